Source: an optimization exercise on an open RTL-to-GDS flow (aim: small area and a short achievable clock period). Production flows keep margins and buffers that such runs may drop.
RTL that was checked went through simulation tests only; none was proved equivalent to the original.
Order is by start time. A run may have started before the one above it ended, and the first run may already hold edits.
Some runs may be left out. An edit can pass the tests and still lose a function that they never use.
The RTL of runs 2 to 4 was laid out without a check of its function.
No activity file was given, so power comes from the tool's default toggle rates.

==> flow/design.v <==
`timescale 1ns / 1ps
module icache_fetch(
    input         clk,
    input         RESET,
    input  [13:0] fetch_addr,    
    input  [31:0] mem_rdata,     
    output [13:0] mem_addr,      
    output [31:0] instr,         
    output [15:0] instr_pc,      
    output        miss           
    );
    reg [9:0]  tag   [0:15];
    reg [1:0]  lru   [0:15];
    reg [15:0] valid;
    reg [31:0] d1 [0:15];
    reg [31:0] d2 [0:15];
    reg [31:0] d3 [0:15];
    reg [2:0]  ph;           
    reg [13:0] addr_q;       
    reg [3:0]  vict;         
    reg        use_mem;      
    reg [31:0] instr_q;
    wire [9:0] a_tag = fetch_addr[13:4];
    wire [1:0] a_set = fetch_addr[3:2];
    wire [1:0] a_off = fetch_addr[1:0];
    reg [3:0]  match;
    reg [1:0]  l [0:3];
    reg [31:0] cand [0:3];
    reg [31:0] hword;
    integer i, s;
    always @(*) begin
        for (i = 0; i < 4; i = i + 1) begin
            match[i] = 1'b0;
            l[i] = 2'b00;
            cand[i] = 32'b0;
            for (s = 0; s < 4; s = s + 1)
                if (a_set == s) begin
                    match[i] = valid[s*4+i] && (tag[s*4+i] == a_tag);
                    l[i] = lru[s*4+i];
                    cand[i] = a_off[1] ? (a_off[0] ? d3[s*4+i] : d2[s*4+i]) : d1[s*4+i];
                end
        end
        hword = match[3] ? cand[3] : match[2] ? cand[2] : match[1] ? cand[1] : cand[0];
    end
    wire hit = |match;
    reg [1:0] lhit [0:3];
    reg [1:0] L;
    always @(*) begin
        L = l[a_off];
        for (i = 0; i < 4; i = i + 1) begin
            lhit[i] = l[i];
            if (L != 2'b00) begin
                if (a_off == i) lhit[i] = 2'b00;
                else if (l[i] != 2'b00 && l[i] < L) lhit[i] = l[i] + 2'b01;
            end
        end
    end
    wire [1:0] q_set = addr_q[3:2];
    reg [3:0] fv;
    reg [1:0] fl [0:3];
    always @(*) begin
        for (i = 0; i < 4; i = i + 1) begin
            fv[i] = 1'b0;
            fl[i] = 2'b00;
            for (s = 0; s < 4; s = s + 1)
                if (q_set == s) begin
                    fv[i] = valid[s*4+i];
                    fl[i] = lru[s*4+i];
                end
        end
    end
    wire [3:0] vict_d = (&fv) ? {fl[3] == 2'b11, fl[2] == 2'b11, fl[1] == 2'b11, fl[0] == 2'b11}
                              : (~fv & (fv + 4'b0001));    
    always @(posedge clk) begin
        addr_q <= fetch_addr;
        vict   <= vict_d;
        use_mem <= (ph == 3'd0) && (a_off == 2'b00);
        if (ph == 3'd0)
            instr_q <= hword;
        else if (ph == {1'b1, addr_q[1:0]})
            instr_q <= mem_rdata;
    end
    genvar g;
    generate for (g = 0; g < 16; g = g + 1) begin : line
        wire sel = vict[g % 4] && (q_set == g / 4);
        always @(posedge clk) begin
            if (sel && ph == 3'd5) d1[g] <= mem_rdata;
            if (sel && ph == 3'd6) d2[g] <= mem_rdata;
            if (sel && ph == 3'd7) d3[g] <= mem_rdata;
            if (sel && ph == 3'd7) tag[g] <= addr_q[13:4];
        end
        always @(posedge clk) begin
            if (RESET) begin
                valid[g] <= 1'b0;
                lru[g]   <= 2'b00;
            end else if (ph == 3'd7) begin
                if (q_set == g / 4) begin
                    if (vict[g % 4]) begin
                        valid[g] <= 1'b1;
                        lru[g]   <= 2'b00;
                    end else if (valid[g])
                        lru[g] <= lru[g] + 2'b01;
                end
            end else if (ph == 3'd0) begin
                if (a_set == g / 4 && hit)
                    lru[g] <= lhit[g % 4];
            end
        end
    end endgenerate
    always @(posedge clk) begin
        if (RESET)
            ph <= 3'd0;
        else if (ph != 3'd0 || !hit)
            ph <= ph + 3'd1;
    end
    assign miss = |ph;
    assign mem_addr = {fetch_addr[13:2],
                       ph[2] & (ph[1] | ph[0]),
                       ph[2] & (ph[1] | ~ph[0])};
    assign instr = use_mem ? mem_rdata : instr_q;
    assign instr_pc = {addr_q, 2'b00};
endmodule
==> flow/run.sh <==
#!/bin/bash
# synth_recipe.tcl (not shown) runs the flow's synth.tcl, then flattens the netlist and writes it again
# the make line also repeats each setting of config.mk as NAME=value (left out here)
make -C /OpenROAD-flow-scripts/flow DESIGN_CONFIG=/design/flow/config.mk WORK_HOME=/design/flow/orfs CLKGATE_MAP_FILE= SYNTH_SCRIPT=/design/flow/synth_recipe.tcl finish
==> flow/config.mk <==
export PLATFORM = sky130hd
export DESIGN_NAME = icache_fetch
export DESIGN_NICKNAME = icache_fetch
export VERILOG_FILES = /design/flow/design.v
export SDC_FILE = /design/flow/constraint.sdc
export NUM_CORES = 4
export LEC_CHECK = 0
export CAP_MARGIN = 20
export CORE_MARGIN = 2
export CORE_UTILIZATION = 40
export SLEW_MARGIN = 20
==> flow/constraint.sdc <==
create_clock -name core_clock -period 8.0 [get_ports {clk}]
set_input_delay 1.6000 -clock core_clock [delete_from_list [all_inputs] [get_ports {clk}]]
set_output_delay 1.6000 -clock core_clock [all_outputs]
set_load 0.01 [all_outputs]
==> run summary, run 1 <==
die span in x approximately 430 µm; gr usage total 0.198; R2R Path End d3[1][18]; DR WL/cell about 26 µm; Crit path max-delay family buffers and inverters; drt total wl approximately 190,000 µm; critical path cell sequence clkdlybuf4s50_1, buf_4, mux2_2, clkdlybuf4s50_1; Num Clock Sinks around 1,800; mean number of vias per cell roughly 5.5; endpoints failing setup 0; Worst Path Required about 6.4 ns; Die Span Y 432 µm; HP Class flip-flop to flip-flop; FFs w/ async S/R, synth 0; Final Max Tran Viols 0; DP Area roughly 77,000 µm²; P_leak between 20 and 30 nW; antenna violations before repair 6; CP endpoint kind primary output; hold endpoint lru[1][1]; DR vias 40,000; GPL Wtd Cong around 0.82; area leader, netlist edfxtp_1; synth warn 10; Worst R2R Start ph[0]; crit share post-route 0.619; main flop type after synthesis edfxtp_1; Synth top area share 0.710; TNS Setup 0 ns; Cell variety after synth 65; clock tree buffer depth 3; Clock transition at path regs roughly 0.060 ns; # fillers approximately 16,000; RSZ-0062 raised after global routing no; flop-to-flop setup slack 4.00 ns; post-route ant nets 0; worst hold stages 2; synthesized area about 73,000 µm²; Setup Fix Bufs, Post-CTS 0; Cell Pwr Density 242 nW/µm²; CP peak stage delay approximately 0.6 ns; Reg2Reg Depth 6; Worst path slowest cell clkdlybuf4s50_1; CTS buffer count between 150 and 200; DRC viols 0; Clock Skews approximately 0.051 ns; GRT overflow 0; number of global-route vias before repair a little under 40,000; Core ar. 181,000 µm²; min-delay src lru[1][1]; Synth Area per Inst 15.6 µm²; # rows between 150 and 200; share of cells above drive strength 1 0.120; Ports about 110; Most common cell on crit path clkdlybuf4s50_1; Synth area leaders edfxtp_1 (71%), mux2i_1 (7.5%), mux4_2 (3.3%), o21ai_0 (2.7%), nand2_1 (2.1%); Max FO, Critical Path 50; status timing/DRC/antenna clean; Detail Placement HPWL 96,500 µm; CTS tree done; Max Cap Viol 0; First-pass DRT Iterations 5; final hold violation count 0; Max Clk Rate between 0.2 and 0.25 GHz; post-synthesis cell count ~4,700; H-tree depth 4; worst-margin pin slew between 1 and 1.5 ns; clock latency (worst-skew pair) 0.82 ns; Post-synth EDFFs 1,728; CP Depth 4; largest net degree at the start of global routing 200; Area Overhead vs Synth 12.6%; Buf/Inv on CP 3; Final nets approximately 4,800; post-route minimum period between 4 and 5 ns; first-pass GRT wire length 269,000 µm; cts hold-fix bufs 0; CTS root buf clkbuf_16; Seq cells post-synth ~1,800; Peak VDD IR 0.000204 V; die area around 190,000 µm²; share of the yosys chip area belonging to registers 0.729; IO Port Bufs approximately 110; Initial DRC Count around 4,000; Slew headroom 0.265; post-CTS sizing 0; final instance area approximately 82,000 µm²; kind of critical path primary input to primary output; critical path arrival 3.35 ns; critical path startpoint category primary input; Initial Util 0.404
-- state kept, by name, indices dropped and copies added, names as in the netlist --
signal   flops
use_mem      1
d3         512
ph           3
d1         512
vict         4
instr_q     32
tag        160
d2         512
addr_q      14
valid       16
lru         32
-- power breakdown --
group	internal, mW	switching (mW)
combinational	0.509	0.898
sequential	10.4	0.0773
clock	4.49	3.57
-- metal layers --
| metal | share of wire | GRT usage |
|---|---|---|
| met5 | 0.00014 | 0 |
| met4 | 0.036 | 0.0759 |
| met3 | 0.065 | 0.0366 |
| met2 | 0.48 | 0.317 |
| met1 | 0.42 | 0.270 |
-- area by class of cell --
class | count | area (µm²) | area share
Sequential cell | 1798 | 53300 | 0.647
Tap cell | 2370 | 2970 | 0.0360
Multi-Input combinational cell | 2562 | 18500 | 0.225
Antenna cell | 3 | 7.51 | 0.0000912
Clock buffer | 231 | 4820 | 0.0586
Inverter | 21 | 86.3 | 0.00105
Timing Repair Buffer | 213 | 1860 | 0.0226
Clock inverter | 102 | 783 | 0.00952
-- tightest hold or removal path, stage by stage (launching register included) --
cell      delay [ns]
dfxtp_1         0.33
o211ai_1        0.09
o21ai_1         0.07
-- worst max path at each step --
| stage | from | end | slack, ns |
|---|---|---|---|
| 3_5_place_dp | fetch_addr[5] | instr_q[31] | 2.54 |
| 2_1_floorplan | fetch_addr[2] | lru[14][0] | 4.26 |
| 3_3_place_gp | fetch_addr[5] | instr_q[20] | 2.53 |
| 6_report | mem_rdata[22] | instr[22] | 3.05 |
| 4_1_cts | mem_rdata[22] | instr[22] | 3.04 |
| 5_1_grt | mem_rdata[22] | instr[22] | 3.00 |
-- stage by stage --
| stage | setup slack (ns) | total power, mW | utilization | hold WS, ns | std cells |
|---|---|---|---|---|---|
| after floorplan | 4.26 | 11.4 | - | 0.497 | 4688 |
| after detailed placement | 2.54 | 12.1 | 0.423 | 0.531 | 6964 |
| after global placement | 2.53 | 12.1 | 0.423 | 0.527 | 6964 |
| after CTS | 3.04 | 20.1 | 0.454 | 0.545 | 7297 |
| after global routing | 3.00 | 20.5 | 0.454 | 0.559 | 7298 |
| final | 3.05 | 20.0 | 0.454 | 0.538 | 7300 |
-- cell usage after synthesis, drive strengths merged (2+ instances only) --
master / number
edfxtp: 1728
mux2i: 545
o21ai: 444
nand2: 413
a21oi: 219
nor2: 204
clkbuf: 178
buf: 129
mux4: 108
a211oi: 99
xnor2: 86
xor2: 77
dfxtp: 70
nor3: 56
and2: 49
mux2: 34
nand3: 24
nor4: 22
inv: 19
o211ai: 19
nor3b: 16
o21a: 16
nand4: 15
o21bai: 15
o22ai: 13
o311a: 13
nand2b: 11
ha: 9
a31oi: 8
o31ai: 7
nor2b: 5
o41ai: 4
or2: 4
a21o: 2
a2bb2oi: 2
a311oi: 2
a31o: 2
and4: 2
clkinv: 2
o22a: 2
or4: 2
-- cells by family after synthesis --
group           Yosys count  share of synthesized area
compound gates          874                     0.0679
fa+ha+maj                 9                    0.00154
buf+inv                 328                     0.0197
mux                     687                      0.113
flops                  1798                      0.729
xor+xnor                163                     0.0195
other cells               1                  0.0000513
simple gates            827                     0.0493
-- cell usage in the layout (no fill, tap or decap), types with 75 or more instances in the layout --
| cell type | instances |
|---|---|
| xor2_1 | 77 |
| mux4_2 | 108 |
| nand2_1 | 411 |
| a21oi_1 | 219 |
| clkdlybuf4s50_1 | 75 |
| buf_4 | 96 |
| nor2_1 | 202 |
| a211oi_1 | 98 |
| clkbuf_16 | 183 |
| xnor2_1 | 86 |
| edfxtp_1 | 1728 |
| o21ai_0 | 401 |
| mux2i_1 | 545 |
==> run 2, diff against run 1 <==
--- a/flow/design.v
+++ b/flow/design.v
@@ -13,7 +13,7 @@
     reg [1:0]  lru   [0:15];
     reg [15:0] valid;
-    reg [31:0] d1 [0:15];
-    reg [31:0] d2 [0:15];
-    reg [31:0] d3 [0:15];
+    reg [32:0] r0 [0:15];    
+    reg [32:0] r1 [0:15];
+    reg [32:0] r2 [0:15];
     reg [2:0]  ph;           
     reg [13:0] addr_q;       
@@ -29,15 +29,27 @@
     reg [31:0] hword;
     integer i, s;
+    reg [2:0]  sl [0:15];
+    reg [31:0] cw;
     always @(*) begin
+        for (i = 0; i < 16; i = i + 1)
+            case (a_off)
+                2'd2:    sl[i] = {r0[i][32], r2[i][32], r1[i][32]};
+                2'd3:    sl[i] = {r1[i][32], r0[i][32], r2[i][32]};
+                default: sl[i] = {r2[i][32], r1[i][32], r0[i][32]};
+            endcase
         for (i = 0; i < 4; i = i + 1) begin
             match[i] = 1'b0;
             l[i] = 2'b00;
-            cand[i] = 32'b0;
+            cw = 32'b0;
             for (s = 0; s < 4; s = s + 1)
                 if (a_set == s) begin
                     match[i] = valid[s*4+i] && (tag[s*4+i] == a_tag);
                     l[i] = lru[s*4+i];
-                    cand[i] = a_off[1] ? (a_off[0] ? d3[s*4+i] : d2[s*4+i]) : d1[s*4+i];
                 end
+            for (s = 0; s < 4; s = s + 1)
+                cw = cw | ({32{a_set == s && sl[s*4+i][0]}} & r0[s*4+i][31:0])
+                        | ({32{a_set == s && sl[s*4+i][1]}} & r1[s*4+i][31:0])
+                        | ({32{a_set == s && sl[s*4+i][2]}} & r2[s*4+i][31:0]);
+            cand[i] = cw;
         end
         hword = match[3] ? cand[3] : match[2] ? cand[2] : match[1] ? cand[1] : cand[0];
@@ -81,11 +93,12 @@
             instr_q <= mem_rdata;
     end
+    wire ins_ph = ph[2] & (ph[1] | ph[0]);
     genvar g;
     generate for (g = 0; g < 16; g = g + 1) begin : line
         wire sel = vict[g % 4] && (q_set == g / 4);
         always @(posedge clk) begin
-            if (sel && ph == 3'd5) d1[g] <= mem_rdata;
-            if (sel && ph == 3'd6) d2[g] <= mem_rdata;
-            if (sel && ph == 3'd7) d3[g] <= mem_rdata;
+            r0[g] <= (sel && ins_ph) ? {ph == 3'd5, mem_rdata} : r2[g];
+            r1[g] <= r0[g];
+            r2[g] <= r1[g];
             if (sel && ph == 3'd7) tag[g] <= addr_q[13:4];
         end
--- a/flow/config.mk
+++ b/flow/config.mk
@@ -9,3 +9,4 @@
 export CORE_MARGIN = 2
 export CORE_UTILIZATION = 40
+export SETUP_SLACK_MARGIN = 4.6
 export SLEW_MARGIN = 20
==> run summary, run 2 <==
status timing/DRC/antenna clean; final instance area 80,100 µm² (-2.7%); Cell variety after synth 77 (+18%); die span in x 396 µm (-8.2%); GRT overflow 0 (unchanged); share of cells above drive strength 1 0.352 (+0.232); GPL Wtd Cong 0.873 (+6.2%); mean number of vias per cell 6.02 (+9.7%); Worst Path Required 6.40 ns (about the same); Max Cap Viol 0 (unchanged); kind of critical path primary input to primary output; DP Worst Slack 2.05 ns (-0.490 ns); crit path launch mem_rdata[3]; leading cell type in the layout, fill and taps excluded dfxtp_1; Max FO, Critical Path 2 (-96%); most frequent cells in the layout dfxtp_1 (1,639), mux2_2 (516), a22oi_1 (395); Clock transition at path regs 0.06 ns (about the same); Worst R2R Start tag[11][0]; CTS tree done; die area 157,000 µm² (-16%); final hold violation count 0 (unchanged); HP Class flip-flop to flip-flop; Initial DRC Count 5,562 (+36%); Synth top area share 0.538 (-0.171); post-synthesis cell count 4,902 (+4.6%); drt total wl 233,000 µm (+24%); Logic pwr share 0.133 (+0.062); synth warn 11 (+1); Core ar. 152,000 µm² (-16%); Finished Layout Cells 7,607 (+4.2%); synthesized area 61,500 µm² (-16%); # rows 143 (-8.3%); First-pass DRT Iterations 6 (+1); DP Cell Count 6,866 (-1.4%); Synth Area per Inst 12.5 µm² (-20%); largest net degree at the start of global routing 54 (-73%); critical path startpoint category primary input; Post-synth EDFFs 192 (-89%); worst hold stages 0 (-2); DP Area 66,200 µm² (-14%); Max Clk Rate 0.254 GHz (+26%); Sw Share 0.264 (+0.0366); share of the yosys chip area belonging to registers 0.632 (-0.0966); FFs w/ async S/R, synth 0 (unchanged); Net Sw Power 5.66 mW (+25%); Cell Pwr Density 268 nW/µm² (+10%); post-route minimum period 3.93 ns (-1.02 ns); area leader, netlist dfxtp_1; Final Max Tran Viols 0 (unchanged); Top Registers r0: 528 flops, r1: 528 flops, r2: 528 flops; P_leak 30.2 nW (+11%); Slew headroom 0.272 (+0.00640); antenna violations before repair 8 (+2); Clk pwr share 0.402 (-0.002); PnR worst setup slack 4.07 ns (+1.02 ns); Num Clock Sinks 1,846 (+2.7%); flop-to-flop setup slack 5.01 ns (+1.01 ns); RSZ-0062 raised after global routing yes; Clock Skews 0.0690 ns (+0.0184 ns); final core occ 0.526 (+0.0713); H-tree depth 4 (unchanged); most frequent cell after synthesis dfxtp_1; hold_ws 0.294 ns (-0.244 ns); DRC viols 0 (unchanged); Reg2Reg Depth 12 (+6); Ports 111 (unchanged); Most common cell on crit path buf_6; Die Span Y 396 µm (-8.2%); first-pass GRT wire length 327,000 µm (+21%); P_int 15.8 mW (+2.3%); post-route ant nets 0 (unchanged); Final nets 5,482 (+13%); main flop type after synthesis dfxtp_1; gr usage total 0.286 (+0.0880); crit share post-route 0.492 (-0.127); cts hold-fix bufs 0 (unchanged); Worst path slowest cell mux2_4; worst-margin pin slew 1.09 ns (-0.0136 ns); min-delay src r1[6][6]; CP endpoint kind primary output; critical path arrival 2.33 ns (-1.02 ns); DR vias 45,800 (+14%); Synth area leaders dfxtp_1 (54%), mux2_2 (10%), edfxtp_1 (9.4%), a22oi_1 (5.1%), a221oi_1 (2.0%); CP peak stage delay 0.34 ns (-0.26 ns); endpoints failing setup 0 (unchanged); Flop pwr share 0.465 (-0.061); most frequent cells after synthesis dfxtp_1 (1,654), mux2_2 (550), a22oi_1 (417); clock tree buffer depth 3 (unchanged); number of global-route vias before repair 45,000 (+16%); Detail Placement HPWL 127,000 µm (+32%); clock latency (worst-skew pair) 0.84 ns (+0.02 ns); Area Overhead vs Synth 30.2%; critical path cell sequence buf_6, buf_12, mux2_4, buf_6; Seq cells post-synth 1,846 (+2.7%); total power 21.4 mW (+7.4%); CTS root buf clkbuf_16; IO Port Bufs 108 (unchanged); DR WL/cell 30.6 µm (+19%); TNS Setup 0 ns (unchanged); Initial Util 0.404 (about the same); Peak VDD IR 0.000201 V (-1.4%); CTS buffer count 182 (+1.1%)
## run 2: cell count changes in the layout (fill, tap and decap cells not counted), moves of 228 or more
| cell | before | now |
|---|---|---|
| a22oi_1 | 1 | 395 |
| buf_4 | 96 | 324 |
| dfxtp_1 | 69 | 1639 |
| edfxtp_1 | 1728 | 192 |
| mux2_2 | 34 | 516 |
| mux2i_1 | 545 | 20 |
| nand2_1 | 411 | 181 |
| o21ai_0 | 401 | 65 |
## run 2: repair_timing
item,in CTS,in global routing
pin swaps,159,122
cloned,30,3
setup endpoints to repair,490,112
resized for setup,1067,160
buffers inserted,304,64
## run 2: kinds of logic (layout without fill, tap and decap cells)
logic type      count (synthesis)  count (layout)  synth area share
flops                        1846            1846             0.632
mux                           623             623             0.115
buf+inv                       402            1064            0.0287
xor+xnor                      163             163            0.0232
other cells                     1               7         0.0000610
fa+ha+maj                      12              12           0.00244
simple gates                  688             695            0.0529
compound gates               1167            1167             0.145
## run 2: critical path: cells and delay by family
kind / cells / cell delay, ns
mux: 1 / 0.34
buf+inv: 3 / 0.38
## run 2: final cells by class
type                            instances  area, µm²
Fill cell                           12600      72200
Sequential cell                      1846      38900
Multi-Input combinational cell       2662      24200
Timing Repair Buffer                  668       8050
Clock buffer                          272       5370
Tap cell                             2030       2540
Clock inverter                         62        677
Inverter                               62        245
Antenna cell                            5       12.5
## run 2: worst paths after layout
kind / endpoint
hold reg to reg: r2[6][6]
setup / recovery: instr[3]
hold / removal: r2[6][6]
setup reg to reg: lru[3][1]
## run 2: layer usage
metal  global-route usage  wire length [µm]  vias up
met5                    0                 8        -
met4                0.139             12300        2
met3               0.0724             24400      559
met2                0.427            101000     2618
met1                0.387             95300    23200
li1                     -                 -    19400
## run 2: power groups by stage
stage	combinational, mW	sequential (mW)	clock, mW
final	2.86	9.97	8.61
after global routing	2.92	9.98	9.05
after CTS	2.67	9.94	8.67
after detailed placement	2.05	10.2	0
after global placement	2.04	10.2	0
after floorplan	1.12	10.0	0
==> run 3, diff against run 2 <==
--- a/flow/design.v
+++ b/flow/design.v
@@ -36,5 +36,6 @@
                 2'd2:    sl[i] = {r0[i][32], r2[i][32], r1[i][32]};
                 2'd3:    sl[i] = {r1[i][32], r0[i][32], r2[i][32]};
-                default: sl[i] = {r2[i][32], r1[i][32], r0[i][32]};
+                2'd1:    sl[i] = {r2[i][32], r1[i][32], r0[i][32]};
+                default: sl[i] = 3'b000;     
             endcase
         for (i = 0; i < 4; i = i + 1) begin
@@ -131,5 +132,5 @@
                        ph[2] & (ph[1] | ph[0]),
                        ph[2] & (ph[1] | ~ph[0])};
-    assign instr = use_mem ? mem_rdata : instr_q;
+    assign instr = ({32{use_mem}} & mem_rdata) | instr_q;
     assign instr_pc = {addr_q, 2'b00};
 endmodule
--- a/flow/config.mk
+++ b/flow/config.mk
@@ -8,5 +8,5 @@
 export CAP_MARGIN = 20
 export CORE_MARGIN = 2
-export CORE_UTILIZATION = 40
-export SETUP_SLACK_MARGIN = 4.6
+export CORE_UTILIZATION = 60
+export SETUP_SLACK_MARGIN = 4.3
 export SLEW_MARGIN = 20
==> run summary, run 3 <==
Peak VDD IR 0.000231 V (+15%); clock tree buffer depth 3 (unchanged); CTS root buf clkbuf_16; P_leak 29.0 nW (-4.0%); post-synthesis cell count 4,839 (-1.3%); critical path arrival 2.21 ns (-0.12 ns); Synth Area per Inst 12.7 µm² (+1.6%); DR vias 44,400 (-2.9%); CP endpoint kind primary output; Synth top area share 0.537 (-0.00146); Top Registers r0: 528 flops, r1: 528 flops, r2: 528 flops; crit share post-route 0.476 (-0.0158); Most common cell on crit path buf_6; H-tree depth 4 (unchanged); DRC viols 0 (unchanged); First-pass DRT Iterations 8 (+2); Max Cap Viol 0 (unchanged); final hold violation count 0 (unchanged); DP Worst Slack 1.95 ns (-0.100 ns); Cell Pwr Density 279 nW/µm² (+4.0%); TNS Setup 0 ns (unchanged); share of cells above drive strength 1 0.289 (-0.0627); Max Clk Rate 0.263 GHz (+3.3%); leading cell type in the layout, fill and taps excluded dfxtp_1; area leader, netlist dfxtp_1; most frequent cells after synthesis dfxtp_1 (1,654), mux2_2 (513), a22oi_1 (327); number of global-route vias before repair 42,800 (-4.9%); clock latency (worst-skew pair) 0.78 ns (-0.06 ns); first-pass GRT wire length 307,000 µm (-6.3%); Post-synth EDFFs 192 (unchanged); drt total wl 219,000 µm (-5.8%); DR WL/cell 32.9 µm (+7.7%); Initial Util 0.605 (+0.201); most frequent cell after synthesis dfxtp_1; Slew headroom 0.278 (+0.00635); Clock transition at path regs 0.06 ns (about the same); PnR worst setup slack 4.19 ns (+0.126 ns); gr usage total 0.400 (+0.113); worst-margin pin slew 1.08 ns (-0.00950 ns); Clock Skews 0.0252 ns (-0.0438 ns); FFs w/ async S/R, synth 0 (unchanged); Finished Layout Cells 6,656 (-13%); CP peak stage delay 0.24 ns (-0.10 ns); IO Port Bufs 108 (unchanged); Detail Placement HPWL 128,000 µm (+0.15%); status timing/DRC/antenna clean; Ports 111 (unchanged); main flop type after synthesis dfxtp_1; Max FO, Critical Path 2 (unchanged); Area Overhead vs Synth 20.7%; RSZ-0062 raised after global routing yes; endpoints failing setup 0 (unchanged); Num Clock Sinks 1,846 (unchanged); synth warn 11 (unchanged); Cell variety after synth 83 (+7.8%); post-route minimum period 3.81 ns (-0.126 ns); critical path cell sequence buf_6, buf_12, a21o_4, buf_6; CTS tree done; most frequent cells in the layout dfxtp_1 (1,644), mux2_2 (513), a22oi_1 (316); Final nets 5,207 (-5.0%); critical path startpoint category primary input; DP Cell Count 6,145 (-11%); Crit path max-delay family buffers and inverters; post-route ant nets 0 (unchanged); antenna violations before repair 14 (+6); GPL Wtd Cong 0.925 (+5.9%); synthesized area 61,700 µm² (+0.27%); Die Span Y 325 µm (-18%); Initial DRC Count 6,250 (+12%); Synth area leaders dfxtp_1 (54%), mux2_2 (9.4%), edfxtp_1 (9.4%), a22oi_1 (4.0%), a22o_1 (2.4%); mean number of vias per cell 6.67 (+11%); share of the yosys chip area belonging to registers 0.631 (-0.00172); HP Class flip-flop to flip-flop; CTS buffer count 177 (-2.7%); final core occ 0.730 (+0.205); Final Max Tran Viols 0 (unchanged); Seq cells post-synth 1,846 (unchanged); Worst Path Required 6.40 ns (about the same); die area 105,000 µm² (-33%); Buf/Inv on CP 3 (unchanged); kind of critical path primary input to primary output; Worst path slowest cell a21o_4; # rows 117 (-18%); Core ar. 102,000 µm² (-33%); GRT overflow 0 (unchanged); largest net degree at the start of global routing 50 (-7.4%); hold_ws 0.337 ns (+0.0431 ns); die span in x 325 µm (-18%)
[run 3: cell types whose count changed after synthesis, moves of 28 or more]
cell,before,now
a211oi_1,56,22
a21o_1,1,33
a22o_1,121,169
a22oi_1,417,327
buf_2,65,111
clkbuf_1,212,163
mux2_2,550,513
nand2_1,192,146
nor2_1,165,112
o21ai_0,105,77
[run 3: report_power, final]
group | switching [mW] | total, mW | internal, mW
Clock | 3.57 | 8.43 | 4.86
Combinational | 1.35 | 2.22 | 0.868
Sequential | 0.295 | 10.1 | 9.79
[run 3: layer usage]
layer | track usage | share of wire
met1 | 0.545 | 0.40
met5 | 0 | 0.000046
met3 | 0.106 | 0.11
met2 | 0.584 | 0.42
met4 | 0.214 | 0.065
[run 3: cell type report]
class	instances	area, µm²
Sequential cell	1846	38900
Fill cell	7012	27500
Multi-Input combinational cell	2597	22500
Timing Repair Buffer	471	5280
Clock buffer	258	5170
Tap cell	1368	1710
Clock inverter	60	656
Inverter	54	218
Antenna cell	2	5.00
[run 3: final timing paths]
path            startpoint          to  slack, ns  cells past startpoint
min reg2reg      r0[14][1]   r1[14][1]       0.34                      0
min              r0[14][1]   r1[14][1]       0.34                      0
max reg2reg     tag[13][3]  lru[13][1]       5.04                     11
max          mem_rdata[25]   instr[25]       4.19                      4
[run 3: per-stage QoR]
step / cell area (µm²) / total power, mW
after global placement: 64800 / 12.0
after CTS: 73000 / 20.6
after detailed placement: 64800 / 12.0
final: 74400 / 20.7
after global routing: 74400 / 21.2
after floorplan: 62100 / 11.0
[run 3: timing repair]
item / 4_1_cts / 5_1_grt
gates cloned: 13 / 8
pin swaps: 29 / 39
hold endpoints to repair: 0 / 0
hold buffers: 0 / 0
endpoints found under the setup margin: 121 / 90
setup buffers: 88 / 79
resized for setup: 730 / 108
[run 3: worst register-to-register path: cells and delay by family (launching register included)]
family	cells	cell delay, ns
and+or+nand+nor	2	0.68
buffers and inverters	3	0.49
xor gates and xnor gates	1	0.20
AOI/OAI and AO/OA	5	1.08
DFF	1	0.39
[run 3: logic make-up after synthesis]
group,share of synthesized area
AOI/OAI and AO/OA,0.153
xor gates and xnor gates,0.0232
adders and majority gates,0.00244
buffers and inverters,0.0303
DFF,0.631
muxes,0.110
other,0.0000608
and+or+nand+nor,0.0502
==> run 4, diff against run 3 <==
--- a/flow/config.mk
+++ b/flow/config.mk
@@ -9,4 +9,7 @@
 export CORE_MARGIN = 2
 export CORE_UTILIZATION = 60
+export CTS_BUF_LIST = sky130_fd_sc_hd__clkbuf_16
+export CTS_CLUSTER_DIAMETER = 100
+export CTS_CLUSTER_SIZE = 30
 export SETUP_SLACK_MARGIN = 4.3
 export SLEW_MARGIN = 20
==> run summary, run 4 <==
Clock Skews 0.0333 ns (+0.00806 ns); most frequent cells after synthesis dfxtp_1 (1,654), mux2_2 (513), a22oi_1 (327); Detail Placement HPWL 128,000 µm (unchanged); P_leak 27.1 nW (-6.8%); leading cell type in the layout, fill and taps excluded dfxtp_1; area leader, netlist dfxtp_1; drt total wl 214,000 µm (-2.6%); CP endpoint kind flip-flop; first-pass GRT wire length 300,000 µm (-2.0%); most frequent cell after synthesis dfxtp_1; main flop type after synthesis dfxtp_1; Cell Pwr Density 239 nW/µm² (-14%); Synth Area per Inst 12.7 µm² (unchanged); Ports 111 (unchanged); Final nets 5,071 (-2.6%); Peak VDD IR 0.000205 V (-11%); Die Span Y 325 µm (unchanged); DP Worst Slack 1.95 ns (unchanged); CTS tree done; First-pass DRT Iterations 8 (unchanged); synth warn 11 (unchanged); GPL Wtd Cong 0.925 (unchanged); post-synthesis cell count 4,839 (unchanged); DRC viols 0 (unchanged); Synth area leaders dfxtp_1 (54%), mux2_2 (9.4%), edfxtp_1 (9.4%), a22oi_1 (4.0%), a22o_1 (2.4%); CTS buffer count 71 (-60%); DP Cell Count 6,145 (unchanged); critical path startpoint category primary input; Final Max Tran Viols 0 (unchanged); final hold violation count 0 (unchanged); clock latency (worst-skew pair) 0.71 ns (-0.07 ns); synthesized area 61,700 µm² (unchanged); IO Port Bufs 108 (unchanged); Num Clock Sinks 1,846 (unchanged); crit share post-route 0.477 (+0.00132); number of global-route vias before repair 41,500 (-3.0%); most frequent cells in the layout dfxtp_1 (1,644), mux2_2 (513), a22oi_1 (318); Max Clk Rate 0.262 GHz (-0.28%); Clock transition at path regs 0.12 ns (+0.06 ns); Area Overhead vs Synth 14.2%; critical path arrival 4.35 ns (+2.14 ns); TNS Setup 0 ns (unchanged); PnR worst setup slack 4.18 ns (-0.0106 ns); DR vias 43,200 (-2.8%); # fillers 7,485 (+6.7%); die area 105,000 µm² (unchanged); share of the yosys chip area belonging to registers 0.631 (unchanged); GRT overflow 0 (unchanged); RSZ-0062 raised after global routing yes; Synth top area share 0.537 (unchanged); post-route minimum period 3.82 ns (+0.0106 ns); endpoints failing setup 0 (unchanged); cts hold-fix bufs 0 (unchanged); status timing/DRC/antenna clean; Top Registers r0: 528 flops, r1: 528 flops, r2: 528 flops; HP Class flip-flop to flip-flop; final core occ 0.691 (-0.0391); Finished Layout Cells 6,403 (-3.8%); kind of critical path primary input to flip-flop; Cell variety after synth 83 (unchanged); clock tree buffer depth 3 (unchanged); Initial DRC Count 6,131 (-1.9%); die span in x 325 µm (unchanged); # rows 117 (unchanged); Max Cap Viol 0 (unchanged); worst-margin pin slew 1.05 ns (-0.0283 ns); Worst Path Required 8.53 ns (+2.13 ns); FFs w/ async S/R, synth 0 (unchanged); largest net degree at the start of global routing 50 (unchanged); antenna violations before repair 9 (-5); post-route ant nets 0 (unchanged); Slew headroom 0.297 (+0.0189); gr usage total 0.391 (-0.00916); share of cells above drive strength 1 0.261 (-0.0280); DR WL/cell 33.4 µm (+1.2%); H-tree depth 3 (-1); Max FO, Critical Path 9 (+7); Seq cells post-synth 1,846 (unchanged); mean number of vias per cell 6.74 (+1.1%); Initial Util 0.605 (unchanged); CTS root buf clkbuf_16; Core ar. 102,000 µm² (unchanged); Post-synth EDFFs 192 (unchanged)
[run 4: cell counts after synthesis]
No cell type changed its count.
[run 4: worst paths after layout]
| kind | to | startpoint | cells past startpoint | slack [ns] |
|---|---|---|---|---|
| min reg2reg | r2[13][31] | r1[13][31] | 0 | 0.34 |
| max reg2reg | instr_q[31] | r1[13][32] | 8 | 4.98 |
| min | r2[13][31] | r1[13][31] | 0 | 0.34 |
| max | instr_q[31] | fetch_addr[1] | 10 | 4.18 |
[run 4: report_power, final]
group	switching (mW)	total, mW	leakage [nW]	internal (mW)
sequential	0.291	10.1	15.3	9.78
clock	2.81	4.53	1.04	1.72
combinational	1.34	2.21	10.7	0.868
[run 4: per-stage QoR]
stage | power, mW | hold WS (ns) | instance area (µm²)
after floorplan | 11.0 | 0.324 | 62100
after global placement | 12.0 | 0.325 | 64800
after detailed placement | 12.0 | 0.330 | 64800
after CTS | 16.7 | 0.349 | 69300
after global routing | 17.2 | 0.354 | 70400
final | 16.8 | 0.344 | 70400
[run 4: cells by family after synthesis]
group                      count (synthesis)  synth area share
AOI/OAI and AO/OA                       1194             0.153
other                                      1         0.0000608
buffers and inverters                    398            0.0303
adders and majority gates                 12           0.00244
muxes                                    600             0.110
xor gates and xnor gates                 163            0.0232
DFF                                     1846             0.631
and+or+nand+nor                          625            0.0502
[run 4: repair_timing]
action,in CTS,in global routing
setup buffers,96,46
gates cloned,14,3
setup endpoints to repair,121,90
pin swaps,32,49
resized for setup,735,105
[run 4: layer usage]
layer  track usage  vias to the layer above  wire length (µm)  share of wire
met5             0                        -                13       0.000061
met2         0.567                     2577             89800           0.42
met4         0.211                        2             14100          0.066
met1         0.541                    21700             86600           0.41
li1              -                    18400                 -              -
met3        0.0936                      512             23000           0.11
[run 4: layout make-up]
cell class / count / area [µm²] / area share
Clock inverter: 22 / 131 / 0.00187
Inverter: 54 / 221 / 0.00314
Sequential cell: 1846 / 38900 / 0.552
Tap cell: 1368 / 1710 / 0.0243
Timing Repair Buffer: 440 / 4990 / 0.0709
Multi-Input combinational cell: 2598 / 22600 / 0.321
Clock buffer: 74 / 1850 / 0.0263
Antenna cell: 1 / 2.50 / 0.0000355
[run 4: critical path, stage by stage]
cell and delay [ns]:
buf_16 0.15, buf_16 0.18, mux2i_4 0.20, buf_4 0.16
a21oi_2 0.56, a32oi_1 0.20, o211ai_1 0.68, or3_1 0.23
a311oi_2 0.10, o31ai_1 0.27
==> run 5, diff against run 4 <==
--- a/flow/design.v
+++ b/flow/design.v
@@ -21,9 +21,12 @@
     reg        use_mem;      
     reg [31:0] instr_q;
+    reg [31:0] mem_q;        
+    reg        done_q;       
     wire [9:0] a_tag = fetch_addr[13:4];
     wire [1:0] a_set = fetch_addr[3:2];
     wire [1:0] a_off = fetch_addr[1:0];
-    reg [3:0]  match;
-    reg [1:0]  l [0:3];
+    reg [15:0] m;            
+    reg [3:0]  hs;           
+    reg [3:0]  match;        
     reg [31:0] cand [0:3];
     reg [31:0] hword;
@@ -32,5 +35,6 @@
     reg [31:0] cw;
     always @(*) begin
-        for (i = 0; i < 16; i = i + 1)
+        for (i = 0; i < 16; i = i + 1) begin
+            m[i] = valid[i] && (tag[i] == a_tag);
             case (a_off)
                 2'd2:    sl[i] = {r0[i][32], r2[i][32], r1[i][32]};
@@ -39,31 +43,33 @@
                 default: sl[i] = 3'b000;     
             endcase
+        end
+        for (s = 0; s < 4; s = s + 1)
+            hs[s] = |m[s*4 +: 4];
         for (i = 0; i < 4; i = i + 1) begin
             match[i] = 1'b0;
-            l[i] = 2'b00;
             cw = 32'b0;
-            for (s = 0; s < 4; s = s + 1)
-                if (a_set == s) begin
-                    match[i] = valid[s*4+i] && (tag[s*4+i] == a_tag);
-                    l[i] = lru[s*4+i];
-                end
-            for (s = 0; s < 4; s = s + 1)
+            for (s = 0; s < 4; s = s + 1) begin
+                match[i] = match[i] | (a_set == s && m[s*4+i]);
                 cw = cw | ({32{a_set == s && sl[s*4+i][0]}} & r0[s*4+i][31:0])
                         | ({32{a_set == s && sl[s*4+i][1]}} & r1[s*4+i][31:0])
                         | ({32{a_set == s && sl[s*4+i][2]}} & r2[s*4+i][31:0]);
+            end
             cand[i] = cw;
         end
-        hword = match[3] ? cand[3] : match[2] ? cand[2] : match[1] ? cand[1] : cand[0];
+        hword = ({32{match[3]}} & cand[3]) | ({32{match[2]}} & cand[2])
+              | ({32{match[1]}} & cand[1]) | ({32{match[0]}} & cand[0]);
     end
-    wire hit = |match;
-    reg [1:0] lhit [0:3];
+    wire hit = |(hs & (4'b0001 << a_set));
+    reg [1:0] lhit [0:15];
     reg [1:0] L;
     always @(*) begin
-        L = l[a_off];
-        for (i = 0; i < 4; i = i + 1) begin
-            lhit[i] = l[i];
-            if (L != 2'b00) begin
-                if (a_off == i) lhit[i] = 2'b00;
-                else if (l[i] != 2'b00 && l[i] < L) lhit[i] = l[i] + 2'b01;
+        for (s = 0; s < 4; s = s + 1) begin
+            L = lru[s*4 + a_off];
+            for (i = 0; i < 4; i = i + 1) begin
+                lhit[s*4+i] = lru[s*4+i];
+                if (L != 2'b00) begin
+                    if (a_off == i) lhit[s*4+i] = 2'b00;
+                    else if (lru[s*4+i] != 2'b00 && lru[s*4+i] < L) lhit[s*4+i] = lru[s*4+i] + 2'b01;
+                end
             end
         end
@@ -85,19 +91,25 @@
     wire [3:0] vict_d = (&fv) ? {fl[3] == 2'b11, fl[2] == 2'b11, fl[1] == 2'b11, fl[0] == 2'b11}
                               : (~fv & (fv + 4'b0001));    
+    wire byp = done_q && (a_off == 2'd3) && (a_set == q_set) && |(match & vict);
     always @(posedge clk) begin
+        mem_q  <= mem_rdata;
+        done_q <= (ph == 3'd7);
         addr_q <= fetch_addr;
         vict   <= vict_d;
-        use_mem <= (ph == 3'd0) && (a_off == 2'b00);
+        use_mem <= ((ph == 3'd0) && (a_off == 2'd0)) || ((ph == 3'd7) && (addr_q[1:0] == 2'd3));
         if (ph == 3'd0)
-            instr_q <= hword;
-        else if (ph == {1'b1, addr_q[1:0]})
-            instr_q <= mem_rdata;
+            instr_q <= byp ? mem_q : hword;
+        else if ((ph == 3'd5 && addr_q[1:0] == 2'd0) || (ph == 3'd6 && addr_q[1:0] == 2'd1) ||
+                 (ph == 3'd7 && addr_q[1:0] == 2'd2))
+            instr_q <= mem_q;
+        else if (ph == 3'd7 && addr_q[1:0] == 2'd3)
+            instr_q <= 32'b0;
     end
-    wire ins_ph = ph[2] & (ph[1] | ph[0]);
+    wire ins_ph = (ph[2] & (ph[1] | ph[0])) | done_q;
     genvar g;
     generate for (g = 0; g < 16; g = g + 1) begin : line
         wire sel = vict[g % 4] && (q_set == g / 4);
         always @(posedge clk) begin
-            r0[g] <= (sel && ins_ph) ? {ph == 3'd5, mem_rdata} : r2[g];
+            r0[g] <= (sel && ins_ph) ? {ph == 3'd6, mem_q} : r2[g];
             r1[g] <= r0[g];
             r2[g] <= r1[g];
@@ -117,6 +129,6 @@
                 end
             end else if (ph == 3'd0) begin
-                if (a_set == g / 4 && hit)
-                    lru[g] <= lhit[g % 4];
+                if (a_set == g / 4 && hs[g / 4])
+                    lru[g] <= lhit[g];
             end
         end
--- a/flow/config.mk
+++ b/flow/config.mk
@@ -10,6 +10,6 @@
 export CORE_UTILIZATION = 60
 export CTS_BUF_LIST = sky130_fd_sc_hd__clkbuf_16
-export CTS_CLUSTER_DIAMETER = 100
-export CTS_CLUSTER_SIZE = 30
-export SETUP_SLACK_MARGIN = 4.3
+export CTS_CLUSTER_DIAMETER = 60
+export CTS_CLUSTER_SIZE = 20
+export SETUP_SLACK_MARGIN = 4.4
 export SLEW_MARGIN = 20
==> run summary, run 5 <==
status timing/DRC/antenna clean; critical path arrival 4.27 ns (-0.08 ns); Detail Placement HPWL 124,000 µm (-2.8%); most frequent cells in the layout dfxtp_1 (1,667), mux2_2 (522), nand2_1 (242); DR WL/cell 31.1 µm (-6.9%); die area 107,000 µm² (+1.6%); Final nets 5,165 (+1.9%); CP peak stage delay 0.50 ns (-0.18 ns); First-pass DRT Iterations 6 (-2); Synth top area share 0.539 (+0.00204); Synth area leaders dfxtp_1 (54%), mux2_2 (9.4%), edfxtp_1 (9.2%), a22o_1 (2.8%), a221oi_1 (2.6%); synthesized area 62,700 µm² (+1.6%); P_leak 27.3 nW (+0.92%); endpoints failing setup 0 (unchanged); Seq cells post-synth 1,879 (+1.8%); hold endpoint r2[0][22]; share of the yosys chip area belonging to registers 0.631 (about the same); Clock Skews 0.0317 ns (-0.00156 ns); post-route ant nets 0 (unchanged); min-delay src r1[0][22]; CTS buffer count 138 (+94%); R2R Path End r0[5][26]; kind of critical path primary input to flip-flop; CTS tree done; synth warn 10 (-1); Worst R2R Start ph[0]; Core ar. 103,000 µm² (+1.6%); number of global-route vias before repair 42,300 (+1.7%); GRT overflow 0 (unchanged); Initial Util 0.605 (about the same); Die Span Y 327 µm (+0.79%); area leader, netlist dfxtp_1; # rows 118 (+0.85%); Top Registers r0: 528 flops, r1: 528 flops, r2: 528 flops; critical path cell sequence buf_2, buf_12, buf_4, buf_12, xnor2_1, nand4_1, nor4_1, a211oi_1, a21o_2, clkbuf_16, a31oi_2, a2111oi_4, mux2i_1; post-synthesis cell count 4,937 (+2.0%); H-tree depth 4 (+1); critical path startpoint category primary input; Peak VDD IR 0.000277 V (+35%); Num Clock Sinks 1,879 (+1.8%); crit share post-route 0.461 (-0.0158); DRC viols 0 (unchanged); Initial DRC Count 4,992 (-19%); PnR worst setup slack 4.31 ns (+0.126 ns); RSZ-0062 raised after global routing yes; Slew headroom 0.174 (-0.123); DP Worst Slack 2.14 ns (+0.196 ns); Final Max Tran Viols 0 (unchanged); Max Clk Rate 0.271 GHz (+3.4%); Cell Pwr Density 244 nW/µm² (+2.1%); Worst path slowest cell a31oi_2; CP endpoint kind flip-flop; final hold violation count 0 (unchanged); Crit path max-delay family compound AO/OA/AOI/OAI gates; share of cells above drive strength 1 0.279 (+0.0181); leading cell type in the layout, fill and taps excluded dfxtp_1; main flop type after synthesis dfxtp_1; largest net degree at the start of global routing 60 (+20%); die span in x 327 µm (+0.79%); Worst Path Required 8.58 ns (+0.05 ns); IO Port Bufs 108 (unchanged); worst hold stages 0 (unchanged); Cell variety after synth 76 (-8.4%); most frequent cells after synthesis dfxtp_1 (1,687), mux2_2 (522), nand2_1 (257); HP Class flip-flop to flip-flop; Synth Area per Inst 12.7 µm² (-0.41%); mean number of vias per cell 6.57 (-2.6%); GPL Wtd Cong 0.900 (-2.7%); worst-margin pin slew 1.24 ns (+0.187 ns); most frequent cell after synthesis dfxtp_1; Ports 111 (unchanged); Area Overhead vs Synth 17.3%; DR vias 43,100 (-0.28%); TNS Setup 0 ns (unchanged); antenna violations before repair 9 (unchanged); Buf/Inv on CP 5 (+2); clock tree buffer depth 3 (unchanged); CTS root buf clkbuf_16; Clock transition at path regs 0.08 ns (-0.04 ns); Max Cap Viol 0 (unchanged); gr usage total 0.369 (-0.0215); Post-synth EDFFs 192 (unchanged); Max FO, Critical Path 16 (+7); Most common cell on crit path buf_12; first-pass GRT wire length 290,000 µm (-3.3%); Reg2Reg Depth 8 (unchanged); post-route minimum period 3.69 ns (-0.126 ns); FFs w/ async S/R, synth 0 (unchanged); drt total wl 204,000 µm (-4.6%); clock latency (worst-skew pair) 0.77 ns (+0.06 ns); flop-to-flop setup slack 4.96 ns (-0.02 ns)
run 5: cell types whose count changed after synthesis, sizes merged, moves of 35 or more:
cell	change
a221oi	+49
nand2	+110
xor2	-116
xnor2	+116
a22oi	-149
a31oi	+45
nand3	-35
run 5: how the worst max path moves through the flow:
stage | start | end | slack [ns] | cells past startpoint
3_5_place_dp | fetch_addr[8] | instr_q[8] | 2.14 | 11
5_1_grt | fetch_addr[4] | instr_q[26] | 4.28 | 13
3_3_place_gp | fetch_addr[8] | instr_q[8] | 2.15 | 11
6_report | fetch_addr[4] | instr_q[26] | 4.31 | 13
2_1_floorplan | fetch_addr[0] | instr_q[0] | 4.27 | 11
4_1_cts | fetch_addr[6] | mem_addr[6] | 4.17 | 3
run 5: cells by family (layout without fill, tap and decap cells):
group / count (synthesis) / count (layout) / share of synthesized area
other: 1 / 3 / 0.0000599
AND/OR/NAND/NOR: 648 / 649 / 0.0483
XOR/XNOR: 163 / 163 / 0.0228
flip-flops: 1879 / 1879 / 0.631
adder cells (fa/ha/maj): 37 / 37 / 0.00739
buffers and inverters: 399 / 637 / 0.0309
AO/OA/AOI/OAI: 1171 / 1171 / 0.145
multiplexers: 639 / 639 / 0.114
run 5: area by class of cell:
class,count,area [µm²]
Tap cell,1380,1730
Sequential cell,1879,39600
Antenna cell,1,2.50
Multi-Input combinational cell,2661,23700
Inverter,49,195
Timing Repair Buffer,351,3780
Fill cell,7266,30000
Clock inverter,92,851
Clock buffer,145,3630
run 5: stage by stage:
step	std cells	hold WS (ns)	area, µm²	utilization	power [mW]
5_1_grt	6557	0.344	73500	0.710	18.3
2_1_floorplan	4938	0.326	63100	-	10.4
4_1_cts	6526	0.344	72200	0.697	17.9
6_report	6558	0.339	73500	0.710	17.9
3_3_place_gp	6222	0.329	65500	0.633	10.9
3_5_place_dp	6223	0.335	65500	0.633	10.9
run 5: worst reg2reg max path, delay by kind of cell, from the launching register on:
family | cells | cell delay (ns)
fa+ha+maj | 1 | 0.23
buf+inv | 2 | 0.24
flops | 1 | 0.36
mux | 1 | 0.60
simple gates | 4 | 1.50
run 5: power breakdown:
part	leakage [nW]	switching [mW]	total, mW	internal, mW
combinational	9.70	0.535	0.867	0.332
clock	2.23	3.45	7.12	3.67
sequential	15.4	0.192	9.92	9.73
total	27.3	4.18	17.9	13.7
run 5: timing repair:
item	in CTS	in global routing
pin swaps	60	29
gates cloned	9	9
hold endpoints to repair	0	0
buffers inserted	57	22
hold buffers	0	0
setup endpoints to repair	126	55
gates resized for setup	703	163
run 5: layer usage:
layer / vias up / GRT usage / wire, µm
met1: 21800 / 0.503 / 84200
li1: 18700 / - / -
met2: 2178 / 0.570 / 91800
met4: 0 / 0.171 / 9690
met3: 394 / 0.0740 / 17900
met5: - / 0 / 0
==> run 6, diff against run 5 <==
--- a/flow/config.mk
+++ b/flow/config.mk
@@ -9,7 +9,4 @@
 export CORE_MARGIN = 2
 export CORE_UTILIZATION = 60
-export CTS_BUF_LIST = sky130_fd_sc_hd__clkbuf_16
-export CTS_CLUSTER_DIAMETER = 60
-export CTS_CLUSTER_SIZE = 20
 export SETUP_SLACK_MARGIN = 4.4
 export SLEW_MARGIN = 20
==> run summary, run 6 <==
CP endpoint kind flip-flop; Clk pwr share 0.450 (+0.052); kind of critical path primary input to flip-flop; Top Registers r0: 528 flops, r1: 528 flops, r2: 528 flops; TNS Setup 0 ns (unchanged); first-pass GRT wire length 293,000 µm (+0.79%); clock tree buffer depth 3 (unchanged); worst-margin pin slew 1.22 ns (-0.0172 ns); Max FO, Critical Path 11 (-5); main flop type after synthesis dfxtp_1; Finished Layout Cells 6,661 (+1.6%); Ports 111 (unchanged); CTS tree done; DP Worst Slack 2.14 ns (unchanged); Flop pwr share 0.507 (-0.047); most frequent cells in the layout dfxtp_1 (1,667), mux2_2 (522), nand2_1 (242); area leader, netlist dfxtp_1; Clock transition at path regs 0.06 ns (-0.02 ns); # rows 118 (unchanged); clock latency (worst-skew pair) 0.79 ns (+0.02 ns); DRC viols 0 (unchanged); Clock Skews 0.0300 ns (-0.00177 ns); leading cell type in the layout, fill and taps excluded dfxtp_1; FFs w/ async S/R, synth 0 (unchanged); CTS root buf clkbuf_16; First-pass DRT Iterations 7 (+1); Initial DRC Count 5,167 (+3.5%); Cell variety after synth 76 (unchanged); GRT overflow 0 (unchanged); critical path cell sequence buf_2, buf_12, buf_4, buf_4, xnor2_1, nand4_1, nor3_1, o41ai_1, o21ai_2, o221ai_1, mux2_2; # fillers 7,116 (-2.1%); DP Cell Count 6,223 (unchanged); die span in x 327 µm (unchanged); antenna violations before repair 9 (unchanged); Detail Placement HPWL 124,000 µm (unchanged); Crit path max-delay family compound AO/OA/AOI/OAI gates; Logic pwr share 0.043 (-0.005); Max Clk Rate 0.272 GHz (+0.48%); Num Clock Sinks 1,879 (unchanged); largest net degree at the start of global routing 60 (unchanged); RSZ-0062 raised after global routing yes; synth warn 10 (unchanged); Seq cells post-synth 1,879 (unchanged); post-synthesis cell count 4,937 (unchanged); Initial Util 0.605 (unchanged); Net Sw Power 4.35 mW (+4.3%); Buf/Inv on CP 4 (-1); post-route minimum period 3.67 ns (-0.0175 ns); P_leak 28.0 nW (+2.5%); Die Span Y 327 µm (unchanged); Cell Pwr Density 262 nW/µm² (+7.7%); Most common cell on crit path buf_4; critical path startpoint category primary input; most frequent cell after synthesis dfxtp_1; Slew headroom 0.185 (+0.0115); mean number of vias per cell 6.52 (-0.67%); die area 107,000 µm² (unchanged); P_int 15.2 mW (+11%); Sw Share 0.222 (-0.0110); Synth top area share 0.539 (unchanged); cts hold-fix bufs 0 (unchanged); H-tree depth 4 (unchanged); status timing/DRC/antenna clean; PnR worst setup slack 4.33 ns (+0.0175 ns); Core ar. 103,000 µm² (unchanged); DR WL/cell 30.7 µm (-1.2%); Synth area leaders dfxtp_1 (54%), mux2_2 (9.4%), edfxtp_1 (9.2%), a22o_1 (2.8%), a221oi_1 (2.6%); CP peak stage delay 0.94 ns (+0.44 ns); crit share post-route 0.459 (-0.00218); endpoints failing setup 0 (unchanged); Final Max Tran Viols 0 (unchanged); Final nets 5,208 (+0.83%); HP Class flip-flop to flip-flop; Post-synth EDFFs 192 (unchanged); final hold violation count 0 (unchanged); gr usage total 0.372 (+0.00264); synthesized area 62,700 µm² (unchanged); number of global-route vias before repair 42,800 (+1.2%); share of the yosys chip area belonging to registers 0.631 (unchanged); Max Cap Viol 0 (unchanged); post-route ant nets 0 (unchanged); CTS buffer count 182 (+32%); DR vias 43,400 (+0.89%); Synth Area per Inst 12.7 µm² (unchanged); Worst path slowest cell o41ai_1; critical path arrival 4.35 ns (+0.08 ns); Area Overhead vs Synth 19.2%; Peak VDD IR 0.000226 V (-18%); drt total wl 204,000 µm (+0.35%); GPL Wtd Cong 0.900 (unchanged); Worst Path Required 8.68 ns (+0.10 ns); share of cells above drive strength 1 0.282 (+0.00248); most frequent cells after synthesis dfxtp_1 (1,687), mux2_2 (522), nand2_1 (257); IO Port Bufs 108 (unchanged)
==> run 6: cell types whose count changed in the layout (fill, tap and decap cells not counted), sizes merged <==
| cell | change |
|---|---|
| buf | +3 |
| bufinv | +3 |
| clkbuf | +134 |
| clkinv | -7 |
| clkinvlp | -7 |
| diode | +3 |
| inv | -26 |
==> run 6: final timing paths <==
check | cells past startpoint | slack [ns] | to | start
min | 0 | 0.33 | r1[2][19] | r0[2][19]
min reg2reg | 0 | 0.33 | r1[2][19] | r0[2][19]
max reg2reg | 8 | 4.95 | r0[5][16] | ph[0]
max | 11 | 4.33 | lru[7][0] | fetch_addr[4]
==> run 6: repair_timing <==
item / 4_1_cts / 5_1_grt
endpoints found under the setup margin: 126 / 57
gates cloned: 9 / 5
endpoints found under the hold margin: 0 / 0
buffers inserted: 62 / 20
pin swaps: 55 / 24
resized for setup: 649 / 156
==> run 6: kinds of logic after synthesis <==
kind of cell               after synthesis  share of synthesized area
adders and majority gates               37                    0.00739
DFF                                   1879                      0.631
buffers and inverters                  399                     0.0309
AOI/OAI and AO/OA                     1171                      0.145
other                                    1                  0.0000599
and+or+nand+nor                        648                     0.0483
muxes                                  639                      0.114
xor gates and xnor gates               163                     0.0228
==> run 6: area by class of cell <==
type	count	area, µm²	area share
antenna	4	10.0	0.000134
tap	1380	1730	0.0231
inverter	49	191	0.00256
clock buffer	283	5530	0.0740
sequential	1879	39600	0.530
multi-input combinational	2661	23300	0.313
timing repair buffer	350	3600	0.0482
clock inverter	55	684	0.00917
==> run 6: per-layer routing <==
metal  global-route usage  wire length [µm]
met5                    0                13
met3               0.0644             18100
met4                0.175             10500
met1                0.509             84400
met2                0.577             91300
==> run 6: per-stage QoR <==
stage	cell area, µm²	utilization	hold slack (ns)	power (mW)
detailed placement	65500	0.633	0.335	10.9
global placement	65500	0.633	0.329	10.9
CTS	73600	0.711	0.323	19.6
finish	74700	0.721	0.325	19.6
floorplan	63100	-	0.326	10.4
global route	74700	0.721	0.333	20.1
==> run 6: power by group through the flow <==
stage	clock network [mW]	logic, mW	registers [mW]
final	8.81	0.846	9.93
after floorplan	0	0.418	10.0
after CTS	8.86	0.800	9.92
after detailed placement	0	0.731	10.1
after global routing	9.24	0.870	9.94
after global placement	0	0.726	10.1
==> run 7, diff against run 6 <==
--- a/flow/design.v
+++ b/flow/design.v
@@ -20,5 +20,5 @@
     reg [3:0]  vict;         
     reg        use_mem;      
-    reg [31:0] instr_q;
+    reg [31:0] instr_qn;     
     reg [31:0] mem_q;        
     reg        done_q;       
@@ -99,20 +99,23 @@
         use_mem <= ((ph == 3'd0) && (a_off == 2'd0)) || ((ph == 3'd7) && (addr_q[1:0] == 2'd3));
         if (ph == 3'd0)
-            instr_q <= byp ? mem_q : hword;
+            instr_qn <= ~(byp ? mem_q : hword);
         else if ((ph == 3'd5 && addr_q[1:0] == 2'd0) || (ph == 3'd6 && addr_q[1:0] == 2'd1) ||
                  (ph == 3'd7 && addr_q[1:0] == 2'd2))
-            instr_q <= mem_q;
+            instr_qn <= ~mem_q;
         else if (ph == 3'd7 && addr_q[1:0] == 2'd3)
-            instr_q <= 32'b0;
+            instr_qn <= 32'hffffffff;
     end
-    wire ins_ph = (ph[2] & (ph[1] | ph[0])) | done_q;
+    wire ins_nx = ph[2];     
+    reg [15:0] ins, keep;
     genvar g;
     generate for (g = 0; g < 16; g = g + 1) begin : line
         wire sel = vict[g % 4] && (q_set == g / 4);
         always @(posedge clk) begin
-            r0[g] <= (sel && ins_ph) ? {ph == 3'd6, mem_q} : r2[g];
+            ins[g]  <= ins_nx && sel;
+            keep[g] <= !(ins_nx && sel);
+            r0[g] <= ({33{ins[g]}} & {ph == 3'd6, mem_q}) | ({33{keep[g]}} & r2[g]);
             r1[g] <= r0[g];
             r2[g] <= r1[g];
-            if (sel && ph == 3'd7) tag[g] <= addr_q[13:4];
+            tag[g] <= ({10{ins[g]}} & addr_q[13:4]) | ({10{keep[g]}} & tag[g]);
         end
         always @(posedge clk) begin
@@ -144,5 +147,5 @@
                        ph[2] & (ph[1] | ph[0]),
                        ph[2] & (ph[1] | ~ph[0])};
-    assign instr = ({32{use_mem}} & mem_rdata) | instr_q;
+    assign instr = ~(~({32{use_mem}} & mem_rdata) & instr_qn);
     assign instr_pc = {addr_q, 2'b00};
 endmodule
--- a/flow/config.mk
+++ b/flow/config.mk
@@ -9,4 +9,7 @@
 export CORE_MARGIN = 2
 export CORE_UTILIZATION = 60
+export CTS_BUF_LIST = sky130_fd_sc_hd__clkbuf_16
+export CTS_CLUSTER_DIAMETER = 60
+export CTS_CLUSTER_SIZE = 20
 export SETUP_SLACK_MARGIN = 4.4
 export SLEW_MARGIN = 20
==> run summary, run 7 <==
DR vias 47,200 (+8.6%); HP Class flip-flop to flip-flop; RSZ-0062 raised after global routing yes; CTS buffer count 130 (-29%); share of cells above drive strength 1 0.190 (-0.0919); clock tree buffer depth 3 (unchanged); Seq cells post-synth 1,911 (+1.7%); Max Cap Viol 0 (unchanged); antenna violations before repair 2 (-7); post-synthesis cell count 5,195 (+5.2%); CTS tree done; share of the yosys chip area belonging to registers 0.621 (-0.00985); CTS root buf clkbuf_16; largest net degree at the start of global routing 67 (+12%); Top Registers r0: 528 flops, r1: 528 flops, r2: 528 flops; Synth top area share 0.606 (+0.0667); drt total wl 227,000 µm (+11%); final core occ 0.704 (-0.0176); worst hold stages 0 (unchanged); Core ar. 103,000 µm² (-0.43%); DP Cell Count 6,362 (+2.2%); Clock transition at path regs 0.08 ns (+0.02 ns); endpoints failing setup 0 (unchanged); Final nets 5,360 (+2.9%); first-pass GRT wire length 322,000 µm (+10%); main flop type after synthesis dfxtp_1; min-delay src r1[15][15]; cts hold-fix bufs 0 (unchanged); flop-to-flop setup slack 4.99 ns (+0.04 ns); worst-margin pin slew 1.10 ns (-0.116 ns); Synth Area per Inst 12.0 µm² (-5.8%); critical path startpoint category primary input; area leader, netlist dfxtp_1; post-route minimum period 3.67 ns (-0.000890 ns); clock latency (worst-skew pair) 0.78 ns (about the same); number of global-route vias before repair 45,300 (+5.9%); First-pass DRT Iterations 10 (+3); final hold violation count 0 (unchanged); die area 106,000 µm² (-0.87%); critical path arrival 4.20 ns (-0.15 ns); Slew headroom 0.254 (+0.0686); Synth area leaders dfxtp_1 (61%), a22o_1 (13%), a22oi_1 (2.3%), a221oi_1 (2.3%), xnor2_1 (2.3%); Cell variety after synth 70 (-7.9%); Clock Skews 0.0311 ns (+0.00112 ns); CP peak stage delay 0.50 ns (-0.44 ns); critical path cell sequence buf_16, buf_4, or2_1, nand2_8, a211oi_4, buf_6, a221oi_1, a31oi_2, a2111oi_2, mux2_2; DR WL/cell 33.7 µm (+9.7%); IO Port Bufs 108 (unchanged); Worst Path Required 8.53 ns (-0.15 ns); Max Clk Rate 0.272 GHz (about the same); TNS Setup 0 ns (unchanged); mean number of vias per cell 7.00 (+7.3%); H-tree depth 4 (unchanged); most frequent cell after synthesis dfxtp_1; Final Max Tran Viols 0 (unchanged); Detail Placement HPWL 138,000 µm (+11%); FFs w/ async S/R, synth 0 (unchanged); R2R Path End instr_qn[26]; most frequent cells after synthesis dfxtp_1 (1,879), a22o_1 (907), clkbuf_1 (351); DRC viols 0 (unchanged); leading cell type in the layout, fill and taps excluded dfxtp_1; Finished Layout Cells 6,741 (+1.2%); crit share post-route 0.459 (about the same); Initial Util 0.603 (-0.00276); CP Depth 10 (-1); Num Clock Sinks 1,911 (+1.7%); Post-synth EDFFs 32 (-83%); status timing/DRC/antenna clean; CP endpoint kind flip-flop; synthesized area 62,100 µm² (-0.88%); Worst R2R Start r1[2][32]; Crit path max-delay family compound AO/OA/AOI/OAI gates; post-route ant nets 0 (unchanged); Cell Pwr Density 247 nW/µm² (-5.9%); die span in x 326 µm (-0.44%); Buf/Inv on CP 3 (-1); GRT overflow 0 (unchanged); Initial DRC Count 6,800 (+32%); Reg2Reg Depth 9 (+1); hold endpoint r2[15][15]; GPL Wtd Cong 0.890 (-1.1%); Ports 111 (unchanged); Max FO, Critical Path 32 (+21); Die Span Y 326 µm (-0.44%); Worst path slowest cell a31oi_2; Peak VDD IR 0.000209 V (-7.1%); synth warn 10 (unchanged); # rows 118 (unchanged); hold_ws 0.341 ns (+0.0156 ns); Area Overhead vs Synth 16.8%; P_leak 27.3 nW (-2.5%); kind of critical path primary input to flip-flop; most frequent cells in the layout dfxtp_1 (1,837), a22o_1 (905), buf_4 (245); gr usage total 0.414 (+0.0421)
## run 7: layout make-up
| class | instances | area (µm²) |
|---|---|---|
| inverters | 58 | 221 |
| clock buffers | 140 | 3500 |
| repair buffers | 463 | 4890 |
| diodes | 1 | 2.50 |
| fillers | 7547 | 30500 |
| multi-input cells | 2711 | 23000 |
| clock inverters | 77 | 554 |
| flip-flops and latches | 1911 | 38600 |
| well taps | 1380 | 1730 |
## run 7: kinds of logic (layout without fill, tap and decap cells)
group | after synthesis | after routing | synth area share
simple gates | 584 | 585 | 0.0448
mux | 123 | 123 | 0.0231
compound gates | 1801 | 1801 | 0.240
xor+xnor | 163 | 163 | 0.0230
fa+ha+maj | 37 | 37 | 0.00745
other cells | 1 | 3 | 0.0000604
buf+inv | 575 | 738 | 0.0407
flops | 1911 | 1911 | 0.621
## run 7: layer usage
metal / share of wire / global-route usage
met4: 0.070 / 0.267
met2: 0.43 / 0.615
met3: 0.11 / 0.0854
met1: 0.39 / 0.552
met5: 0.000057 / 0
## run 7: how the worst max path moves through the flow
| stage | from | end | slack (ns) |
|---|---|---|---|
| floorplan | fetch_addr[0] | instr_qn[28] | 4.16 |
| global placement | fetch_addr[0] | instr_qn[24] | 1.91 |
| detailed placement | fetch_addr[0] | instr_qn[24] | 1.86 |
| CTS | fetch_addr[0] | instr_qn[3] | 4.33 |
| global route | fetch_addr[0] | instr_qn[26] | 4.30 |
| finish | fetch_addr[0] | instr_qn[0] | 4.33 |
## run 7: where the power goes
group          switching (mW)  internal [mW]  total [mW]
Combinational           0.587          0.456        1.04
Sequential              0.274           9.90        10.2
Clock                    3.46           3.23        6.69
## run 7: metrics by stage
| stage | instance area [µm²] | setup slack (ns) | total power [mW] |
|---|---|---|---|
| floorplan | 62800 | 4.16 | 10.8 |
| global placement | 64700 | 1.91 | 11.2 |
| detailed placement | 64800 | 1.86 | 11.2 |
| CTS | 71300 | 4.33 | 17.8 |
| global route | 72500 | 4.30 | 18.3 |
| finish | 72500 | 4.33 | 17.9 |
## run 7: timing repair
action | CTS | global route
gates cloned | 16 | 4
buffers inserted | 111 | 30
resized for setup | 712 | 181
endpoints found under the hold margin | 0 | 0
setup endpoints to repair | 120 | 55
pin swaps | 78 | 75
==> run 8, diff against run 7 <==
--- a/flow/config.mk
+++ b/flow/config.mk
@@ -10,6 +10,6 @@
 export CORE_UTILIZATION = 60
 export CTS_BUF_LIST = sky130_fd_sc_hd__clkbuf_16
-export CTS_CLUSTER_DIAMETER = 60
-export CTS_CLUSTER_SIZE = 20
-export SETUP_SLACK_MARGIN = 4.4
+export CTS_CLUSTER_DIAMETER = 70
+export CTS_CLUSTER_SIZE = 24
+export SETUP_SLACK_MARGIN = 4.25
 export SLEW_MARGIN = 20
==> run summary, run 8 <==
CTS buffer count 99 (-24%); Initial Util 0.603 (unchanged); Buf/Inv on CP 6 (+3); CP endpoint kind flip-flop; Post-synth EDFFs 32 (unchanged); area leader, netlist dfxtp_1; # fillers 7,737 (+2.5%); critical path startpoint category primary input; CP Depth 14 (+4); Cell variety after synth 70 (unchanged); Synth Area per Inst 12.0 µm² (unchanged); clock tree buffer depth 3 (unchanged); die area 106,000 µm² (unchanged); synth warn 10 (unchanged); final instance area 70,500 µm² (-2.8%); First-pass DRT Iterations 9 (-1); largest net degree at the start of global routing 68 (+1.5%); share of cells above drive strength 1 0.153 (-0.0367); mean number of vias per cell 7.06 (+0.91%); critical path cell sequence buf_12, buf_12, buf_8, or2_1, buf_6, buf_12, a2111oi_4, buf_12, a22o_1, a221o_1, a221oi_2, nand4_1, a2111oi_4, mux2_4; Crit path max-delay family compound AO/OA/AOI/OAI gates; CP peak stage delay 0.58 ns (+0.08 ns); Synth area leaders dfxtp_1 (61%), a22o_1 (13%), a22oi_1 (2.3%), a221oi_1 (2.3%), xnor2_1 (2.3%); Clock transition at path regs 0.10 ns (+0.02 ns); GRT overflow 0 (unchanged); PnR worst setup slack 4.13 ns (-0.193 ns); Top Registers r0: 528 flops, r1: 528 flops, r2: 528 flops; most frequent cell after synthesis dfxtp_1; TNS Setup 0 ns (unchanged); Reg2Reg Depth 10 (+1); antenna violations before repair 3 (+1); total power 16.8 mW (-6.1%); Ports 111 (unchanged); Die Span Y 326 µm (unchanged); hold endpoint r2[9][18]; Net Sw Power 4.05 mW (-6.3%); clock latency (worst-skew pair) 0.74 ns (-0.04 ns); Sw Share 0.241 (-0.000596); Final Max Tran Viols 0 (unchanged); die span in x 326 µm (unchanged); DP Worst Slack 2.00 ns (+0.144 ns); leading cell type in the layout, fill and taps excluded dfxtp_1; R2R Path End instr_qn[30]; Num Clock Sinks 1,911 (unchanged); GPL Wtd Cong 0.926 (+4.0%); Max Clk Rate 0.259 GHz (-5.0%); P_int 12.8 mW (-6.0%); Seq cells post-synth 1,911 (unchanged); final hold violation count 0 (unchanged); cts hold-fix bufs 0 (unchanged); critical path arrival 4.47 ns (+0.27 ns); FFs w/ async S/R, synth 0 (unchanged); Most common cell on crit path buf_12; post-route minimum period 3.87 ns (+0.193 ns); CTS root buf clkbuf_16; Worst R2R Start r2[11][32]; kind of critical path primary input to flip-flop; endpoints failing setup 0 (unchanged); DR vias 46,700 (-1.1%); DP Area 64,600 µm² (-0.30%); Core ar. 103,000 µm² (unchanged); Cell Pwr Density 239 nW/µm² (-3.3%); HP Class flip-flop to flip-flop; main flop type after synthesis dfxtp_1; Logic pwr share 0.058 (about the same); post-route ant nets 0 (unchanged); Worst Path Required 8.60 ns (+0.07 ns); Worst path slowest cell nand4_1; # rows 118 (unchanged); DRC viols 0 (unchanged); most frequent cells in the layout dfxtp_1 (1,842), a22o_1 (905), nand2_1 (239); min-delay src r1[9][18]; Synth top area share 0.606 (unchanged); crit share post-route 0.483 (+0.0242); CTS tree done; Clk pwr share 0.338 (-0.036); Slew headroom 0.189 (-0.0649); # diodes 0 (-1); Max Cap Viol 0 (unchanged); RSZ-0062 raised after global routing yes; gr usage total 0.409 (-0.00457); Clock Skews 0.0350 ns (+0.00393 ns); worst-margin pin slew 1.21 ns (+0.110 ns); final core occ 0.684 (-0.0199); Detail Placement HPWL 134,000 µm (-2.9%); status timing/DRC/antenna clean; P_leak 26.2 nW (-4.0%); synthesized area 62,100 µm² (unchanged); number of global-route vias before repair 44,700 (-1.2%); Initial DRC Count 6,704 (-1.4%); share of the yosys chip area belonging to registers 0.621 (unchanged); Flop pwr share 0.604 (+0.036); H-tree depth 3 (-1); first-pass GRT wire length 319,000 µm (-0.94%); Area Overhead vs Synth 13.5%; worst hold stages 0 (unchanged); most frequent cells after synthesis dfxtp_1 (1,879), a22o_1 (907), clkbuf_1 (351); Final nets 5,255 (-2.0%); drt total wl 225,000 µm (-0.67%); flop-to-flop setup slack 4.87 ns (-0.12 ns); Peak VDD IR 0.000195 V (-6.8%); DR WL/cell 34.1 µm (+1.4%); IO Port Bufs 108 (unchanged); post-synthesis cell count 5,195 (unchanged); Max FO, Critical Path 3 (-91%)
## run 8: cell counts after synthesis
No cell type changed its count.
## run 8: power by group through the flow
stage | combinational, mW | clock, mW | sequential, mW
2_1_floorplan | 0.555 | 0 | 10.3
3_3_place_gp | 0.842 | 0 | 10.4
3_5_place_dp | 0.849 | 0 | 10.4
4_1_cts | 0.925 | 5.69 | 10.1
5_1_grt | 1.01 | 6.01 | 10.2
6_report | 0.979 | 5.68 | 10.2
## run 8: worst reg2reg max path, cell delays in order (launching register included)
cell,delay (ns)
dfxtp_1,0.49
mux2i_1,0.14
mux2i_2,0.48
buf_4,0.21
buf_4,0.34
a22o_1,0.24
a222oi_1,0.09
and3_1,0.21
a31oi_4,0.34
a2111oi_2,0.09
mux2_2,0.28
## run 8: routing by layer
metal / part of all wire / track usage / vias up / wire (µm)
met1: 0.39 / 0.540 / 23400 / 87500
met4: 0.073 / 0.264 / 6 / 16500
li1: - / - / 19600 / -
met3: 0.10 / 0.0895 / 582 / 23600
met2: 0.43 / 0.611 / 3092 / 97900
met5: 0.00016 / 0 / - / 36
## run 8: cell families (layout without fill, tap and decap cells)
family                   Yosys count  in the layout  share of synthesized area
buffers and inverters            575            603                     0.0407
flip-flops                      1911           1911                      0.621
AO/OA/AOI/OAI                   1801           1801                      0.240
multiplexers                     123            124                     0.0231
AND/OR/NAND/NOR                  584            585                     0.0448
adder cells (fa/ha/maj)           37             37                    0.00745
XOR/XNOR                         163            163                     0.0230
other                              1              2                  0.0000604
## run 8: how the worst max path moves through the flow
| stage | start | endpoint |
|---|---|---|
| finish | fetch_addr[2] | instr_qn[21] |
| detailed placement | fetch_addr[0] | instr_qn[12] |
| CTS | fetch_addr[4] | instr_qn[2] |
| floorplan | fetch_addr[0] | instr_qn[28] |
| global placement | fetch_addr[1] | instr_qn[19] |
| global route | fetch_addr[2] | instr_qn[21] |
## run 8: timing repair
action                                  4_1_cts  5_1_grt
endpoints found under the setup margin      115       44
pin swaps                                    69       52
cloned                                       13        3
setup buffers                                67       29
gates resized for setup                     539      114
## run 8: per-stage QoR
step,hold WS (ns),std cells
after global routing,0.343,6606
final,0.338,6606
after detailed placement,0.335,6337
after CTS,0.337,6574
after global placement,0.332,6337
after floorplan,0.326,5196
## run 8: layout make-up
type	instances	area (µm²)	area share
Multi-Input combinational cell	2712	22700	0.322
Timing Repair Buffer	388	4140	0.0587
Tap cell	1380	1730	0.0245
Clock buffer	101	2530	0.0359
Clock inverter	56	502	0.00712
Inverter	58	221	0.00314
Sequential cell	1911	38600	0.548
==> run 9, diff against run 8 <==
--- a/flow/design.v
+++ b/flow/design.v
@@ -21,4 +21,6 @@
     reg        use_mem;      
     reg [31:0] instr_qn;     
+    reg        c_look, c_cap, c_hold, c_one;    
+    wire [2:0] ph_nx;
     reg [31:0] mem_q;        
     reg        done_q;       
@@ -61,4 +63,5 @@
     end
     wire hit = |(hs & (4'b0001 << a_set));
+    assign ph_nx = RESET ? 3'd0 : (ph != 3'd0 || !hit) ? ph + 3'd1 : 3'd0;
     reg [1:0] lhit [0:15];
     reg [1:0] L;
@@ -98,11 +101,12 @@
         vict   <= vict_d;
         use_mem <= ((ph == 3'd0) && (a_off == 2'd0)) || ((ph == 3'd7) && (addr_q[1:0] == 2'd3));
-        if (ph == 3'd0)
-            instr_qn <= ~(byp ? mem_q : hword);
-        else if ((ph == 3'd5 && addr_q[1:0] == 2'd0) || (ph == 3'd6 && addr_q[1:0] == 2'd1) ||
-                 (ph == 3'd7 && addr_q[1:0] == 2'd2))
-            instr_qn <= ~mem_q;
-        else if (ph == 3'd7 && addr_q[1:0] == 2'd3)
-            instr_qn <= 32'hffffffff;
+        instr_qn <= ({32{c_look}} & ~(byp ? mem_q : hword)) | ({32{c_cap}} & ~mem_q)
+                  | ({32{c_hold}} & instr_qn) | {32{c_one}};
+        c_look <= ph_nx == 3'd0;
+        c_cap  <= (ph_nx == 3'd5 && addr_q[1:0] == 2'd0) || (ph_nx == 3'd6 && addr_q[1:0] == 2'd1) ||
+                  (ph_nx == 3'd7 && addr_q[1:0] == 2'd2);
+        c_one  <= ph_nx == 3'd7 && addr_q[1:0] == 2'd3;
+        c_hold <= !(ph_nx == 3'd0) && !((ph_nx == 3'd5 && addr_q[1:0] == 2'd0) || (ph_nx == 3'd6 && addr_q[1:0] == 2'd1) ||
+                  (ph_nx == 3'd7 && addr_q[1:0] == 2'd2)) && !(ph_nx == 3'd7 && addr_q[1:0] == 2'd3);
     end
     wire ins_nx = ph[2];     
@@ -137,10 +141,6 @@
         end
     end endgenerate
-    always @(posedge clk) begin
-        if (RESET)
-            ph <= 3'd0;
-        else if (ph != 3'd0 || !hit)
-            ph <= ph + 3'd1;
-    end
+    always @(posedge clk)
+        ph <= ph_nx;
     assign miss = |ph;
     assign mem_addr = {fetch_addr[13:2],
--- a/flow/config.mk
+++ b/flow/config.mk
@@ -12,4 +12,4 @@
 export CTS_CLUSTER_DIAMETER = 70
 export CTS_CLUSTER_SIZE = 24
-export SETUP_SLACK_MARGIN = 4.25
+export SETUP_SLACK_MARGIN = 4.4
 export SLEW_MARGIN = 20
==> run summary, run 9 <==
gr usage total 0.404 (-0.00502); Slew headroom 0.161 (-0.0276); endpoints failing setup 0 (unchanged); drt total wl 222,000 µm (-1.5%); CTS tree done; P_leak 25.5 nW (-2.6%); GRT overflow 0 (unchanged); antenna violations before repair 14 (+11); Cell variety after synth 82 (+17%); Max Cap Viol 0 (unchanged); Peak VDD IR 0.000212 V (+8.4%); number of global-route vias before repair 45,000 (+0.64%); critical path arrival 4.35 ns (-0.12 ns); post-route ant nets 0 (unchanged); Clk pwr share 0.334 (-0.004); CP peak stage delay 0.44 ns (-0.14 ns); Clock transition at path regs 0.09 ns (about the same); min-delay src r1[8][15]; main flop type after synthesis dfxtp_1; critical path startpoint category primary input; Area Overhead vs Synth 14.7%; P_int 12.7 mW (-0.54%); H-tree depth 3 (unchanged); Worst Path Required 8.57 ns (-0.03 ns); mean number of vias per cell 7.23 (+2.4%); clock latency (worst-skew pair) 0.73 ns (about the same); RSZ-0062 raised after global routing yes; Core ar. 102,000 µm² (-1.3%); TNS Setup 0 ns (unchanged); most frequent cell after synthesis dfxtp_1; Initial DRC Count 8,070 (+20%); Initial Util 0.605 (+0.00279); share of the yosys chip area belonging to registers 0.622 (+0.00121); Synth area leaders dfxtp_1 (62%), a22o_1 (11%), a222oi_1 (3.3%), a22oi_1 (3.0%), clkbuf_1 (2.3%); synthesized area 61,600 µm² (-0.82%); DRC viols 0 (unchanged); worst-margin pin slew 1.26 ns (+0.0413 ns); Seq cells post-synth 1,915 (+0.21%); DR vias 47,600 (+2.0%); Most common cell on crit path buf_12; critical path cell sequence buf_2, buf_12, buf_6, buf_12, buf_4, xnor2_1, nand4_1, nor4_1, nor2_1, mux2_2, buf_12, a21oi_2, or4_1, o221ai_2; Top Registers r0: 528 flops, r1: 528 flops, r2: 528 flops; area leader, netlist dfxtp_1; CTS root buf clkbuf_16; Worst R2R Start valid[9]; Sw Share 0.238 (-0.00264); Detail Placement HPWL 128,000 µm (-3.9%); largest net degree at the start of global routing 56 (-18%); kind of critical path primary input to flip-flop; die span in x 324 µm (-0.40%); Synth Area per Inst 11.9 µm² (-0.39%); # fillers 7,415 (-4.2%); DR WL/cell 33.8 µm (-1.1%); footprint of the multi-input gates 23,100 µm² (+1.6%); share of cells above drive strength 1 0.170 (+0.0163); post-route minimum period 3.78 ns (-0.0851 ns); synth warn 10 (unchanged); CP endpoint kind flip-flop; most frequent cells in the layout dfxtp_1 (1,863), a22o_1 (796), a22oi_1 (248); leading cell type in the layout, fill and taps excluded dfxtp_1; # rows 117 (-0.85%); Final nets 5,255 (unchanged); HP Class flip-flop to flip-flop; GPL Wtd Cong 0.894 (-3.5%); most frequent cells after synthesis dfxtp_1 (1,915), a22o_1 (796), clkbuf_1 (370); First-pass DRT Iterations 8 (-1); Synth top area share 0.622 (+0.0167); first-pass GRT wire length 316,000 µm (-0.85%); Logic pwr share 0.052 (-0.006); Cell Pwr Density 236 nW/µm² (-1.1%); Post-synth EDFFs 0 (-100%); Ports 111 (unchanged); status timing/DRC/antenna clean; clock tree buffer depth 3 (unchanged); IO Port Bufs 108 (unchanged); Reg area 38,400 µm² (-0.50%); die area 105,000 µm² (-0.81%); post-synthesis cell count 5,173 (-0.42%); crit path launch fetch_addr[12]; Worst path slowest cell a21oi_2; Num Clock Sinks 1,915 (+0.21%); Max FO, Critical Path 31 (+28); Clock Skews 0.0392 ns (+0.00422 ns); crit share post-route 0.473 (-0.0106); CTS buffer count 98 (-1.0%); Flop pwr share 0.614 (+0.010); Final Max Tran Viols 0 (unchanged); final hold violation count 0 (unchanged); Net Sw Power 3.97 mW (-2.0%); FFs w/ async S/R, synth 0 (unchanged); Max Clk Rate 0.264 GHz (+2.3%); hold_ws 0.344 ns (+0.00642 ns); Die Span Y 324 µm (-0.40%)
-- run 9: cell types whose count changed in the layout (fill, tap and decap cells not counted), moves of 40 or more --
| cell | previous run | this run |
|---|---|---|
| a222oi_1 | 103 | 201 |
| a22o_1 | 905 | 796 |
| nand2_1 | 239 | 158 |
| a22oi_1 | 192 | 248 |
| a21oi_1 | 75 | 129 |
| a221oi_1 | 137 | 83 |
| o21ai_0 | 70 | 22 |
| nand4_1 | 79 | 39 |
-- run 9: repair_timing --
| action | CTS | global route |
|---|---|---|
| pin swaps | 60 | 25 |
| gates resized for setup | 637 | 121 |
| setup buffers | 98 | 49 |
| hold buffers | 0 | 0 |
| setup endpoints to repair | 129 | 73 |
| gates cloned | 14 | 6 |
-- run 9: kinds of logic after synthesis --
kind of cell,synth area share
AO/OA/AOI/OAI,0.241
multiplexers,0.0180
other,0.0000609
buffers and inverters,0.0410
XOR/XNOR,0.0232
adder cells (fa/ha/maj),0.00752
AND/OR/NAND/NOR,0.0463
flip-flops,0.622
-- run 9: layout make-up --
cell class	instances	share of cell area
Inverter	80	0.00432
Multi-Input combinational cell	2676	0.327
Tap cell	1368	0.0242
Timing Repair Buffer	399	0.0596
Sequential cell	1915	0.544
Clock buffer	100	0.0354
Antenna cell	4	0.000142
Clock inverter	37	0.00561
-- run 9: metal layers --
layer,GRT usage,up-vias,wire length [µm]
met5,0,-,56
met4,0.181,8,10300
met3,0.103,570,28500
met2,0.575,3468,92300
met1,0.579,23900,91000
li1,-,19700,-
-- run 9: worst paths after layout --
path | slack [ns] | endpoint | cells after the start
max | 4.22 | instr_qn[29] | 14
min | 0.34 | r2[8][15] | 0
max reg2reg | 5.04 | instr_qn[8] | 8
min reg2reg | 0.34 | r2[8][15] | 0
-- run 9: power groups by stage --
stage	combinational, mW	clock (mW)	sequential (mW)
CTS	0.801	5.57	10.2
global placement	0.723	0	10.4
floorplan	0.522	0	10.3
global route	0.896	5.90	10.3
finish	0.859	5.58	10.2
detailed placement	0.735	0	10.4
-- run 9: critical path: cells and delay by family --
family	cells	cell delay [ns]
buf+inv	6	0.86
simple gates	4	0.75
compound gates	2	0.52
mux	1	0.35
xor+xnor	1	0.22
-- run 9: per-stage QoR --
stage | instances | instance area [µm²] | power [mW] | util | setup WS [ns]
finish | 6579 | 70700 | 16.7 | 0.694 | 4.22
global route | 6575 | 70600 | 17.1 | 0.694 | 4.25
CTS | 6520 | 69400 | 16.6 | 0.682 | 4.20
detailed placement | 6271 | 64100 | 11.2 | 0.630 | 2.26
global placement | 6267 | 64100 | 11.2 | 0.630 | 1.94
floorplan | 5174 | 62100 | 10.8 | - | 4.12
==> run 10, diff against run 9 <==
--- a/flow/config.mk
+++ b/flow/config.mk
@@ -12,4 +12,4 @@
 export CTS_CLUSTER_DIAMETER = 70
 export CTS_CLUSTER_SIZE = 24
-export SETUP_SLACK_MARGIN = 4.4
+export SETUP_SLACK_MARGIN = 4.5
 export SLEW_MARGIN = 20
==> run summary, run 10 <==
Initial Util 0.605 (unchanged); DP Worst Slack 2.10 ns (-0.160 ns); Buf/Inv on CP 4 (-2); Area Overhead vs Synth 14.7% (about the same); area leader, netlist dfxtp_1; Cell Pwr Density 236 nW/µm² (about the same); crit share post-route 0.488 (+0.0155); First-pass DRT Iterations 10 (+2); CTS root buf clkbuf_16; CTS buffer count 96 (-2.0%); Peak VDD IR 0.000186 V (-12%); Max Clk Rate 0.256 GHz (-3.2%); FFs w/ async S/R, synth 0 (unchanged); kind of critical path primary input to flip-flop; Worst Path Required 8.65 ns (+0.08 ns); HP Class flip-flop to flip-flop; Final nets 5,243 (-0.23%); synth warn 10 (unchanged); worst-margin pin slew 1.22 ns (-0.0326 ns); share of cells above drive strength 1 0.173 (+0.00335); final hold violation count 0 (unchanged); DR vias 47,600 (-0.013%); Initial DRC Count 8,024 (-0.57%); CP endpoint kind flip-flop; status timing/DRC/antenna clean; GRT overflow 0 (unchanged); Worst path slowest cell a211oi_1; Post-synth EDFFs 0 (unchanged); CTS tree done; critical path cell sequence bufbuf_16, nor4b_4, buf_4, buf_12, o2bb2ai_4, buf_6, a222oi_1, nand4_1, a211oi_1, o221ai_1, o221ai_2; DP Area 64,200 µm² (about the same); Max FO, Critical Path 28 (-9.7%); share of the yosys chip area belonging to registers 0.622 (unchanged); Synth Area per Inst 11.9 µm² (unchanged); TNS Setup 0 ns (unchanged); endpoints failing setup 0 (unchanged); die area 105,000 µm² (unchanged); Die Span Y 324 µm (unchanged); DR WL/cell 34.4 µm (+1.9%); post-synthesis cell count 5,173 (unchanged); DP Cell Count 6,277 (+0.096%); P_leak 25.7 nW (+0.70%); cts hold-fix bufs 0 (unchanged); Ports 111 (unchanged); GPL Wtd Cong 0.899 (+0.60%); Num Clock Sinks 1,915 (unchanged); Max Cap Viol 0 (unchanged); mean number of vias per cell 7.25 (+0.28%); largest net degree at the start of global routing 56 (unchanged); clock latency (worst-skew pair) 0.73 ns (about the same); clock tree buffer depth 3 (unchanged); gr usage total 0.411 (+0.00672); Clock Skews 0.0462 ns (+0.00700 ns); Crit path max-delay family compound AO/OA/AOI/OAI gates; number of global-route vias before repair 44,900 (-0.31%); Core ar. 102,000 µm² (unchanged); H-tree depth 3 (unchanged); most frequent cell after synthesis dfxtp_1; final instance area 70,600 µm² (about the same); post-route minimum period 3.91 ns (+0.124 ns); synthesized area 61,600 µm² (unchanged); main flop type after synthesis dfxtp_1; CP peak stage delay 0.72 ns (+0.28 ns); Finished Layout Cells 6,560 (-0.29%); most frequent cells after synthesis dfxtp_1 (1,915), a22o_1 (796), clkbuf_1 (370); Top Registers r0: 528 flops, r1: 528 flops, r2: 528 flops; antenna violations before repair 20 (+6); Synth top area share 0.622 (unchanged); drt total wl 226,000 µm (+1.6%); Clock transition at path regs 0.09 ns (about the same); Detail Placement HPWL 130,000 µm (+1.6%); Synth area leaders dfxtp_1 (62%), a22o_1 (11%), a222oi_1 (3.3%), a22oi_1 (3.0%), clkbuf_1 (2.3%); critical path arrival 4.56 ns (+0.21 ns); Slew headroom 0.183 (+0.0217); post-route ant nets 0 (unchanged); DRC viols 0 (unchanged); most frequent cells in the layout dfxtp_1 (1,867), a22o_1 (796), a22oi_1 (248); Final Max Tran Viols 0 (unchanged); critical path startpoint category primary input; die span in x 324 µm (unchanged); # rows 117 (unchanged); first-pass GRT wire length 319,000 µm (+0.92%); PnR worst setup slack 4.09 ns (-0.124 ns); IO Port Bufs 108 (unchanged); Seq cells post-synth 1,915 (unchanged); Cell variety after synth 82 (unchanged); leading cell type in the layout, fill and taps excluded dfxtp_1; RSZ-0062 raised after global routing yes
[run 10: cell counts after synthesis]
No cell type changed its count.
[run 10: worst paths after layout]
kind	start	endpoint	slack [ns]	cells after the start
worst max-delay path	fetch_addr[1]	instr_qn[27]	4.09	11
worst min-delay path	r1[3][22]	r2[3][22]	0.34	0
worst min register to register	r1[3][22]	r2[3][22]	0.34	0
worst max register to register	valid[9]	instr_qn[6]	4.93	12
[run 10: stage by stage]
stage | hold WS (ns) | utilization | power, mW
CTS | 0.346 | 0.688 | 16.6
detailed placement | 0.335 | 0.631 | 11.2
floorplan | 0.326 | - | 10.8
global placement | 0.329 | 0.630 | 11.1
finish | 0.340 | 0.694 | 16.7
global route | 0.348 | 0.694 | 17.1
[run 10: logic make-up after synthesis]
kind of cell             Yosys count  share of synthesized area
other                              1                  0.0000609
buffers and inverters            589                     0.0410
AO/OA/AOI/OAI                   1817                      0.241
AND/OR/NAND/NOR                  557                     0.0463
multiplexers                      94                     0.0180
XOR/XNOR                         163                     0.0232
adder cells (fa/ha/maj)           37                    0.00752
flip-flops                      1915                      0.622
[run 10: where the power goes]
part	switching (mW)	internal (mW)	total (mW)	leakage, nW
clock network	3.13	2.37	5.50	1.38
registers	0.322	9.89	10.2	15.5
logic	0.498	0.450	0.948	8.83
total	3.95	12.7	16.7	25.7
[run 10: per-layer routing]
metal,global-route usage,share of wire,wire [µm],vias up
li1,-,-,-,19600
met1,0.575,0.40,90500,23700
met2,0.577,0.41,92600,3582
met3,0.126,0.14,30700,628
met4,0.197,0.052,11800,10
met5,0.00725,0.00070,158,-
[run 10: final cells by class]
class | count | area, µm²
Timing Repair Buffer | 392 | 4330
Sequential cell | 1915 | 38400
Tap cell | 1368 | 1710
Clock buffer | 99 | 2480
Fill cell | 7344 | 31100
Clock inverter | 28 | 335
Antenna cell | 5 | 12.5
Inverter | 80 | 305
Multi-Input combinational cell | 2673 | 23000
[run 10: what timing repair did]
action	CTS	global route
cloned	17	0
pin swaps	77	32
setup endpoints to repair	129	109
resized for setup	743	84
setup buffers	113	20
[run 10: worst register-to-register path, delay by kind of cell, from the launching register on]
family          cells  cell delay [ns]
compound gates      3             0.33
mux                 1             0.55
flops               1             0.62
simple gates        3             0.74
buf+inv             5             0.73
==> run 11, diff against run 10 <==
--- a/flow/config.mk
+++ b/flow/config.mk
@@ -12,4 +12,4 @@
 export CTS_CLUSTER_DIAMETER = 70
 export CTS_CLUSTER_SIZE = 24
-export SETUP_SLACK_MARGIN = 4.5
+export SETUP_SLACK_MARGIN = 4.25
 export SLEW_MARGIN = 20
==> run summary, run 11 <==
status timing/DRC/antenna clean; TNS Setup 0 ns (unchanged); Worst Path Required 8.60 ns (-0.05 ns); HP Class flip-flop to flip-flop; H-tree depth 3 (unchanged); First-pass DRT Iterations 9 (-1); share of cells above drive strength 1 0.155 (-0.0183); Synth top area share 0.622 (unchanged); critical path arrival 4.46 ns (-0.10 ns); most frequent cells after synthesis dfxtp_1 (1,915), a22o_1 (796), clkbuf_1 (370); clock latency (worst-skew pair) 0.74 ns (about the same); critical path startpoint category primary input; die span in x 324 µm (unchanged); most frequent cells in the layout dfxtp_1 (1,865), a22o_1 (796), a22oi_1 (248); mean number of vias per cell 7.24 (-0.18%); Final nets 5,262 (+0.36%); RSZ-0062 raised after global routing yes; Core ar. 102,000 µm² (unchanged); Max Cap Viol 0 (unchanged); Top Registers r0: 528 flops, r1: 528 flops, r2: 528 flops; CTS tree done; Worst path slowest cell or4_1; CTS buffer count 97 (+1.0%); number of global-route vias before repair 45,200 (+0.68%); Synth Area per Inst 11.9 µm² (unchanged); Initial DRC Count 7,983 (-0.51%); FFs w/ async S/R, synth 0 (unchanged); CP endpoint kind flip-flop; largest net degree at the start of global routing 56 (unchanged); final hold violation count 0 (unchanged); share of the yosys chip area belonging to registers 0.622 (unchanged); Final Max Tran Viols 0 (unchanged); Area Overhead vs Synth 13.8%; CTS root buf clkbuf_16; Clock Skews 0.0400 ns (-0.00628 ns); Peak VDD IR 0.000220 V (+18%); Post-synth EDFFs 0 (unchanged); drt total wl 228,000 µm (+0.97%); die area 105,000 µm² (unchanged); Slew headroom 0.170 (-0.0132); most frequent cell after synthesis dfxtp_1; Cell variety after synth 82 (unchanged); Max Clk Rate 0.259 GHz (+1.3%); area leader, netlist dfxtp_1; leading cell type in the layout, fill and taps excluded dfxtp_1; Max FO, Critical Path 32 (+14%); hold_ws 0.335 ns (-0.00525 ns); Num Clock Sinks 1,915 (unchanged); clock tree buffer depth 3 (unchanged); critical path cell sequence buf_2, buf_12, buf_12, buf_4, xnor2_1, nand3_1, or4_1, o41ai_1, mux2i_4, buf_4, o22ai_2, or3_1, o221ai_1; Seq cells post-synth 1,915 (unchanged); Cell Pwr Density 239 nW/µm² (+1.3%); Buf/Inv on CP 5 (+1); Clock transition at path regs 0.09 ns (about the same); DR WL/cell 34.6 µm (+0.45%); IO Port Bufs 108 (unchanged); GPL Wtd Cong 0.923 (+2.7%); GRT overflow 0 (unchanged); Synth area leaders dfxtp_1 (62%), a22o_1 (11%), a222oi_1 (3.3%), a22oi_1 (3.0%), clkbuf_1 (2.3%); post-route ant nets 0 (unchanged); worst-margin pin slew 1.24 ns (+0.0197 ns); synth warn 10 (unchanged); post-synthesis cell count 5,173 (unchanged); P_leak 25.7 nW (-0.14%); first-pass GRT wire length 324,000 µm (+1.5%); synthesized area 61,600 µm² (unchanged); CP peak stage delay 0.52 ns (-0.20 ns); Detail Placement HPWL 135,000 µm (+3.8%); antenna violations before repair 34 (+70%); Crit path max-delay family simple AND/OR/NAND/NOR gates; crit share post-route 0.482 (-0.00645); DRC viols 0 (unchanged); Initial Util 0.605 (unchanged); # rows 117 (unchanged); main flop type after synthesis dfxtp_1; endpoints failing setup 0 (unchanged); Die Span Y 324 µm (unchanged); gr usage total 0.416 (+0.00492); Ports 111 (unchanged); post-route minimum period 3.85 ns (-0.0516 ns); DR vias 47,800 (+0.34%); kind of critical path primary input to flip-flop
==> run 11: cell types whose count changed in the layout (fill, tap and decap cells not counted), sizes merged <==
cell           delta
dlygate4sd2      +29
buf              -24
clkdlybuf4s15    +13
clkinv            +9
inv               +4
bufbuf            -3
bufinv            +3
diode             +3
clkinvlp          -2
clkdlybuf4s50     +1
dlymetal6s2s      +1
==> run 11: timing repair <==
action / 4_1_cts / 5_1_grt
setup endpoints to repair: 129 / 65
pin swaps: 70 / 31
buffers inserted: 109 / 22
hold buffers: 0 / 0
cloned: 11 / 3
resized for setup: 466 / 111
==> run 11: kinds of logic (layout without fill, tap and decap cells) <==
logic type,count (synthesis),count (layout),share of synthesized area
and+or+nand+nor,557,557,0.0463
other,1,10,0.0000609
buffers and inverters,589,630,0.0410
AOI/OAI and AO/OA,1817,1820,0.241
xor gates and xnor gates,163,163,0.0232
DFF,1915,1915,0.622
muxes,94,94,0.0180
adders and majority gates,37,37,0.00752
==> run 11: report_power, final <==
part | switching [mW] | internal [mW] | total (mW)
sequential | 0.328 | 9.89 | 10.2
combinational | 0.488 | 0.400 | 0.889
clock | 3.19 | 2.47 | 5.66
==> run 11: per-stage QoR <==
stage                     instances  area (µm²)  power, mW   util  setup WS, ns
after floorplan                5174       61900       10.8      -          4.12
after global placement         6299       64100       11.2  0.630          1.99
after detailed placement       6301       64100       11.2  0.630          2.19
after CTS                      6561       69300       16.7  0.681          3.99
after global routing           6590       70100       17.2  0.689          4.10
final                          6594       70100       16.8  0.689          4.15
==> run 11: area by class of cell <==
cell class                      count  area (µm²)
Clock buffer                       98        2450
Antenna cell                        8        20.0
Multi-Input combinational cell   2673       22600
Timing Repair Buffer              410        4170
Fill cell                        7529       31600
Clock inverter                     42         498
Sequential cell                  1915       38400
Inverter                           80         304
Tap cell                         1368        1710
==> run 11: per-layer routing <==
layer  up-vias  share of wire  GRT usage  wire length, µm
met2      3646           0.41      0.585            94200
met5         -         0.0012          0              281
li1      19700              -          -                -
met1     23700           0.40      0.585            90700
met3       658           0.14      0.122            31100
met4        28          0.051      0.201            11700
==> run 11: final timing paths <==
path,start,endpoint,slack [ns],cells past startpoint
setup / recovery,fetch_addr[12],instr_qn[14],4.15,13
hold reg to reg,r1[3][19],r2[3][19],0.33,0
setup reg to reg,valid[8],instr_qn[14],4.94,8
hold / removal,r1[3][19],r2[3][19],0.33,0
==> run 12, diff against run 11 <==
--- a/flow/config.mk
+++ b/flow/config.mk
@@ -8,8 +8,8 @@
 export CAP_MARGIN = 20
 export CORE_MARGIN = 2
-export CORE_UTILIZATION = 60
+export CORE_UTILIZATION = 70
 export CTS_BUF_LIST = sky130_fd_sc_hd__clkbuf_16
 export CTS_CLUSTER_DIAMETER = 70
 export CTS_CLUSTER_SIZE = 24
-export SETUP_SLACK_MARGIN = 4.25
+export SETUP_SLACK_MARGIN = 4.3
 export SLEW_MARGIN = 20
==> run summary, run 12 <==
status timing/DRC/antenna clean; critical path arrival 4.43 ns (-0.03 ns); endpoints failing setup 0 (unchanged); post-route ant nets 0 (unchanged); clock latency (worst-skew pair) 0.72 ns (-0.02 ns); hold endpoint r2[4][4]; drt total wl 223,000 µm (-2.1%); critical path startpoint category primary input; Initial Util 0.708 (+0.102); First-pass DRT Iterations 9 (unchanged); Die Span Y 301 µm (-7.3%); Reg2Reg Depth 9 (+1); PnR worst setup slack 4.13 ns (-0.0158 ns); Clock transition at path regs 0.10 ns (about the same); Post-synth EDFFs 0 (unchanged); Clock Skews 0.0420 ns (+0.00202 ns); GRT overflow 0 (unchanged); min-delay src r1[4][4]; CTS tree done; gr usage total 0.476 (+0.0599); H-tree depth 3 (unchanged); Core ar. 87,000 µm² (-14%); flop-to-flop setup slack 4.89 ns (-0.05 ns); main flop type after synthesis dfxtp_1; most frequent cells after synthesis dfxtp_1 (1,915), a22o_1 (796), clkbuf_1 (370); most frequent cells in the layout dfxtp_1 (1,864), a22o_1 (796), a22oi_1 (247); Worst R2R Start valid[9]; final hold violation count 0 (unchanged); DP Worst Slack 1.96 ns (-0.228 ns); final core occ 0.811 (+0.122); post-route minimum period 3.87 ns (+0.0158 ns); RSZ-0062 raised after global routing yes; Top Registers r0: 528 flops, r1: 528 flops, r2: 528 flops; synth warn 10 (unchanged); antenna violations before repair 19 (-44%); GPL Wtd Cong 0.935 (+1.3%); first-pass GRT wire length 317,000 µm (-2.3%); Num Clock Sinks 1,915 (unchanged); Worst Path Required 8.56 ns (-0.04 ns); footprint of the multi-input gates 23,500 µm² (+4.2%); Initial DRC Count 9,524 (+19%); share of the yosys chip area belonging to registers 0.622 (unchanged); Slew headroom 0.164 (-0.00631); hold_ws 0.338 ns (+0.00355 ns); Cell Pwr Density 231 nW/µm² (-3.4%); Max FO, Critical Path 34 (+6.3%); Final Max Tran Viols 0 (unchanged); # rows 108 (-7.7%); DR vias 48,800 (+2.3%); Synth Area per Inst 11.9 µm² (unchanged); CP endpoint kind flip-flop; Max Cap Viol 0 (unchanged); cts hold-fix bufs 0 (unchanged); HP Class flip-flop to flip-flop; Max Clk Rate 0.258 GHz (-0.41%); FFs w/ async S/R, synth 0 (unchanged); largest net degree at the start of global routing 56 (unchanged); Reg area 38,400 µm² (about the same); worst hold stages 0 (unchanged); post-synthesis cell count 5,173 (unchanged); worst-margin pin slew 1.25 ns (+0.00945 ns); Ports 111 (unchanged); kind of critical path primary input to flip-flop; CTS buffer count 91 (-6.2%); # fillers 5,046 (-33%); synthesized area 61,600 µm² (unchanged); share of cells above drive strength 1 0.172 (+0.0176); Area Overhead vs Synth 14.5%; CTS root buf clkbuf_16; total power 16.3 mW (-2.8%); number of global-route vias before repair 46,300 (+2.6%); mean number of vias per cell 7.69 (+6.2%); DR WL/cell 35.1 µm (+1.7%); Cell variety after synth 82 (unchanged); area leader, netlist dfxtp_1; Detail Placement HPWL 124,000 µm (-8.6%); Seq cells post-synth 1,915 (unchanged); IO Port Bufs 108 (unchanged); Synth top area share 0.622 (unchanged); TNS Setup 0 ns (unchanged); DRC viols 0 (unchanged); Synth area leaders dfxtp_1 (62%), a22o_1 (11%), a222oi_1 (3.3%), a22oi_1 (3.0%), clkbuf_1 (2.3%); P_leak 25.6 nW (-0.33%); R2R Path End instr_qn[18]; leading cell type in the layout, fill and taps excluded dfxtp_1; Final nets 5,254 (-0.15%); clock tree buffer depth 3 (unchanged); crit share post-route 0.484 (+0.00198); Peak VDD IR 0.000231 V (+5.0%); die span in x 301 µm (-7.3%); die area 90,400 µm² (-14%); most frequent cell after synthesis dfxtp_1
run 12: cell counts after synthesis:
Identical to the previous run, type by type.
run 12: final cells by class:
type / count / share of cell area
diodes: 10 / 0.000355
clock inverters: 16 / 0.00200
flip-flops and latches: 1915 / 0.544
multi-input cells: 2677 / 0.333
well taps: 1155 / 0.0205
inverters: 80 / 0.00429
clock buffers: 92 / 0.0326
repair buffers: 404 / 0.0627
run 12: per-stage QoR:
| stage | area (µm²) | instances |
|---|---|---|
| after global routing | 70500 | 6339 |
| after global placement | 63600 | 6051 |
| after detailed placement | 63600 | 6052 |
| after CTS | 68900 | 6286 |
| after floorplan | 62000 | 5174 |
| final | 70600 | 6349 |
run 12: report_power, final:
part	internal (mW)	switching [mW]	leakage, nW
Combinational	0.443	0.502	8.89
Sequential	9.89	0.344	15.5
Clock	2.09	3.01	1.21
Total	12.4	3.86	25.6
run 12: how the worst max path moves through the flow:
stage,end,start
6_report,instr_qn[0],fetch_addr[0]
5_1_grt,instr_qn[23],fetch_addr[1]
4_1_cts,instr_qn[14],fetch_addr[0]
3_5_place_dp,instr_qn[14],fetch_addr[2]
3_3_place_gp,instr_qn[14],fetch_addr[4]
2_1_floorplan,lru[14][0],fetch_addr[1]
run 12: critical path, cell delays in order:
cell	delay, ns
buf_16	0.26
buf_8	0.32
and2_1	0.35
nand4_1	0.81
o21ai_4	0.43
buf_12	0.18
buf_12	0.11
buf_12	0.09
buf_16	0.13
o221ai_2	0.09
run 12: what timing repair did:
action	in CTS	in global routing
pin swaps	80	63
resized for setup	589	220
setup buffers	110	49
endpoints found under the setup margin	130	95
gates cloned	16	4
hold endpoints to repair	0	0
run 12: metal layers:
layer	vias up	GRT usage	share of wire
li1	19700	-	-
met1	23800	0.633	0.36
met2	4489	0.666	0.41
met3	903	0.175	0.16
met4	16	0.279	0.064
met5	-	0	0.00043
run 12: kinds of logic after synthesis:
family,Yosys count,share of synthesized area
mux,94,0.0180
simple gates,557,0.0463
fa+ha+maj,37,0.00752
flops,1915,0.622
xor+xnor,163,0.0232
compound gates,1817,0.241
other cells,1,0.0000609
buf+inv,589,0.0410
==> run 13, diff against run 12 <==
--- a/flow/design.v
+++ b/flow/design.v
@@ -21,6 +21,4 @@
     reg        use_mem;      
     reg [31:0] instr_qn;     
-    reg        c_look, c_cap, c_hold, c_one;    
-    wire [2:0] ph_nx;
     reg [31:0] mem_q;        
     reg        done_q;       
@@ -63,5 +61,4 @@
     end
     wire hit = |(hs & (4'b0001 << a_set));
-    assign ph_nx = RESET ? 3'd0 : (ph != 3'd0 || !hit) ? ph + 3'd1 : 3'd0;
     reg [1:0] lhit [0:15];
     reg [1:0] L;
@@ -101,12 +98,11 @@
         vict   <= vict_d;
         use_mem <= ((ph == 3'd0) && (a_off == 2'd0)) || ((ph == 3'd7) && (addr_q[1:0] == 2'd3));
-        instr_qn <= ({32{c_look}} & ~(byp ? mem_q : hword)) | ({32{c_cap}} & ~mem_q)
-                  | ({32{c_hold}} & instr_qn) | {32{c_one}};
-        c_look <= ph_nx == 3'd0;
-        c_cap  <= (ph_nx == 3'd5 && addr_q[1:0] == 2'd0) || (ph_nx == 3'd6 && addr_q[1:0] == 2'd1) ||
-                  (ph_nx == 3'd7 && addr_q[1:0] == 2'd2);
-        c_one  <= ph_nx == 3'd7 && addr_q[1:0] == 2'd3;
-        c_hold <= !(ph_nx == 3'd0) && !((ph_nx == 3'd5 && addr_q[1:0] == 2'd0) || (ph_nx == 3'd6 && addr_q[1:0] == 2'd1) ||
-                  (ph_nx == 3'd7 && addr_q[1:0] == 2'd2)) && !(ph_nx == 3'd7 && addr_q[1:0] == 2'd3);
+        if (ph == 3'd0)
+            instr_qn <= ~(byp ? mem_q : hword);
+        else if ((ph == 3'd5 && addr_q[1:0] == 2'd0) || (ph == 3'd6 && addr_q[1:0] == 2'd1) ||
+                 (ph == 3'd7 && addr_q[1:0] == 2'd2))
+            instr_qn <= ~mem_q;
+        else if (ph == 3'd7 && addr_q[1:0] == 2'd3)
+            instr_qn <= 32'hffffffff;
     end
     wire ins_nx = ph[2];     
@@ -141,6 +137,10 @@
         end
     end endgenerate
-    always @(posedge clk)
-        ph <= ph_nx;
+    always @(posedge clk) begin
+        if (RESET)
+            ph <= 3'd0;
+        else if (ph != 3'd0 || !hit)
+            ph <= ph + 3'd1;
+    end
     assign miss = |ph;
     assign mem_addr = {fetch_addr[13:2],
--- a/flow/config.mk
+++ b/flow/config.mk
@@ -8,8 +8,8 @@
 export CAP_MARGIN = 20
 export CORE_MARGIN = 2
-export CORE_UTILIZATION = 70
+export CORE_UTILIZATION = 60
 export CTS_BUF_LIST = sky130_fd_sc_hd__clkbuf_16
-export CTS_CLUSTER_DIAMETER = 70
-export CTS_CLUSTER_SIZE = 24
-export SETUP_SLACK_MARGIN = 4.3
+export CTS_CLUSTER_DIAMETER = 75
+export CTS_CLUSTER_SIZE = 26
+export SETUP_SLACK_MARGIN = 4.15
 export SLEW_MARGIN = 20
==> run summary, run 13 <==
Final Max Tran Viols 0 (unchanged); most frequent cell after synthesis dfxtp_1; DRC viols 0 (unchanged); share of cells above drive strength 1 0.139 (-0.0333); first-pass GRT wire length 324,000 µm (+2.2%); largest net degree at the start of global routing 68 (+21%); clock tree buffer depth 3 (unchanged); HP Class flip-flop to flip-flop; die area 106,000 µm² (+17%); CP peak stage delay 0.48 ns (-0.33 ns); PnR worst setup slack 4.09 ns (-0.0359 ns); synthesized area 62,100 µm² (+0.82%); status timing/DRC/antenna clean; Crit path max-delay family compound AO/OA/AOI/OAI gates; Peak VDD IR 0.000243 V (+5.3%); GPL Wtd Cong 0.940 (+0.48%); Max FO, Critical Path 16 (-53%); worst hold stages 0 (unchanged); cts hold-fix bufs 0 (unchanged); drt total wl 228,000 µm (+2.0%); Final nets 5,249 (-0.095%); crit share post-route 0.488 (+0.00448); TNS Setup 0 ns (unchanged); total power 16.2 mW (-0.34%); synth warn 10 (unchanged); Most common cell on crit path buf_4; DR vias 46,600 (-4.6%); Core ar. 103,000 µm² (+18%); Synth top area share 0.606 (-0.0167); CP endpoint kind flip-flop; share of the yosys chip area belonging to registers 0.621 (-0.00121); CTS buffer count 87 (-4.4%); critical path cell sequence buf_16, buf_4, mux2i_1, a21oi_2, and2_4, buf_4, a222oi_1, nand2_1, o31a_1, a2111oi_4, mux2_4; mean number of vias per cell 7.08 (-8.0%); Slew headroom 0.267 (+0.103); FFs w/ async S/R, synth 0 (unchanged); Synth area leaders dfxtp_1 (61%), a22o_1 (13%), a22oi_1 (2.3%), a221oi_1 (2.3%), xnor2_1 (2.3%); H-tree depth 3 (unchanged); Worst R2R Start r2[2][32]; DP Cell Count 6,360 (+5.1%); die span in x 326 µm (+8.3%); Worst path slowest cell a2111oi_4; worst-margin pin slew 1.10 ns (-0.153 ns); CTS root buf clkbuf_16; Ports 111 (unchanged); DP Area 64,500 µm² (+1.4%); Initial DRC Count 7,166 (-25%); kind of critical path primary input to flip-flop; Reg2Reg Depth 9 (unchanged); Max Clk Rate 0.256 GHz (-0.92%); # rows 118 (+9.3%); Synth Area per Inst 12.0 µm² (+0.40%); GRT overflow 0 (unchanged); leading cell type in the layout, fill and taps excluded dfxtp_1; Die Span Y 326 µm (+8.3%); number of global-route vias before repair 44,400 (-4.1%); DR WL/cell 34.6 µm (-1.6%); DP Worst Slack 1.69 ns (-0.269 ns); Clock Skews 0.0309 ns (-0.0110 ns); main flop type after synthesis dfxtp_1; # fillers 7,917 (+57%); final instance area 69,100 µm² (-2.0%); Seq cells post-synth 1,911 (-0.21%); final core occ 0.671 (-0.140); clock latency (worst-skew pair) 0.72 ns (about the same); flop-to-flop setup slack 4.84 ns (-0.05 ns); P_leak 25.7 nW (+0.52%); Finished Layout Cells 6,578 (+3.6%); endpoints failing setup 0 (unchanged); critical path startpoint category primary input; final hold violation count 0 (unchanged); RSZ-0062 raised after global routing yes; CTS tree done; IO Port Bufs 108 (unchanged); area leader, netlist dfxtp_1; antenna violations before repair 9 (-10); critical path arrival 4.50 ns (+0.07 ns); CP Depth 11 (+1); Top Registers r0: 528 flops, r1: 528 flops, r2: 528 flops; Max Cap Viol 0 (unchanged); First-pass DRT Iterations 6 (-3); Buf/Inv on CP 3 (-3); post-route minimum period 3.91 ns (+0.0359 ns); hold_ws 0.339 ns (+0.000159 ns); Area Overhead vs Synth 11.3%; Clock transition at path regs 0.11 ns (about the same); R2R Path End instr_qn[24]; min-delay src r1[2][24]; most frequent cells after synthesis dfxtp_1 (1,879), a22o_1 (907), clkbuf_1 (351); post-synthesis cell count 5,195 (+0.43%); Detail Placement HPWL 138,000 µm (+12%); most frequent cells in the layout dfxtp_1 (1,836), a22o_1 (906), nand2_1 (245); Post-synth EDFFs 32 (+32); Initial Util 0.603 (-0.105); Num Clock Sinks 1,911 (-0.21%); Worst Path Required 8.60 ns (+0.04 ns); Cell Pwr Density 235 nW/µm² (+1.7%); hold endpoint r2[2][24]; Cell variety after synth 70 (-15%); gr usage total 0.416 (-0.0597); post-route ant nets 0 (unchanged)
run 13: worst register-to-register path, stage by stage (launching register included):
cell       delay (ns)
dfxtp_1          0.37
mux2_4           0.29
a22o_1           0.33
and2_1           0.21
buf_4            0.23
a22o_1           0.21
a221o_1          0.25
o31a_1           0.46
a2111oi_4        0.48
mux2_4           0.22
run 13: layout make-up:
| type | instances | area [µm²] | share of cell area |
|---|---|---|---|
| antenna | 2 | 5.00 | 0.0000724 |
| clock buffer | 88 | 2200 | 0.0319 |
| clock inverter | 33 | 248 | 0.00358 |
| inverter | 58 | 221 | 0.00320 |
| multi-input combinational | 2711 | 22400 | 0.324 |
| sequential | 1911 | 38600 | 0.559 |
| tap | 1380 | 1730 | 0.0250 |
| timing repair buffer | 395 | 3680 | 0.0532 |
run 13: worst max-delay path by stage:
stage,from,to,slack (ns)
final,fetch_addr[0],instr_qn[24],4.09
after global routing,fetch_addr[0],instr_qn[19],4.09
after CTS,fetch_addr[0],instr_qn[14],4.07
after detailed placement,fetch_addr[0],instr_qn[14],1.69
after global placement,fetch_addr[0],instr_qn[14],1.70
after floorplan,fetch_addr[8],instr_qn[23],4.13
run 13: cells by family after synthesis:
group,Yosys count,share of synthesized area
XOR/XNOR,163,0.0230
adder cells (fa/ha/maj),37,0.00745
other,1,0.0000604
multiplexers,123,0.0231
AND/OR/NAND/NOR,584,0.0448
flip-flops,1911,0.621
AO/OA/AOI/OAI,1801,0.240
buffers and inverters,575,0.0407
run 13: repair_timing:
item	CTS	global route
buffers inserted	68	16
endpoints found under the setup margin	119	52
gates cloned	8	3
gates resized for setup	445	103
pin swaps	58	28
run 13: where the power goes:
group,switching (mW),internal [mW],leakage (nW),total [mW]
sequential,0.266,9.90,15.5,10.2
combinational,0.572,0.394,9.05,0.965
clock,3.06,2.04,1.24,5.10
total,3.90,12.3,25.7,16.2
run 13: routing by layer:
| metal | global-route usage | wire [µm] | up-vias |
|---|---|---|---|
| met5 | 0 | 27 | - |
| met4 | 0.244 | 15600 | 4 |
| met3 | 0.0887 | 24500 | 535 |
| met2 | 0.620 | 97800 | 3103 |
| met1 | 0.561 | 89500 | 23400 |
| li1 | - | - | 19500 |
==> run 14, diff against run 13 <==
--- a/flow/design.v
+++ b/flow/design.v
@@ -21,4 +21,6 @@
     reg        use_mem;      
     reg [31:0] instr_qn;     
+    reg        c_look, c_cap, c_hold, c_one;    
+    wire [2:0] ph_nx;
     reg [31:0] mem_q;        
     reg        done_q;       
@@ -61,4 +63,5 @@
     end
     wire hit = |(hs & (4'b0001 << a_set));
+    assign ph_nx = RESET ? 3'd0 : (ph != 3'd0 || !hit) ? ph + 3'd1 : 3'd0;
     reg [1:0] lhit [0:15];
     reg [1:0] L;
@@ -98,11 +101,12 @@
         vict   <= vict_d;
         use_mem <= ((ph == 3'd0) && (a_off == 2'd0)) || ((ph == 3'd7) && (addr_q[1:0] == 2'd3));
-        if (ph == 3'd0)
-            instr_qn <= ~(byp ? mem_q : hword);
-        else if ((ph == 3'd5 && addr_q[1:0] == 2'd0) || (ph == 3'd6 && addr_q[1:0] == 2'd1) ||
-                 (ph == 3'd7 && addr_q[1:0] == 2'd2))
-            instr_qn <= ~mem_q;
-        else if (ph == 3'd7 && addr_q[1:0] == 2'd3)
-            instr_qn <= 32'hffffffff;
+        instr_qn <= ({32{c_look}} & ~(byp ? mem_q : hword)) | ({32{c_cap}} & ~mem_q)
+                  | ({32{c_hold}} & instr_qn) | {32{c_one}};
+        c_look <= ph_nx == 3'd0;
+        c_cap  <= (ph_nx == 3'd5 && addr_q[1:0] == 2'd0) || (ph_nx == 3'd6 && addr_q[1:0] == 2'd1) ||
+                  (ph_nx == 3'd7 && addr_q[1:0] == 2'd2);
+        c_one  <= ph_nx == 3'd7 && addr_q[1:0] == 2'd3;
+        c_hold <= !(ph_nx == 3'd0) && !((ph_nx == 3'd5 && addr_q[1:0] == 2'd0) || (ph_nx == 3'd6 && addr_q[1:0] == 2'd1) ||
+                  (ph_nx == 3'd7 && addr_q[1:0] == 2'd2)) && !(ph_nx == 3'd7 && addr_q[1:0] == 2'd3);
     end
     wire ins_nx = ph[2];     
@@ -137,10 +141,6 @@
         end
     end endgenerate
-    always @(posedge clk) begin
-        if (RESET)
-            ph <= 3'd0;
-        else if (ph != 3'd0 || !hit)
-            ph <= ph + 3'd1;
-    end
+    always @(posedge clk)
+        ph <= ph_nx;
     assign miss = |ph;
     assign mem_addr = {fetch_addr[13:2],
--- a/flow/config.mk
+++ b/flow/config.mk
@@ -12,4 +12,4 @@
 export CTS_CLUSTER_DIAMETER = 75
 export CTS_CLUSTER_SIZE = 26
-export SETUP_SLACK_MARGIN = 4.15
+export SETUP_SLACK_MARGIN = 4.35
 export SLEW_MARGIN = 20
==> run summary, run 14 <==
Initial DRC Count 8,597 (+20%); main flop type after synthesis dfxtp_1; Finished Layout Cells 6,564 (-0.21%); HP Class flip-flop to flip-flop; Final Max Tran Viols 0 (unchanged); cts hold-fix bufs 0 (unchanged); IO Port Bufs 108 (unchanged); Synth Area per Inst 11.9 µm² (-0.39%); Detail Placement HPWL 129,000 µm (-6.7%); worst-margin pin slew 1.25 ns (+0.152 ns); critical path arrival 4.47 ns (-0.03 ns); Sw Share 0.237 (-0.00284); Cell variety after synth 82 (+17%); Post-synth EDFFs 0 (-100%); most frequent cell after synthesis dfxtp_1; mean number of vias per cell 7.24 (+2.3%); Flop pwr share 0.627 (about the same); Peak VDD IR 0.000203 V (-16%); Ports 111 (unchanged); share of cells above drive strength 1 0.168 (+0.0288); post-synthesis cell count 5,173 (-0.42%); Area Overhead vs Synth 14.1%; Net Sw Power 3.86 mW (-0.86%); total power 16.3 mW (+0.33%); most frequent cells after synthesis dfxtp_1 (1,915), a22o_1 (796), clkbuf_1 (370); TNS Setup 0 ns (unchanged); Max FO, Critical Path 23 (+7); H-tree depth 3 (unchanged); synth warn 10 (unchanged); endpoints failing setup 0 (unchanged); Max Cap Viol 0 (unchanged); most frequent cells in the layout dfxtp_1 (1,864), a22o_1 (796), a22oi_1 (248); final instance area 70,300 µm² (+1.7%); Worst Path Required 8.65 ns (+0.05 ns); GPL Wtd Cong 0.904 (-3.8%); die area 105,000 µm² (-0.81%); CTS tree done; post-route ant nets 0 (unchanged); RSZ-0062 raised after global routing yes; die span in x 324 µm (-0.40%); largest net degree at the start of global routing 56 (-18%); Max Clk Rate 0.262 GHz (+2.3%); Synth top area share 0.622 (+0.0167); CTS root buf clkbuf_16; First-pass DRT Iterations 14 (+8); final hold violation count 0 (unchanged); antenna violations before repair 19 (+10); Synth area leaders dfxtp_1 (62%), a22o_1 (11%), a222oi_1 (3.3%), a22oi_1 (3.0%), clkbuf_1 (2.3%); number of global-route vias before repair 45,000 (+1.3%); leading cell type in the layout, fill and taps excluded dfxtp_1; kind of critical path primary input to flip-flop; Num Clock Sinks 1,915 (+0.21%); Clock transition at path regs 0.10 ns (about the same); share of the yosys chip area belonging to registers 0.622 (+0.00121); # fillers 7,394 (-6.6%); CTS buffer count 88 (+1.1%); DP Area 64,100 µm² (-0.63%); DR vias 47,500 (+2.1%); area leader, netlist dfxtp_1; P_int 12.4 mW (+0.71%); Final nets 5,257 (+0.15%); critical path startpoint category primary input; clock tree buffer depth 3 (unchanged); P_leak 25.5 nW (-0.93%); Cell Pwr Density 232 nW/µm² (-1.3%); Logic pwr share 0.056 (-0.003); Core ar. 102,000 µm² (-1.3%); DP Cell Count 6,279 (-1.3%); crit share post-route 0.477 (-0.0111); synthesized area 61,600 µm² (-0.82%); post-route minimum period 3.82 ns (-0.0886 ns); Die Span Y 324 µm (-0.40%); DR WL/cell 34.2 µm (-1.0%); FFs w/ async S/R, synth 0 (unchanged); status timing/DRC/antenna clean; Top Registers r0: 528 flops, r1: 528 flops, r2: 528 flops; GRT overflow 0 (unchanged); gr usage total 0.412 (-0.00380); Clock Skews 0.0386 ns (+0.00766 ns); CP endpoint kind flip-flop; drt total wl 225,000 µm (-1.2%); clock latency (worst-skew pair) 0.73 ns (about the same); Initial Util 0.605 (+0.00279); first-pass GRT wire length 322,000 µm (-0.72%); Clk pwr share 0.317 (+0.003); Slew headroom 0.164 (-0.102); DRC viols 0 (unchanged); Seq cells post-synth 1,915 (+0.21%); # rows 117 (-0.85%)
run 14: area by class of cell:
type / count / area [µm²] / share of cell area
antenna: 4 / 10.0 / 0.000142
clock buffer: 92 / 2300 / 0.0328
clock inverter: 18 / 194 / 0.00276
inverter: 80 / 303 / 0.00431
multi-input combinational: 2676 / 23100 / 0.329
sequential: 1915 / 38400 / 0.547
tap: 1368 / 1710 / 0.0244
timing repair buffer: 411 / 4250 / 0.0604
run 14: kinds of logic (layout without fill, tap and decap cells):
group / count (synthesis) / count (layout) / share of synthesized area
AOI/OAI and AO/OA: 1817 / 1823 / 0.241
xor gates and xnor gates: 163 / 163 / 0.0232
adders and majority gates: 37 / 37 / 0.00752
buffers and inverters: 589 / 601 / 0.0410
DFF: 1915 / 1915 / 0.622
muxes: 94 / 94 / 0.0180
other: 1 / 6 / 0.0000609
and+or+nand+nor: 557 / 557 / 0.0463
run 14: critical path: stages:
cell and delay (ns):
buf_16 0.15, inv_1 0.51, nor2_2 0.22, buf_4 0.24, nand2_1 0.40, o211ai_1 0.17, nor2_1 0.33, o22ai_1 0.24
or3_4 0.43, o221ai_2 0.12
run 14: worst paths after layout:
path                            cells past startpoint  slack [ns]           end          start
worst max register to register                     13        4.88  instr_qn[18]      tag[9][5]
worst max-delay path                               10        4.18   instr_qn[4]  fetch_addr[2]
worst min-delay path                                0        0.34      r2[8][4]       r1[8][4]
worst min register to register                      0        0.34      r2[8][4]       r1[8][4]
run 14: power by group through the flow:
stage	clock, mW	combinational (mW)	sequential [mW]
after floorplan	0	0.522	10.3
after global placement	0	0.744	10.4
after detailed placement	0	0.753	10.4
after CTS	5.16	0.860	10.2
after global routing	5.50	0.942	10.2
final	5.16	0.906	10.2
run 14: timing repair:
item	4_1_cts	5_1_grt
endpoints found under the setup margin	129	82
pin swaps	84	72
endpoints found under the hold margin	0	0
gates cloned	18	3
resized for setup	632	128
setup buffers	130	20
run 14: through the flow:
step	hold WS, ns	setup WS, ns	utilization
6_report	0.341	4.18	0.691
3_5_place_dp	0.335	2.00	0.630
4_1_cts	0.350	4.26	0.683
5_1_grt	0.351	4.20	0.691
3_3_place_gp	0.331	1.99	0.630
2_1_floorplan	0.326	4.12	-
run 14: metal layers:
layer / track usage / vias to the layer above / share of wire
met2: 0.569 / 3578 / 0.41
met3: 0.125 / 628 / 0.14
met5: 0 / - / 0.0016
met4: 0.197 / 26 / 0.051
met1: 0.588 / 23600 / 0.40
li1: - / 19700 / -

-- port drivers added, routing unchanged --
In the flow no input, the clock included, has a driving cell. The finished layouts below were timed again as built, in two steps. Step 1 sets driving cells, clkbuf_16 on the clock port and buf_2 on the other inputs (assumed; they add their load-dependent delay and slew). Step 2 moves the port delays by t, midway between the first and last clock arrival at a register: inputs arrive t later, outputs are due t later. That takes back most of the time a late clock gives input paths. Three values: no drivers, after step 1, after step 2; two values: the first two.
run	shift t [ns]	setup WS [ns]	worst setup path after step 2	slew at the worst register clock pin (ns)	cell pins on the clock port's net
run 1	0.873	3.049 / 3.026 / 2.517	input to register	0.06 / 0.06	1
run 2	0.881	4.066 / 4.035 / 3.260	input to register	0.07 / 0.07	1
run 3	0.839	4.192 / 4.048 / 3.218	input to register	0.07 / 0.07	1
run 4	0.769	4.182 / 4.022 / 3.253	input to register	0.12 / 0.12	1
run 5	0.830	4.308 / 4.209 / 3.379	input to register	0.09 / 0.09	1
run 6	0.848	4.326 / 4.199 / 3.351	input to register	0.07 / 0.07	1
run 7	0.837	4.326 / 4.138 / 3.301	input to register	0.09 / 0.09	1
run 8	0.792	4.133 / 3.972 / 3.180	input to register	0.10 / 0.10	1
run 9	0.790	4.218 / 4.151 / 3.360	input to register	0.10 / 0.10	1
run 10	0.778	4.094 / 3.959 / 3.181	input to register	0.10 / 0.10	1
run 11	0.790	4.146 / 4.068 / 3.278	input to register	0.10 / 0.10	1
run 12	0.768	4.130 / 3.989 / 3.221	input to register	0.10 / 0.10	1
run 13	0.778	4.094 / 3.941 / 3.163	input to register	0.11 / 0.11	1
run 14	0.789	4.183 / 4.052 / 3.263	input to register	0.11 / 0.11	1
After both steps setup and hold are still met in every run listed. The setup slack of run 7, which loses most, moves by -0.188 ns with the drivers and by -1.025 ns with both steps.
